Context: an optimization exercise on an open-source flow, tuned for small area and few clock cycles. The choices shown serve that exercise and are no tape-out recipe. At most, simulation tests tie the RTL to the original design; equivalence was not proved. Order is by start time. A run may have started before the one above it ended, and the first run may already hold edits. Not every run is shown, and edits may drop behaviour that the tests do not exercise. The RTL of runs 1 to 3 and 5 was laid out without a check of its function. Power figures rest on the tool's default switching activity, not on a simulated workload.

`flow/flow/run.sh`:
```
#!/bin/bash
# Layout flow: the standard ORFS flow (standard.sh), with two changes:
# the ports are buffered with buf_2 instead of the slower clkdlybuf4s50_1,
# and clock tree synthesis adds no dummy loads.
set -euo pipefail
export BUFFER_PORTS_ARGS="-buffer_cell sky130_fd_sc_hd__buf_2"
export CTS_ARGS="-sink_clustering_enable -repair_clock_nets -dont_use_dummy_load"
bash standard.sh finish > make_finish.log 2>&1
```
`flow/standard.sh`:
```
#!/bin/bash
# synth_recipe.tcl (not shown) runs the flow's synth.tcl, then flattens the netlist and writes it again
# the make line also repeats each setting of config.mk as NAME=value (left out here)
make -C /OpenROAD-flow-scripts/flow DESIGN_CONFIG=/design/flow/config.mk WORK_HOME=/design/flow/orfs CLKGATE_MAP_FILE= SYNTH_SCRIPT=/design/flow/synth_recipe.tcl "${@:-finish}"
```
`flow/config.mk`:
```
export PLATFORM = sky130hd
export DESIGN_NAME = riscv
export DESIGN_NICKNAME = riscv
export VERILOG_FILES = /design/flow/design.v
export SDC_FILE = /design/flow/constraint.sdc
export NUM_CORES = 4
export LEC_CHECK = 0
export CAP_MARGIN = 20
export CORE_MARGIN = 2
export CORE_UTILIZATION = 40
export SLEW_MARGIN = 20
export SYNTH_HIERARCHICAL = 1
export SYNTH_MINIMUM_KEEP_SIZE = 0
```
`flow/constraint.sdc`:
```
create_clock -name core_clock -period 10.0 [get_ports {clk}]
set_input_delay 2.0000 -clock core_clock [delete_from_list [all_inputs] [get_ports {clk}]]
set_output_delay 2.0000 -clock core_clock [all_outputs]
set_load 0.01 [all_outputs]
```
`flow/design.v`:
```
module alu(input  logic [31:0] a, b,
           input  logic [2:0]  f3,
           input  logic        sub,      
           input  logic        arith,    
           input  logic        addonly,  
           output logic [31:0] sum,      
           output logic        eq, lt, ltu,
           output logic [31:0] y);
    logic [32:0] s33;
    logic [31:0] bx, shin, shr, shl;
    logic        fill;
    assign bx  = b ^ {32{sub}};
    assign s33 = {1'b0, a} + {1'b0, bx} + {32'd0, sub};
    assign sum = s33[31:0];
    assign eq  = (sum == 32'd0);
    assign ltu = ~s33[32];
    assign lt  = (a[31] ^ b[31]) ? a[31] : sum[31];
    always_comb
        for (int i = 0; i < 32; i++) shin[i] = f3[2] ? a[i] : a[31-i];
    assign fill = arith & a[31];
    assign shr  = 32'($signed({fill, shin}) >>> b[4:0]);
    always_comb
        for (int i = 0; i < 32; i++) shl[i] = shr[31-i];
    always_comb
        if (addonly) y = sum;
        else
            case (f3)
                3'b000:  y = sum;
                3'b001:  y = shl;
                3'b010:  y = {31'd0, lt};
                3'b011:  y = {31'd0, ltu};
                3'b100:  y = a ^ b;
                3'b101:  y = shr;
                3'b110:  y = a | b;
                default: y = a & b;
            endcase
endmodule
module rf_read_bit(input  logic [30:0] d,
                   input  logic [30:0] sel,
                   output logic        y);
    assign y = |(d & sel);
endmodule
module register_file(input  logic        clk,
                     input  logic        we,
                     input  logic [4:0]  ra1, ra2, wa,
                     input  logic [31:0] wd,
                     output logic [31:0] rd1, rd2);
    logic [31:0] rf [1:31];
    always_ff @(posedge clk)
        if (we && wa != 5'd0) rf[wa] <= wd;
    logic [30:0] sel1, sel2;
    always_comb
        for (int i = 1; i < 32; i++) begin
            sel1[i-1] = (ra1 == 5'(i));
            sel2[i-1] = (ra2 == 5'(i));
        end
    for (genvar b = 0; b < 32; b++) begin : g_bit
        logic [30:0] col;
        for (genvar i = 1; i < 32; i++) begin : g_col
            assign col[i-1] = rf[i][b];
        end
        rf_read_bit p1 (.d(col), .sel(sel1), .y(rd1[b]));
        rf_read_bit p2 (.d(col), .sel(sel2), .y(rd2[b]));
    end
endmodule
module riscv (  input   logic                       clk, reset,
                input   logic [31:0]          mem_i_rd,
                input   logic [31:0]       mem_d_rd,
                output  logic                       mem_d_we,
                output  logic [3:0]      mem_d_wmask,
                output  logic [31:0]       mem_d_a,
                output  logic [31:0]       mem_d_wd,
                output  logic [31:0]     mem_i_ra);
    logic [31:2] pc;
    logic [31:0] ins;
    assign mem_i_ra = {pc, 2'b00};
    assign ins = mem_i_rd;
    logic [4:0] opc;
    logic [2:0] f3;
    logic is_lui, is_auipc, is_jal, is_jalr, is_br, is_load, is_store, is_opimm, is_op;
    assign opc = ins[6:2];
    assign f3  = ins[14:12];
    assign is_lui   = (opc == 5'b01101);
    assign is_auipc = (opc == 5'b00101);
    assign is_jal   = (opc == 5'b11011);
    assign is_jalr  = (opc == 5'b11001);
    assign is_br    = (opc == 5'b11000);
    assign is_load  = (opc == 5'b00000);
    assign is_store = (opc == 5'b01000);
    assign is_opimm = (opc == 5'b00100);
    assign is_op    = (opc == 5'b01100);
    logic [31:0] imm_i, imm_s, imm_b, imm_u, imm_j;
    assign imm_i = {{20{ins[31]}}, ins[31:20]};
    assign imm_s = {{20{ins[31]}}, ins[31:25], ins[11:7]};
    assign imm_b = {{19{ins[31]}}, ins[31], ins[7], ins[30:25], ins[11:8], 1'b0};
    assign imm_u = {ins[31:12], 12'd0};
    assign imm_j = {{11{ins[31]}}, ins[31], ins[19:12], ins[20], ins[30:21], 1'b0};
    logic        rf_we;
    logic [31:0] rs1v, rs2v, wdata;
    assign rf_we = is_lui | is_auipc | is_jal | is_jalr | is_load | is_opimm | is_op;
    register_file rf (.clk(clk), .we(rf_we),
                      .ra1(ins[19:15]), .ra2(ins[24:20]), .wa(ins[11:7]),
                      .wd(wdata), .rd1(rs1v), .rd2(rs2v));
    logic [31:0] alu_b, sum, alu_y;
    logic        sub, eq, lt, ltu;
    assign alu_b = (is_op | is_br) ? rs2v : (is_store ? imm_s : imm_i);
    assign sub   = is_br | ((is_op | is_opimm) & (f3[2:1] == 2'b01))
                 | (is_op & ins[30] & (f3 == 3'b000));
    alu alu (.a(rs1v), .b(alu_b), .f3(f3), .sub(sub),
             .arith(ins[30]), .addonly(~(is_op | is_opimm)),
             .sum(sum), .eq(eq), .lt(lt), .ltu(ltu), .y(alu_y));
    logic cond, taken;
    always_comb
        case (f3[2:1])
            2'b00:   cond = eq;
            2'b10:   cond = lt;
            default: cond = ltu;
        endcase
    assign taken = is_jal | is_jalr | (is_br & (cond ^ f3[0]));
    logic [31:0] tgt, pc_imm;
    assign pc_imm = is_br ? imm_b : (is_jal ? imm_j : imm_u);
    assign tgt    = (is_lui ? 32'd0 : {pc, 2'b00}) + pc_imm;
    logic [31:2] pc4;
    assign pc4 = pc + 30'd1;
    assign mem_d_a  = sum;
    assign mem_d_we = is_store;
    always_comb begin
        case (f3[1:0])
            2'b00:   mem_d_wmask = 4'b0001 << sum[1:0];
            2'b01:   mem_d_wmask = sum[1] ? 4'b1100 : 4'b0011;
            default: mem_d_wmask = 4'b1111;
        endcase
        case (f3[1:0])
            2'b00:   mem_d_wd = {4{rs2v[7:0]}};
            2'b01:   mem_d_wd = {2{rs2v[15:0]}};
            default: mem_d_wd = rs2v;
        endcase
    end
    logic [15:0] rd16;
    logic [7:0]  rd8;
    logic [31:0] ld;
    assign rd16 = sum[1] ? mem_d_rd[31:16] : mem_d_rd[15:0];
    assign rd8  = sum[0] ? rd16[15:8] : rd16[7:0];
    always_comb
        case (f3[1:0])
            2'b00:   ld = {{24{rd8[7] & ~f3[2]}}, rd8};
            2'b01:   ld = {{16{rd16[15] & ~f3[2]}}, rd16};
            default: ld = mem_d_rd;
        endcase
    always_comb
        if (is_load)                wdata = ld;
        else if (is_jal | is_jalr)  wdata = {pc4, 2'b00};
        else if (is_lui | is_auipc) wdata = tgt;
        else                        wdata = alu_y;
    always_ff @(posedge clk or posedge reset)
        if (reset)
            pc <= 30'h80;    
        else if (taken)
            pc <= is_jalr ? sum[31:2] : tgt[31:2];
        else
            pc <= pc4;
endmodule
```
==> flow_summary.yaml, run 1 <==
status:
  outcome: "finished clean"
worst_setup_path:
  cpMostUsedCell: "buf_4"
  cp-start-kind: "primary input"
  cp_cell_sequence: "buf_2 > buf_4 > nand3b_1 > nor2_4 > buf_4 > a22o_1 > a221oi_2 > nand3_1 > or4_1 > a21o_1 > xor2_1 > ha_1 > a21oi_1 > o21ai_0 > buf_4 > or3_1 > o221a_2 > nor4_1 > nor2_1 > xor2_1 > buf_2"
  slowest_delay_ns: 0.84
  critical-path-slowest-cell: "or4_1"
  required_ns: 8.00
  crit_family: "simple AND/OR/NAND/NOR gates"
  crit_type: "primary input to output port"
  worstPathMaxFanout: 15
  path_buf_inv: 5
  crit_path_end_kind: "output port"
  cp.arrival_ns: 7.91
synth:
  synth_edf_count: 992
  synthesis.area_um2: 53200
  synthTopCellsByArea: "edfxtp_1, a22oi_1, ha_1"
  synth_warnings: 9
  synth_seq_cells: 1022
  netlist-cell-type-count: 89
  yosys.area.top_type: "edfxtp_1"
  ys.flop_type: "edfxtp_1"
  synth_top_area_share: 0.560
  syn_inst: 4301
  postSynthAreaPerCell_um2: 12.4
  async_flop_share: 0.0294
  ys_seq_area_frac: 0.574
routing:
  detail_route.wl_per_cell_um: 34.6
  antenna_left: 0
  vias: 45382
  drc: 0
  drt-pass1-iter-count: 9
  vias_per_cell: 6.84
  drt_iter0_drc: 7085
  wirelength_um: 230000
timing:
  final-hold-violation-count: 0
  relSlewSlack: 0.193
  fin_crit_sh: 0.991
  fin_crit_ns: 9.91
  skew_ns: 0.124
  drv_slew: 0
  whs_ns: 0.618
  rsz0062_at_grt: "false"
  finalSetupTns_ns: 0
  max_freq_ghz: 0.101
  tightest_slew_ns: 1.21
  finalSetupViolations: 0
placed_design:
  routabilityCongestion: 1.06
  placed_area_um2: 60200
  hpwl_um: 165000
  port_buffers: 162
layout:
  multi_input_area_um2: 22600
  area_delta_synth_final_pct: 18.2
  drive_above_1_share: 0.209
  seqCellArea_um2: 30500
  n_fill_cell: 11972
  layout.nets: 5067
  fin_area_um2: 62900
pwr:
  leakage_nw: 22.0
  power_density_nw_per_um2: 207
  total_power_mw: 13.0
  vdd_drop_max_uv: 152
clocking:
  cts.path.max_buffers: 3
  root_buffer: "clkbuf_16"
  cts.reportedPaths.clkPinSlew_ns: 0.06
  cts_inserted_buffers: 106
  cts_tree: "done"
  clock_latency_ns: 0.76
  clock-sinks: 1022
  cts_max_level: 3
  hold_buffers: 0
run:
  max_cap_viol_count: 0
global_routing:
  grt_pass1_vias: 42590
  grt_overflow: 0
  grt_max_degree: 56
  grt_pass1_wl_um: 318000
  grt_usage: 0.327
  antenna_found_initial: 6
hold_path:
  worstHoldPathType: "flip-flop to flip-flop"
floorplan:
  initial_utilization: 0.404
  num_rows: 133
  die_area_um2: 136000
  die_x_um: 369
  num_io_pins: 167
  die_h_um: 369
  core_area_um2: 132000
[synthesized netlist by cell type, drive strengths merged, types with 21 or more instances]
cell type / n
edfxtp: 992
a22oi: 788
nand2: 264
nor2: 239
a21oi: 204
nand3: 172
nand4: 143
o21ai: 138
ha: 125
clkbuf: 120
inv: 116
a221oi: 82
a222oi: 72
a22o: 70
or4: 67
xor2: 67
a21o: 66
xnor2: 51
mux2i: 46
mux4: 41
and2: 38
dfrtp: 29
mux2: 28
a31oi: 26
and3: 26
buf: 23
nor3: 22
a211oi: 21
[cell usage in the layout, fill, tap and decap left out, types with 49 or more instances in the layout]
master       n
buf_2      160
or4_1       66
o21ai_0    134
nand3_1    172
edfxtp_1   992
nor2_4      76
xor2_1      67
a22oi_1    788
a22o_1      70
a21o_1      65
clkbuf_16  106
nand4_1    143
xnor2_1     49
nor2_1     141
nand2_1    264
buf_4      417
inv_1      114
a222oi_1    72
a221oi_2    64
ha_1       125
a21oi_1    184
[kinds of logic (layout without fill, tap and decap cells)]
logic type | count (synthesis) | after routing | share of synthesized area
muxes | 115 | 115 | 0.0322
adders and majority gates | 127 | 127 | 0.0301
xor gates and xnor gates | 118 | 118 | 0.0196
and+or+nand+nor | 1061 | 1062 | 0.100
DFF | 1022 | 1022 | 0.574
AOI/OAI and AO/OA | 1597 | 1597 | 0.225
other | 1 | 9 | 0.0000705
buffers and inverters | 260 | 829 | 0.0188
[Yosys stat by module, one instance, submodules excluded]
module,times used,cells
rf_read_bit,64,20
register_file,1,1130
alu,1,1009
riscv,1,882
[state kept, by name, summed over array words and instances, names as in the netlist]
name,flops
pc,30
rf.rf,992
[final cells by class]
type,instances,area share
flip-flops and latches,1022,0.485
multi-input cells,3021,0.359
repair buffers,606,0.0717
clock buffers,106,0.0422
well taps,1755,0.0349
inverters,117,0.00698
diodes,7,0.000278
[per-stage QoR]
step	std cells	util	setup WS, ns
after floorplan	4302	-	0.315
after global placement	6520	0.457	0.122
after detailed placement	6520	0.457	0.0840
after CTS	6626	0.477	0.0659
after global routing	6627	0.477	0.0101
final	6634	0.477	0.0904
[layer usage]
metal | vias to the layer above | share of wire | global-route usage
met5 | - | 0.00023 | 0
met4 | 8 | 0.078 | 0.214
met3 | 648 | 0.12 | 0.0725
met2 | 3162 | 0.44 | 0.494
met1 | 22610 | 0.37 | 0.424
li1 | 18954 | - | -
[path summary, 6_finish.rpt]
| path | from | endpoint | slack (ns) | cells past startpoint |
|---|---|---|---|---|
| min | pc[2] | pc[2] | 0.62 | 1 |
| max in group asynchronous | reset | pc[6] | 8.21 | 3 |
| min in group asynchronous | reset | pc[7] | 1.44 | 3 |
| max reg2reg | rf.rf[14][2] | pc[30] | 2.71 | 27 |
| max | mem_i_rd[22] | mem_d_a[29] | 0.09 | 21 |
| min reg2reg | pc[2] | pc[2] | 0.62 | 1 |
[report_power, final]
group          total, mW  internal (mW)  switching, mW
sequential          5.51           5.39          0.124
combinational       4.17           1.32           2.85
clock               3.35           1.84           1.51
total               13.0           8.55           4.48
[what timing repair did]
item / in CTS / in global routing
endpoints found under the hold margin: 0 / 0
endpoints found under the setup margin: 0 / 7
buffers inserted: 0 / 0
gates resized for setup: 0 / 4
==> inputs of run 2 (changes only) <==
==> flow/run.sh (new file) <==
#!/bin/bash
# synth_recipe.tcl (not shown) runs the flow's synth.tcl, then flattens the netlist and writes it again
# the make line also repeats each setting of config.mk as NAME=value (left out here)
make -C /OpenROAD-flow-scripts/flow DESIGN_CONFIG=/design/flow/config.mk WORK_HOME=/design/flow/orfs CLKGATE_MAP_FILE= SYNTH_SCRIPT=/design/flow/synth_recipe.tcl finish
--- a/flow/config.mk
+++ b/flow/config.mk
@@ -10,2 +10,5 @@
 export CORE_UTILIZATION = 40
+export CTS_BUF_LIST = sky130_fd_sc_hd__clkbuf_8
+export GPL_TIMING_DRIVEN = 0
+export SETUP_SLACK_MARGIN = 0.2
 export SLEW_MARGIN = 20
removed: flow/flow/run.sh
removed: flow/standard.sh
==> run 2 against run 1 <==
Against the previous run:
- the layout now fails its checks (negative setup slack)
- non-clock buffer count is 44 lower
- first-iteration DRC count is 18% higher
- global-route usage is 2.2 points higher
- critical endpoint is now mem_d_a[19]
- largest cell class unchanged
==> flow_summary.yaml, run 2 <==
status:
  outcome: "failed layout checks"
  violations: "negative setup slack"
worst_setup_path:
  r2r-start: "rf.rf[5][2]"
  required_ns: 8.00
  crit_path_end_kind: "output port"
  cp.arrival_ns: 8.01
  ff2ff_path_depth: 41
  worstPathMaxFanout: 19
  regToRegSetupSlack_ns: 1.92
  cp-start-kind: "primary input"
  crit_end: "mem_d_a[19]"
  cp-startpoint: "mem_i_rd[15]"
  r2r_end: "pc[31]"
  crit_type: "primary input to output port"
timing:
  fin_crit_sh: 1.00
  tightest_slew_ns: 1.23
  relSlewSlack: 0.179
  rsz0062_at_grt: "true"
  drv_slew: 0
  fin_crit_ns: 10.01
  finalSetupViolations: 1
  max_freq_ghz: 0.0999
  final-hold-violation-count: 0
  skew_ns: 0.0681
  finalSetupTns_ns: -0.0125
  timing.final.ws_setup_ns: -0.0125
  whs_ns: 0.604
clocking:
  clock-sinks: 1022
  cts.path.max_buffers: 3
  cts.reportedPaths.clkPinSlew_ns: 0.06
  hold_buffers: 0
  cts_tree: "done"
  root_buffer: "clkbuf_8"
  clock_latency_ns: 0.92
  cts_inserted_buffers: 167
  cts_max_level: 4
global_routing:
  grt_pass1_wl_um: 337000
  grt_overflow: 0
  grt_max_degree: 32
  grt_usage: 0.350
  grt_pass1_vias: 44501
  antenna_found_initial: 11
placed_design:
  port_buffers: 159
  placed_area_um2: 61600
  routabilityCongestion: 1.10
  hpwl_um: 175000
synth:
  postSynthAreaPerCell_um2: 12.4
  ys.flop_type: "edfxtp_1"
  syn_inst: 4301
  netlist-cell-type-count: 89
  synth_seq_cells: 1022
  synthesis.area_um2: 53200
  yosys.area.top_type: "edfxtp_1"
  synth_top_area_share: 0.560
  synth_common_cells: "edfxtp_1, a22oi_1, nand2_1"
  async_flop_share: 0.0294
  yosysMostFrequentCell: "edfxtp_1"
  ys_seq_area_frac: 0.574
  synth_warnings: 9
  synth_edf_count: 992
  synthTopCellsByArea: "edfxtp_1, a22oi_1, ha_1"
layout:
  largest_register_ffs: 992
  multi_input_area_um2: 23300
  area_delta_synth_final_pct: 24.8
  layout.nets: 5083
  fin_area_um2: 66400
  layout_common_cells: "edfxtp_1, a22oi_1, nand2_1, a21oi_1, clkbuf_8"
  largest_registers: "rf.rf: 992 flops, pc: 30 flops"
  layout_commonest_cell: "edfxtp_1"
  seqCellArea_um2: 30500
  drive_above_1_share: 0.177
  n_fill_cell: 11386
  largest_register: "rf.rf"
floorplan:
  die_x_um: 369
  initial_utilization: 0.404
  num_io_pins: 167
  die_h_um: 369
  num_rows: 133
  die_area_um2: 136000
  core_area_um2: 132000
routing:
  vias: 47420
  wirelength_um: 245000
  vias_per_cell: 6.99
  drt-pass1-iter-count: 10
  drc: 0
  antenna_left: 0
  detail_route.wl_per_cell_um: 36.1
  drt_iter0_drc: 8387
pwr:
  leakage_nw: 22.7
  vdd_drop_max_uv: 165
  power_density_nw_per_um2: 207
hold_path:
  worstHoldStart: "pc[2]"
  worstHoldPathType: "flip-flop to flip-flop"
run:
  max_cap_viol_count: 0
==> run 2: final cells by class <==
type,count,share of cell area
Antenna cell,18,0.000678
Buffer,140,0.00983
Clock buffer,170,0.0352
Clock inverter,124,0.0112
Inverter,117,0.00661
Multi-Input combinational cell,3020,0.351
Sequential cell,1022,0.460
Tap cell,1755,0.0331
Timing Repair Buffer,422,0.0927
==> run 2: per-layer routing <==
layer	vias to the layer above	global-route usage	wire length (um)
li1	19133	-	-
met1	23413	0.438	86700
met2	3946	0.508	104000
met3	920	0.109	33000
met4	8	0.257	21300
met5	-	0.00783	183
==> run 2: through the flow <==
step / worst slack [ns] / util / std cells / power, mW
2_1_floorplan: 0.315 / - / 4302 / 7.59
3_3_place_gp: -7.35 / 0.433 / 6216 / 9.46
3_5_place_dp: -3.11 / 0.467 / 6355 / 9.89
4_1_cts: 0.167 / 0.502 / 6759 / 13.5
5_1_grt: -0.00742 / 0.504 / 6771 / 14.1
6_report: -0.0125 / 0.504 / 6788 / 13.7
==> run 2: logic make-up (layout without fill, tap and decap cells) <==
| family | count (synthesis) | after routing | share of synthesized area |
|---|---|---|---|
| DFF | 1022 | 1022 | 0.574 |
| and+or+nand+nor | 1061 | 1061 | 0.100 |
| xor gates and xnor gates | 118 | 118 | 0.0196 |
| AOI/OAI and AO/OA | 1597 | 1597 | 0.225 |
| adders and majority gates | 127 | 127 | 0.0301 |
| muxes | 115 | 115 | 0.0322 |
| buffers and inverters | 260 | 973 | 0.0188 |
| other | 1 | 20 | 0.0000705 |
==> run 2: worst min-delay path by stage <==
stage                     cells past startpoint    end
final                                         1  pc[2]
after global routing                          1  pc[2]
after CTS                                     1  pc[2]
after detailed placement                      1  pc[2]
after global placement                        1  pc[2]
after floorplan                               1  pc[2]
==> run 2: Yosys stat by module (local to each module, per instance) <==
module         times used  cell area, um^2
rf_read_bit            64              154
alu                     1             7010
riscv                   1             5930
register_file           1            30400
==> run 2: timing repair <==
item                                    in CTS  in global routing
setup buffers                              112                 10
gates resized for setup                    158                 49
endpoints found under the setup margin    1057                 57
pin swaps                                   57                 15
==> run 2: worst max-delay path, cell delays in order <==
cell	delay [ns]
clkdlybuf4s50_1	0.84
nand3b_1	0.33
nor2_4	0.20
buf_16	0.23
a222oi_1	0.38
nand3_1	0.26
or4_4	0.75
ha_1	0.51
o21ai_0	0.19
a2111oi_0	0.51
o21ai_1	0.21
a211o_1	0.32
o211ai_1	0.12
a21oi_1	0.14
xnor2_2	0.35
clkdlybuf4s50_1	0.61
==> run 2: power by group <==
group          total (mW)  switching [mW]  internal [mW]
logic                4.70            3.07           1.63
registers            5.52           0.133           5.38
clock network        3.50            1.78           1.73
total                13.7            4.98           8.74
==> inputs of run 3 (changes only) <==
--- a/flow/design.v
+++ b/flow/design.v
@@ -8,10 +8,24 @@
            output logic [31:0] y);
-    logic [32:0] s33;
-    logic [31:0] bx, shin, shr, shl;
-    logic        fill;
-    assign bx  = b ^ {32{sub}};
-    assign s33 = {1'b0, a} + {1'b0, bx} + {32'd0, sub};
-    assign sum = s33[31:0];
+    logic [31:0] bx, p, g, c, shin, shr, shl;
+    logic        cout, fill;
+    assign bx = b ^ {32{sub}};
+    assign p  = a ^ bx;
+    assign g  = a & bx;
+    always_comb begin
+        logic [31:0] gg, pp;
+        gg = g;
+        pp = p;
+        gg[0] = g[0] | (p[0] & sub);
+        for (int l = 0; l < 5; l++)
+            for (int j = 0; j < 32; j++)
+                if (j & (1 << l)) begin
+                    gg[j] = gg[j] | (pp[j] & gg[((j >> l) << l) - 1]);
+                    pp[j] = pp[j] & pp[((j >> l) << l) - 1];
+                end
+        c    = {gg[30:0], sub};
+        cout = gg[31];
+    end
+    assign sum = p ^ c;
     assign eq  = (sum == 32'd0);
-    assign ltu = ~s33[32];
+    assign ltu = ~cout;
     assign lt  = (a[31] ^ b[31]) ? a[31] : sum[31];
@@ -23,15 +37,41 @@
         for (int i = 0; i < 32; i++) shl[i] = shr[31-i];
-    always_comb
-        if (addonly) y = sum;
-        else
-            case (f3)
-                3'b000:  y = sum;
-                3'b001:  y = shl;
-                3'b010:  y = {31'd0, lt};
-                3'b011:  y = {31'd0, ltu};
-                3'b100:  y = a ^ b;
-                3'b101:  y = shr;
-                3'b110:  y = a | b;
-                default: y = a & b;
-            endcase
+    logic s_add, s_sll, s_slt, s_sltu, s_xor, s_srl, s_or, s_and;
+    assign s_add  = addonly | (f3 == 3'b000);
+    assign s_sll  = ~addonly & (f3 == 3'b001);
+    assign s_slt  = ~addonly & (f3 == 3'b010);
+    assign s_sltu = ~addonly & (f3 == 3'b011);
+    assign s_xor  = ~addonly & (f3 == 3'b100);
+    assign s_srl  = ~addonly & (f3 == 3'b101);
+    assign s_or   = ~addonly & (f3 == 3'b110);
+    assign s_and  = ~addonly & (f3 == 3'b111);
+    assign y = ({32{s_add}} & sum) | ({32{s_sll}} & shl) | ({32{s_srl}} & shr)
+             | ({32{s_xor}} & p) | ({32{s_or}} & (p | g)) | ({32{s_and}} & g)
+             | {31'd0, (s_slt & lt) | (s_sltu & ltu)};
+endmodule
+module add32_bk(input  logic [31:0] a, b,
+                output logic [31:0] s);
+    logic [31:0] p, g, c;
+    assign p = a ^ b;
+    assign g = a & b;
+    always_comb begin
+        logic [31:0] gg, pp;
+        gg = g;
+        pp = p;
+        for (int i = 1; i <= 5; i++)
+            for (int j = (1 << i) - 1; j < 32; j += (1 << i)) begin
+                gg[j] = gg[j] | (pp[j] & gg[j - (1 << (i - 1))]);
+                pp[j] = pp[j] & pp[j - (1 << (i - 1))];
+            end
+        for (int i = 5; i > 0; i--)
+            for (int j = (1 << i) + (1 << (i - 1)) - 1; j < 32; j += (1 << i)) begin
+                gg[j] = gg[j] | (pp[j] & gg[j - (1 << (i - 1))]);
+                pp[j] = pp[j] & pp[j - (1 << (i - 1))];
+            end
+        c = {gg[30:0], 1'b0};
+    end
+    assign s = p ^ c;
+endmodule
+module aoi222(input  logic a0, b0, a1, b1, a2, b2,
+              output logic y);
+    assign y = ~((a0 & b0) | (a1 & b1) | (a2 & b2));
 endmodule
@@ -40,3 +80,10 @@
                    output logic        y);
-    assign y = |(d & sel);
+    logic [10:0] n;
+    for (genvar k = 0; k < 10; k++) begin : g_aoi
+        aoi222 u (.a0(d[3*k]),   .b0(sel[3*k]),
+                  .a1(d[3*k+1]), .b1(sel[3*k+1]),
+                  .a2(d[3*k+2]), .b2(sel[3*k+2]), .y(n[k]));
+    end
+    assign n[10] = ~(d[30] & sel[30]);
+    assign y = ~&n;
 endmodule
@@ -73,6 +120,6 @@
                 output  logic [31:0]     mem_i_ra);
-    logic [31:2] pc;
-    logic [31:0] ins;
-    assign mem_i_ra = {pc, 2'b00};
-    assign ins = mem_i_rd;
+    logic [31:2] pc, npc;
+    logic [31:0] ir, ins;
+    assign mem_i_ra = {npc, 2'b00};
+    assign ins = ir;
     logic [4:0] opc;
@@ -121,3 +168,3 @@
     assign pc_imm = is_br ? imm_b : (is_jal ? imm_j : imm_u);
-    assign tgt    = (is_lui ? 32'd0 : {pc, 2'b00}) + pc_imm;
+    add32_bk tgt_add (.a(is_lui ? 32'd0 : {pc, 2'b00}), .b(pc_imm), .s(tgt));
     logic [31:2] pc4;
@@ -154,9 +201,11 @@
         else                        wdata = alu_y;
+    assign npc = taken ? (is_jalr ? sum[31:2] : tgt[31:2]) : pc4;
     always_ff @(posedge clk or posedge reset)
-        if (reset)
-            pc <= 30'h80;    
-        else if (taken)
-            pc <= is_jalr ? sum[31:2] : tgt[31:2];
-        else
-            pc <= pc4;
-endmodule
+        if (reset) begin
+            pc <= 30'h7f;            
+            ir <= 32'h00000013;      
+        end else begin
+            pc <= npc;
+            ir <= mem_i_rd;
+        end
+endmodule
==> flow/flow/run.sh (new file) <==
#!/bin/bash
# Layout flow: the standard ORFS flow (standard.sh), with these changes:
# the ports are buffered with buf_2 instead of the slower clkdlybuf4s50_1,
# and clock tree synthesis uses larger sink clusters and adds no dummy loads.
set -euo pipefail
export BUFFER_PORTS_ARGS="-buffer_cell sky130_fd_sc_hd__buf_2"
export CTS_ARGS="-sink_clustering_enable -repair_clock_nets -dont_use_dummy_load -sink_clustering_size 30 -sink_clustering_max_diameter 100"
bash standard.sh finish > make_finish.log 2>&1
==> flow/standard.sh (new file) <==
#!/bin/bash
# synth_recipe.tcl (not shown) runs the flow's synth.tcl, then flattens the netlist and writes it again
# the make line also repeats each setting of config.mk as NAME=value (left out here)
make -C /OpenROAD-flow-scripts/flow DESIGN_CONFIG=/design/flow/config.mk WORK_HOME=/design/flow/orfs CLKGATE_MAP_FILE= SYNTH_SCRIPT=/design/flow/synth_recipe.tcl "${@:-finish}"
==> flow/config.mk (replaced) <==
export PLATFORM = sky130hd
export DESIGN_NAME = riscv
export DESIGN_NICKNAME = riscv
export VERILOG_FILES = /design/flow/design.v
export SDC_FILE = /design/flow/constraint.sdc
export NUM_CORES = 4
export LEC_CHECK = 0
export CAP_MARGIN = 10
export CORE_MARGIN = 2
export CORE_UTILIZATION = 50
export SLEW_MARGIN = 10
export SYNTH_HIERARCHICAL = 1
export SYNTH_MINIMUM_KEEP_SIZE = 0
removed: flow/run.sh
==> run 3 against run 2 <==
Against the previous run:
- the layout still fails its checks (negative setup slack)
- cell area fell by 5.7%
- fmax fell by 7.8%
- first-iteration DRC count rose by 14%
- critical path depth rose by 20
- die area fell by 22%
- largest power group unchanged
- hold slack improved by 0.20 ns
==> flow_summary.yaml, run 3 <==
layout:
  largest_register_ffs: 992
  layout_common_cells: "edfxtp_1, a222oi_1, buf_4, nand2_1, nand4_1"
  fin_cells: 5824
  largest_register: "rf.rf"
  fin_area_um2: 62700
  drive_above_1_share: 0.291
  largest_registers: "rf.rf: 992 flops, ir: 30 flops, pc: 30 flops"
  layout_commonest_cell: "edfxtp_1"
  layout.nets: 4633
  n_fill_cell: 7851
  postLayoutCoreUtil: 0.615
  area_delta_synth_final_pct: 21.9
synth:
  yosysMostFrequentCell: "edfxtp_1"
  ys_seq_area_frac: 0.609
  synth_edf_count: 992
  synth_common_cells: "edfxtp_1, a222oi_1, nand2_1"
  synth_warnings: 10
  syn_inst: 3628
  synth_seq_cells: 1052
  synthesis.area_um2: 51400
  postSynthAreaPerCell_um2: 14.2
  synthTopCellsByArea: "edfxtp_1, a222oi_1, mux2i_1"
  synth_top_area_share: 0.579
  netlist-cell-type-count: 98
  yosys.area.top_type: "edfxtp_1"
  async_flop_share: 0.0570
  ys.flop_type: "edfxtp_1"
global_routing:
  grt_usage: 0.409
  grt_pass1_vias: 41604
  grt_max_degree: 62
  antenna_found_initial: 9
  grt_overflow: 0
  grt_pass1_wl_um: 309000
routing:
  vias: 43072
  detail_route.wl_per_cell_um: 38.3
  drt-pass1-iter-count: 13
  drc: 0
  wirelength_um: 223000
  drt_iter0_drc: 9555
  vias_per_cell: 7.40
  antenna_left: 0
status:
  outcome: "failed layout checks"
  violations: "negative setup slack"
worst_setup_path:
  critical-path-slowest-cell: "a2111o_2"
  crit_type: "flip-flop to output port"
  crit_path_end_kind: "output port"
  cp.arrival_ns: 8.86
  cp-start-kind: "flip-flop"
  worstPathMaxFanout: 8
  cp-startpoint: "ir[24]"
  slowest_delay_ns: 0.57
  required_ns: 8.00
  r2r-start: "ir[24]"
floorplan:
  num_rows: 117
  num_io_pins: 167
  initial_utilization: 0.505
  die_h_um: 325
  die_area_um2: 105000
  die_x_um: 325
  core_area_um2: 102000
hold_path:
  worstHoldPathType: "flip-flop to flip-flop"
  worstHoldStart: "pc[28]"
pwr:
  intPower_mw: 7.84
  seq_power_share: 0.460
  leakage_nw: 22.7
  power_density_nw_per_um2: 195
  p_switching_mw: 4.40
  switching_share: 0.360
  p_clk_frac: 0.172
  p_comb_frac: 0.367
  vdd_drop_max_uv: 189
run:
  max_cap_viol_count: 0
timing:
  fin_crit_sh: 1.09
  timing.final.ws_setup_ns: -0.860
  relSlewSlack: 0.216
  rsz0062_at_grt: "true"
  fin_crit_ns: 10.86
  final-hold-violation-count: 0
  drv_slew: 0
  skew_ns: 0.154
  tightest_slew_ns: 1.17
  finalSetupViolations: 30
  max_freq_ghz: 0.0921
clocking:
  root_buffer: "clkbuf_16"
  cts_max_level: 2
  clock_latency_ns: 0.73
  cts.path.max_buffers: 3
  cts.reportedPaths.clkPinSlew_ns: 0.12
  clock-sinks: 1052
  cts_tree: "done"
  cts_inserted_buffers: 45
placed_design:
  routabilityCongestion: 1.05
  pre_cts_slack_ns: -0.942
  placed_area_um2: 59900
  hpwl_um: 162000
  dp_cells: 5686
  port_buffers: 162
## run 3: cell count changes after synthesis, sizes merged, moves of 64 or more
cell    before  now
a2111o       0   64
a21oi      204   85
a222oi      72  641
a22o        70    6
a22oi      788   27
mux2i       46  143
nand3      172   22
o21ai      138   74
## run 3: modules after synthesis, one instance, submodules excluded
module / times used / cells
add32_bk: 1 / 149
alu: 1 / 792
aoi222: 640 / 1
register_file: 1 / 1130
rf_read_bit: 64 / 4
riscv: 1 / 661
## run 3: final timing paths
path | cells past startpoint | slack [ns] | endpoint
min | 2 | 0.80 | pc[28]
max | 36 | -0.86 | mem_i_ra[19]
max reg2reg | 36 | 1.64 | pc[29]
min in group asynchronous | 3 | 1.59 | ir[24]
max in group asynchronous | 3 | 7.66 | ir[13]
min reg2reg | 2 | 0.80 | pc[28]
## run 3: logic make-up (layout without fill, tap and decap cells)
family	Yosys count	count (layout)	synth area share
mux	227	227	0.0543
buf+inv	254	1072	0.0198
simple gates	769	769	0.0747
other cells	1	11	0.0000729
flops	1052	1052	0.609
xor+xnor	103	103	0.0175
fa+ha+maj	116	116	0.0312
compound gates	1106	1106	0.194
## run 3: layout make-up
class / instances / area (um^2) / area share
repair buffers: 892 / 7260 / 0.116
inverters: 135 / 507 / 0.00809
diodes: 6 / 15.0 / 0.000240
multi-input cells: 2326 / 20700 / 0.331
well taps: 1368 / 1710 / 0.0273
clock buffers: 45 / 1130 / 0.0180
flip-flops and latches: 1052 / 31300 / 0.500
## run 3: power by group through the flow
stage | logic [mW] | registers [mW] | clock network [mW]
after floorplan | 1.93 | 5.71 | 0
after global placement | 4.05 | 5.72 | 0
after detailed placement | 4.12 | 5.72 | 0
after CTS | 4.32 | 5.63 | 2.12
after global routing | 4.66 | 5.64 | 2.25
final | 4.50 | 5.64 | 2.11
## run 3: stage by stage
stage / total power, mW / setup TNS [ns] / hold WS [ns]
6_report: 12.2 / -24.33 / 0.801
5_1_grt: 12.6 / -28.74 / 0.827
4_1_cts: 12.1 / -27.50 / 0.800
3_5_place_dp: 9.85 / -26.27 / 0.704
3_3_place_gp: 9.78 / -22.81 / 0.690
2_1_floorplan: 7.64 / 0 / 0.673
## run 3: what timing repair did
item / in CTS / in global routing
pin swaps: 69 / 41
cloned: 2 / 0
buffers inserted: 65 / 27
gates resized for setup: 123 / 54
endpoints found under the setup margin: 30 / 30
hold buffers: 0 / 0
## run 3: critical path: cells and delay by family, from the launching register on
| family | cells | cell delay, ns |
|---|---|---|
| simple gates | 13 | 2.85 |
| compound gates | 7 | 1.94 |
| buf+inv | 10 | 1.46 |
| fa+ha+maj | 2 | 0.82 |
| flops | 1 | 0.51 |
| xor+xnor | 2 | 0.29 |
| mux | 2 | 0.28 |
## run 3: layer usage
layer,GRT usage,wire length (um),vias up
li1,-,-,17564
met1,0.495,75700,21366
met2,0.644,100000,3453
met3,0.106,27700,687
met4,0.280,18900,2
met5,0,12,-
==> inputs of run 4 (changes only) <==
--- a/flow/design.v
+++ b/flow/design.v
@@ -120,6 +120,6 @@
                 output  logic [31:0]     mem_i_ra);
-    logic [31:2] pc, npc;
-    logic [31:0] ir, ins;
-    assign mem_i_ra = {npc, 2'b00};
-    assign ins = ir;
+    logic [31:2] pc;
+    logic [31:0] ins;
+    assign mem_i_ra = {pc, 2'b00};
+    assign ins = mem_i_rd;
     logic [4:0] opc;
@@ -201,11 +201,9 @@
         else                        wdata = alu_y;
-    assign npc = taken ? (is_jalr ? sum[31:2] : tgt[31:2]) : pc4;
     always_ff @(posedge clk or posedge reset)
-        if (reset) begin
-            pc <= 30'h7f;            
-            ir <= 32'h00000013;      
-        end else begin
-            pc <= npc;
-            ir <= mem_i_rd;
-        end
-endmodule
+        if (reset)
+            pc <= 30'h80;    
+        else if (taken)
+            pc <= is_jalr ? sum[31:2] : tgt[31:2];
+        else
+            pc <= pc4;
+endmodule
==> flow/flow/run.sh (replaced) <==
#!/bin/bash
# Layout flow: the standard ORFS flow (standard.sh), with two changes:
# the ports are buffered with buf_2 instead of the slower clkdlybuf4s50_1,
# and clock tree synthesis adds no dummy loads.
set -euo pipefail
export BUFFER_PORTS_ARGS="-buffer_cell sky130_fd_sc_hd__buf_2"
export CTS_ARGS="-sink_clustering_enable -repair_clock_nets -dont_use_dummy_load"
bash standard.sh finish > make_finish.log 2>&1
--- a/flow/config.mk
+++ b/flow/config.mk
@@ -7,6 +7,6 @@
 export LEC_CHECK = 0
-export CAP_MARGIN = 10
+export CAP_MARGIN = 20
 export CORE_MARGIN = 2
-export CORE_UTILIZATION = 50
-export SLEW_MARGIN = 10
+export CORE_UTILIZATION = 40
+export SLEW_MARGIN = 20
 export SYNTH_HIERARCHICAL = 1
==> run 4 against run 3 <==
Against the previous run:
- worst setup slack improved by 1.1 ns
- die area rose by 23%
- critical path depth fell by 16
- first-iteration DRC count rose by 1.2%
- critical endpoint is now mem_d_a[31]
- clock skew fell by 0.042 ns
- clock power rose by 55%
- largest cell class unchanged
- now clean on timing, DRC and antenna
==> flow_summary.yaml, run 4 <==
status:
  outcome: "finished clean"
layout:
  fin_area_um2: 60400
  n_fill_cell: 11100
  largest_register: "rf.rf"
  area_delta_synth_final_pct: 19.4
  largest_registers: "rf.rf: 992 flops, pc: 30 flops"
  seqCellArea_um2: 30500
  layout_commonest_cell: "edfxtp_1"
  drive_above_1_share: 0.226
  largest_register_ffs: 992
  layout.nets: 4390
  multi_input_area_um2: 20200
  postLayoutCoreUtil: 0.481
  fin_cells: 5860
  layout_common_cells: "edfxtp_1, a222oi_1, buf_4, nand2_1, buf_2"
synth:
  synth-compound-area-share: 0.200
  yosys.area.top_type: "edfxtp_1"
  synth_edf_count: 992
  synth_warnings: 10
  syn_inst: 3628
  ys_seq_area_frac: 0.603
  synth_seq_cells: 1022
  synth-xor-area-share: 0.0180
  ys.flop_type: "edfxtp_1"
  netlist-cell-type-count: 101
  synthTopCellsByArea: "edfxtp_1, a222oi_1, mux2i_1"
  synth_simple_gate_area_frac: 0.0786
  synthesis.area_um2: 50600
  yosysMostFrequentCell: "edfxtp_1"
  synthAdderAreaFrac: 0.0317
  synth_top_family_by_area: "compound AO/OA/AOI/OAI gates"
  synth_top_area_share: 0.588
  synth_common_cells: "edfxtp_1, a222oi_1, nand2_1"
  postSynthAreaPerCell_um2: 14.0
  async_flop_share: 0.0294
  synth.mux.area_fraction: 0.0486
routing:
  vias: 42004
  drt-pass1-iter-count: 15
  drt_iter0_drc: 9673
  vias_per_cell: 7.17
  antenna_left: 0
  drc: 0
  detail_route.wl_per_cell_um: 36.9
  wirelength_um: 217000
placed_design:
  port_buffers: 162
  pre_cts_slack_ns: -0.00595
  hpwl_um: 153000
  routabilityCongestion: 1.00
  dp_cells: 5744
  placed_area_um2: 57700
global_routing:
  antenna_found_initial: 15
  grt_usage: 0.323
  grt_pass1_vias: 39615
  grt_overflow: 0
  grt_max_degree: 69
  grt_pass1_wl_um: 300000
worst_setup_path:
  regToRegSetupSlack_ns: 2.42
  crit_path_end_kind: "output port"
  cp.arrival_ns: 7.79
  worstPathMaxFanout: 18
  slowest_delay_ns: 0.61
  crit_type: "primary input to output port"
  cp-start-kind: "primary input"
  cp_cell_sequence: "buf_2 > nand2b_1 > buf_4 > nor2_4 > buf_4 > a222oi_1 > nand4_1 > a2111o_1 > nand2_1 > nand2_1 > xor2_1 > inv_1 > ha_1 > a21o_1 > a21oi_1 > o21ai_0 > a21oi_1 > a311oi_4 > xnor2_1 > buf_2"
  path_buf_inv: 5
  crit_family: "compound AO/OA/AOI/OAI gates"
  critical-path-slowest-cell: "a2111o_1"
  required_ns: 8.00
timing:
  tightest_slew_ns: 1.13
  max_freq_ghz: 0.102
  rsz0062_at_grt: "false"
  relSlewSlack: 0.245
  drv_slew: 0
  finalSetupViolations: 0
  finalSetupTns_ns: 0
  fin_crit_ns: 9.79
  final-hold-violation-count: 0
  whs_ns: 0.709
  skew_ns: 0.112
  timing.final.ws_setup_ns: 0.209
  fin_crit_sh: 0.979
pwr:
  vdd_drop_max_uv: 168
  total_power_mw: 12.8
  power_density_nw_per_um2: 213
  leakage_nw: 21.2
floorplan:
  core_area_um2: 126000
  die_area_um2: 129000
  initial_utilization: 0.403
  num_io_pins: 167
  die_h_um: 360
  die_x_um: 360
  num_rows: 130
clocking:
  clock-sinks: 1022
  hold_buffers: 0
  cts_max_level: 3
  cts.reportedPaths.clkPinSlew_ns: 0.06
  clock_latency_ns: 0.73
  cts_resized: 0
  cts_tree: "done"
  root_buffer: "clkbuf_16"
  cts_inserted_buffers: 103
  cts.path.max_buffers: 3
run:
  max_cap_viol_count: 0
hold_path:
  worstHoldPathType: "flip-flop to flip-flop"
## run 4: worst reg2reg max path, delay by kind of cell (launching register included)
kind / cells / cell delay [ns]
flip-flops: 1 / 0.38
XOR/XNOR: 2 / 0.27
buffers and inverters: 4 / 0.67
AO/OA/AOI/OAI: 11 / 3.06
multiplexers: 2 / 0.32
adder cells (fa/ha/maj): 2 / 0.77
AND/OR/NAND/NOR: 8 / 2.06
## run 4: Yosys stat by module, one instance, submodules excluded
module | cell area (um^2) | flip-flops and latches | cells
riscv | 4810 | 30 | 631
alu | 5890 | 0 | 822
add32_bk | 1320 | 0 | 149
rf_read_bit | 27.5 | 0 | 4
register_file | 30400 | 992 | 1130
aoi222 | 10.0 | 0 | 1
## run 4: cell type report
cell class              count  area share
inverters                 126     0.00783
diodes                      3    0.000124
clock buffers             103      0.0427
flip-flops and latches   1022       0.505
well taps                1650      0.0342
multi-input cells        2362       0.334
repair buffers            594      0.0759
## run 4: what timing repair did
| item | 4_1_cts | 5_1_grt |
|---|---|---|
| setup endpoints to repair | 0 | 2 |
| hold endpoints to repair | 0 | 0 |
| buffers inserted | 0 | 7 |
## run 4: worst paths after layout
| check | to | start | cells after the start |
|---|---|---|---|
| worst max-delay path | mem_d_a[31] | mem_i_rd[21] | 20 |
| worst max register to register | pc[6] | rf.rf[28][2] | 29 |
| max in group asynchronous | pc[25] | reset | 3 |
| worst min register to register | pc[2] | pc[2] | 1 |
| min in group asynchronous | pc[24] | reset | 3 |
| worst min-delay path | pc[2] | pc[2] | 1 |
## run 4: report_power, final
group | internal (mW) | switching (mW)
combinational | 1.24 | 2.79
sequential | 5.40 | 0.132
clock | 1.79 | 1.48
total | 8.44 | 4.41
## run 4: logic make-up after synthesis
group | count (synthesis)
XOR/XNOR | 104
multiplexers | 196
other | 1
AO/OA/AOI/OAI | 1128
flip-flops | 1022
buffers and inverters | 248
adder cells (fa/ha/maj) | 116
AND/OR/NAND/NOR | 813
## run 4: metal layers
metal,track usage,vias up,part of all wire
met3,0.0872,532,0.14
met5,0,-,0.00047
met1,0.425,21003,0.36
met2,0.487,3324,0.43
met4,0.171,14,0.065
li1,-,17131,-
Testbench counts for the RTL of run 4, summed over its fixed seeds: cycles 20,768.
==> inputs of run 5 (changes only) <==
--- a/flow/design.v
+++ b/flow/design.v
@@ -4,3 +4,4 @@
            input  logic        arith,    
-           input  logic        addonly,  
+           input  logic        alu_en,   
+           input  logic [31:0] ext,      
            output logic [31:0] sum,      
@@ -28,3 +29,3 @@
     assign sum = p ^ c;
-    assign eq  = (sum == 32'd0);
+    assign eq  = &p;         
     assign ltu = ~cout;
@@ -38,13 +39,13 @@
     logic s_add, s_sll, s_slt, s_sltu, s_xor, s_srl, s_or, s_and;
-    assign s_add  = addonly | (f3 == 3'b000);
-    assign s_sll  = ~addonly & (f3 == 3'b001);
-    assign s_slt  = ~addonly & (f3 == 3'b010);
-    assign s_sltu = ~addonly & (f3 == 3'b011);
-    assign s_xor  = ~addonly & (f3 == 3'b100);
-    assign s_srl  = ~addonly & (f3 == 3'b101);
-    assign s_or   = ~addonly & (f3 == 3'b110);
-    assign s_and  = ~addonly & (f3 == 3'b111);
+    assign s_add  = alu_en & (f3 == 3'b000);
+    assign s_sll  = alu_en & (f3 == 3'b001);
+    assign s_slt  = alu_en & (f3 == 3'b010);
+    assign s_sltu = alu_en & (f3 == 3'b011);
+    assign s_xor  = alu_en & (f3 == 3'b100);
+    assign s_srl  = alu_en & (f3 == 3'b101);
+    assign s_or   = alu_en & (f3 == 3'b110);
+    assign s_and  = alu_en & (f3 == 3'b111);
     assign y = ({32{s_add}} & sum) | ({32{s_sll}} & shl) | ({32{s_srl}} & shr)
              | ({32{s_xor}} & p) | ({32{s_or}} & (p | g)) | ({32{s_and}} & g)
-             | {31'd0, (s_slt & lt) | (s_sltu & ltu)};
+             | {31'd0, (s_slt & lt) | (s_sltu & ltu)} | ext;
 endmodule
@@ -120,6 +121,7 @@
                 output  logic [31:0]     mem_i_ra);
-    logic [31:2] pc;
-    logic [31:0] ins;
-    assign mem_i_ra = {pc, 2'b00};
-    assign ins = mem_i_rd;
+    logic [31:2] pc, npc, pc4;
+    assign pc4 = pc + 30'd1;
+    logic [31:0] ir, ins;
+    assign mem_i_ra = {npc, 2'b00};
+    assign ins = ir;
     logic [4:0] opc;
@@ -150,3 +152,3 @@
                       .wd(wdata), .rd1(rs1v), .rd2(rs2v));
-    logic [31:0] alu_b, sum, alu_y;
+    logic [31:0] alu_b, sum, alu_y, ld, tgt;
     logic        sub, eq, lt, ltu;
@@ -155,4 +157,7 @@
                  | (is_op & ins[30] & (f3 == 3'b000));
+    logic [31:0] ext;
+    assign ext = ({32{is_load}} & ld) | ({32{is_jal | is_jalr}} & {pc4, 2'b00})
+               | ({32{is_lui | is_auipc}} & tgt);
     alu alu (.a(rs1v), .b(alu_b), .f3(f3), .sub(sub),
-             .arith(ins[30]), .addonly(~(is_op | is_opimm)),
+             .arith(ins[30]), .alu_en(is_op | is_opimm), .ext(ext),
              .sum(sum), .eq(eq), .lt(lt), .ltu(ltu), .y(alu_y));
@@ -166,7 +171,5 @@
     assign taken = is_jal | is_jalr | (is_br & (cond ^ f3[0]));
-    logic [31:0] tgt, pc_imm;
+    logic [31:0] pc_imm;
     assign pc_imm = is_br ? imm_b : (is_jal ? imm_j : imm_u);
     add32_bk tgt_add (.a(is_lui ? 32'd0 : {pc, 2'b00}), .b(pc_imm), .s(tgt));
-    logic [31:2] pc4;
-    assign pc4 = pc + 30'd1;
     assign mem_d_a  = sum;
@@ -187,3 +190,2 @@
     logic [7:0]  rd8;
-    logic [31:0] ld;
     assign rd16 = sum[1] ? mem_d_rd[31:16] : mem_d_rd[15:0];
@@ -196,14 +198,12 @@
         endcase
-    always_comb
-        if (is_load)                wdata = ld;
-        else if (is_jal | is_jalr)  wdata = {pc4, 2'b00};
-        else if (is_lui | is_auipc) wdata = tgt;
-        else                        wdata = alu_y;
+    assign wdata = alu_y;
+    assign npc = taken ? (is_jalr ? sum[31:2] : tgt[31:2]) : pc4;
     always_ff @(posedge clk or posedge reset)
-        if (reset)
-            pc <= 30'h80;    
-        else if (taken)
-            pc <= is_jalr ? sum[31:2] : tgt[31:2];
-        else
-            pc <= pc4;
-endmodule
+        if (reset) begin
+            pc <= 30'h7f;            
+            ir <= 32'h00000013;      
+        end else begin
+            pc <= npc;
+            ir <= mem_i_rd;
+        end
+endmodule
==> flow/flow/run.sh (replaced) <==
#!/bin/bash
# Layout flow: the standard ORFS flow (standard.sh), with these changes:
# the ports are buffered with buf_2 instead of the slower clkdlybuf4s50_1,
# and clock tree synthesis uses larger sink clusters and adds no dummy loads.
set -euo pipefail
export BUFFER_PORTS_ARGS="-buffer_cell sky130_fd_sc_hd__buf_2"
export CTS_ARGS="-sink_clustering_enable -repair_clock_nets -dont_use_dummy_load -sink_clustering_size 20 -sink_clustering_max_diameter 80"
bash standard.sh finish > make_finish.log 2>&1
--- a/flow/config.mk
+++ b/flow/config.mk
@@ -9,3 +9,4 @@
 export CORE_MARGIN = 2
-export CORE_UTILIZATION = 40
+export CORE_UTILIZATION = 45
+export GPL_TIMING_DRIVEN = 0
 export SLEW_MARGIN = 20
==> run 5 against run 4 <==
Against the previous run:
- area after synthesis up 0.78%
- largest cell class unchanged
- worst setup slack got worse by 0.29 ns
- now fails the layout checks on negative setup slack
- via count rose by 1.9%
==> flow_summary.yaml, run 5 <==
pwr:
  total_power_mw: 10.9
  power_density_nw_per_um2: 176
  leakage_nw: 21.4
  vdd_drop_max_uv: 119
worst_setup_path:
  crit_path_end_kind: "output port"
  regToRegSetupSlack_ns: 2.14
  r2r_end: "rf.rf[31][0]"
  required_ns: 8.00
  crit_end: "mem_i_ra[3]"
  r2r-start: "ir[20]"
  ff2ff_path_depth: 25
  crit_type: "flip-flop to output port"
  cp-startpoint: "ir[20]"
  cp.arrival_ns: 8.08
  worstPathMaxFanout: 19
  cp-start-kind: "flip-flop"
synth:
  synth_seq_cells: 1052
  netlist-cell-type-count: 89
  ys_seq_area_frac: 0.613
  synth_common_cells: "edfxtp_1, a222oi_1, nor2_1"
  synthesis.area_um2: 51000
  syn_inst: 3528
  synthTopCellsByArea: "edfxtp_1, a222oi_1, dfrtp_1"
  ys.flop_type: "edfxtp_1"
  async_flop_share: 0.0570
  synth_warnings: 10
  yosysMostFrequentCell: "edfxtp_1"
  yosys.area.top_type: "edfxtp_1"
  synth_edf_count: 992
  postSynthAreaPerCell_um2: 14.5
  synth_top_area_share: 0.584
routing:
  wirelength_um: 239000
  drt_iter0_drc: 10776
  vias: 42815
  antenna_left: 0
  detail_route.wl_per_cell_um: 43.3
  vias_per_cell: 7.76
  drc: 0
  drt-pass1-iter-count: 12
layout:
  layout_common_cells: "edfxtp_1, a222oi_1, buf_2, nand2_1, nand4_1"
  layout_commonest_cell: "edfxtp_1"
  layout.nets: 4190
  fin_cells: 5515
  area_delta_synth_final_pct: 20.6
  largest_register: "rf.rf"
  drive_above_1_share: 0.212
  largest_register_ffs: 992
  largest_registers: "rf.rf: 992 flops, ir: 30 flops, pc: 30 flops"
status:
  outcome: "failed layout checks"
  violations: "negative setup slack"
clocking:
  root_buffer: "clkbuf_16"
  cts_tree: "done"
  cts_max_level: 3
  clock_latency_ns: 0.71
  cts.reportedPaths.clkPinSlew_ns: 0.07
  clock-sinks: 1052
  cts.path.max_buffers: 3
  cts_inserted_buffers: 69
  hold_buffers: 0
timing:
  whs_ns: 0.660
  timing.final.ws_setup_ns: -0.0776
  finalSetupViolations: 14
  fin_crit_sh: 1.01
  max_freq_ghz: 0.0992
  final-hold-violation-count: 0
  skew_ns: 0.123
  relSlewSlack: 0.107
  drv_slew: 0
  fin_crit_ns: 10.08
  tightest_slew_ns: 1.33
hold_path:
  worstHoldPathType: "flip-flop to flip-flop"
  worstHoldStart: "pc[2]"
  holdPathStages: 1
global_routing:
  grt_overflow: 0
  grt_max_degree: 38
  grt_usage: 0.399
  antenna_found_initial: 11
  grt_pass1_wl_um: 324000
  grt_pass1_vias: 40610
floorplan:
  num_io_pins: 167
  die_x_um: 341
  core_area_um2: 112000
  num_rows: 123
  die_area_um2: 116000
  die_h_um: 341
  initial_utilization: 0.454
placed_design:
  hpwl_um: 170000
  port_buffers: 162
  dp_cells: 5361
  routabilityCongestion: 1.04
run:
  max_cap_viol_count: 0
run 5: cell types whose count changed after synthesis, sizes merged, moves of 17 or more:
cell | before | now
a211oi | 26 | 6
mux2 | 38 | 55
a21o | 37 | 59
a21oi | 98 | 124
nor2b | 28 | 11
nand2 | 249 | 173
a22oi | 31 | 10
dfrtp | 29 | 52
nor2 | 227 | 177
run 5: cells by family after synthesis:
logic type	share of synthesized area
multiplexers	0.0524
buffers and inverters	0.0201
XOR/XNOR	0.0194
AND/OR/NAND/NOR	0.0647
AO/OA/AOI/OAI	0.198
other	0.0000735
flip-flops	0.613
adder cells (fa/ha/maj)	0.0315
run 5: per-layer routing:
metal  vias to the layer above  GRT usage  routed length, um
met2                      4103      0.597             102000
li1                      16619          -                  -
met3                       926      0.128              35700
met1                     21153      0.489              79200
met4                        14      0.287              21400
met5                         -    0.00531                219
run 5: per-stage QoR:
stage | cell area, um^2 | util | setup TNS [ns] | setup slack, ns
global placement | 53700 | 0.478 | -3745.06 | -5.76
detailed placement | 58500 | 0.520 | -179.77 | -3.11
floorplan | 51000 | - | 0 | 0.550
CTS | 61100 | 0.544 | 0 | 0.0150
finish | 61500 | 0.547 | -0.443 | -0.0776
global route | 61500 | 0.547 | -0.120 | -0.0321
run 5: area by class of cell:
| cell class | instances | area, um^2 |
|---|---|---|
| multi-input cells | 2240 | 20100 |
| plain buffers | 99 | 609 |
| inverters | 129 | 487 |
| fillers | 9079 | 51000 |
| clock buffers | 69 | 1730 |
| flip-flops and latches | 1052 | 31300 |
| diodes | 8 | 20.0 |
| repair buffers | 418 | 5390 |
| well taps | 1500 | 1880 |
run 5: what timing repair did:
action	in CTS	in global routing
pin swaps	44	36
buffers inserted	62	26
setup endpoints to repair	378	30
hold endpoints to repair	0	0
gates resized for setup	108	39
run 5: where the power goes:
part | switching, mW | internal [mW]
sequential | 0.130 | 5.03
combinational | 1.99 | 1.02
clock | 1.46 | 1.23
run 5: worst min-delay path by stage:
stage and to:
2_1_floorplan pc[31], 3_3_place_gp pc[31], 3_5_place_dp pc[31], 4_1_cts pc[31], 5_1_grt pc[2], 6_report pc[2]
run 5: per-module statistics from Yosys, one instance, submodules excluded:
| module | area [um^2] | cells | flip-flops and latches |
|---|---|---|---|
| alu | 5870 | 771 | 0 |
| add32_bk | 1320 | 149 | 0 |
| register_file | 30400 | 1130 | 992 |
| aoi222 | 10.0 | 1 | 0 |
| rf_read_bit | 27.5 | 4 | 0 |
| riscv | 5220 | 582 | 60 |
run 5: critical path: stages, from the launching register on:
cell and delay (ns):
dfrtp_4 0.57, or3b_4 0.31, nor2_4 0.10, buf_4 0.17, buf_16 0.16, a222oi_1 0.44
nand4_1 0.72, a2111o_1 0.70, a21o_1 0.25, xor2_4 0.24, inv_1 0.07, ha_2 0.42
and2_1 0.21, nand4_1 0.22, nor2_1 0.26, a21o_1 0.23, o41ai_4 0.09, buf_4 0.17
xnor2_2 0.21, maj3_1 0.40, mux2i_1 0.15, o21ai_1 0.11, xnor2_1 0.17, a21oi_2 0.14
buf_6 0.15, buf_12 0.16, mux2_2 0.38, buf_2 0.16
==> inputs of run 6 (changes only) <==
--- a/flow/design.v
+++ b/flow/design.v
@@ -9,7 +9,7 @@
            output logic [31:0] y);
-    logic [31:0] bx, p, g, c, shin, shr, shl;
+    logic [31:0] ax, p, g, c, shin, shr, shl;
     logic        cout, fill;
-    assign bx = b ^ {32{sub}};
-    assign p  = a ^ bx;
-    assign g  = a & bx;
+    assign ax = a ^ {32{sub}};
+    assign p  = ax ^ b;
+    assign g  = ax & b;
     always_comb begin
@@ -18,3 +18,2 @@
         pp = p;
-        gg[0] = g[0] | (p[0] & sub);
         for (int l = 0; l < 5; l++)
@@ -25,9 +24,9 @@
                 end
-        c    = {gg[30:0], sub};
+        c    = {gg[30:0], 1'b0};
         cout = gg[31];
     end
-    assign sum = p ^ c;
-    assign eq  = &p;         
-    assign ltu = ~cout;
-    assign lt  = (a[31] ^ b[31]) ? a[31] : sum[31];
+    assign sum = p ^ c;                      
+    assign eq  = &p;                         
+    assign ltu = cout;                       
+    assign lt  = (a[31] ^ b[31]) ? a[31] : ~sum[31];
     always_comb
@@ -47,3 +46,3 @@
     assign s_and  = alu_en & (f3 == 3'b111);
-    assign y = ({32{s_add}} & sum) | ({32{s_sll}} & shl) | ({32{s_srl}} & shr)
+    assign y = ({32{s_add}} & (sum ^ {32{sub}})) | ({32{s_sll}} & shl) | ({32{s_srl}} & shr)
              | ({32{s_xor}} & p) | ({32{s_or}} & (p | g)) | ({32{s_and}} & g)
@@ -121,7 +120,7 @@
                 output  logic [31:0]     mem_i_ra);
-    logic [31:2] pc, npc, pc4;
+    logic [31:2] pc, pc4;
     assign pc4 = pc + 30'd1;
-    logic [31:0] ir, ins;
-    assign mem_i_ra = {npc, 2'b00};
-    assign ins = ir;
+    logic [31:0] ins;
+    assign mem_i_ra = {pc, 2'b00};
+    assign ins = mem_i_rd;
     logic [4:0] opc;
@@ -199,11 +198,9 @@
     assign wdata = alu_y;
-    assign npc = taken ? (is_jalr ? sum[31:2] : tgt[31:2]) : pc4;
     always_ff @(posedge clk or posedge reset)
-        if (reset) begin
-            pc <= 30'h7f;            
-            ir <= 32'h00000013;      
-        end else begin
-            pc <= npc;
-            ir <= mem_i_rd;
-        end
-endmodule
+        if (reset)
+            pc <= 30'h80;    
+        else if (taken)
+            pc <= is_jalr ? sum[31:2] : tgt[31:2];
+        else
+            pc <= pc4;
+endmodule
==> flow/flow/run.sh (replaced) <==
#!/bin/bash
# Layout flow: the standard ORFS flow (standard.sh), with two changes:
# the ports are buffered with buf_2 instead of the slower clkdlybuf4s50_1,
# and clock tree synthesis adds no dummy loads.
set -euo pipefail
export BUFFER_PORTS_ARGS="-buffer_cell sky130_fd_sc_hd__buf_2"
export CTS_ARGS="-sink_clustering_enable -repair_clock_nets -dont_use_dummy_load"
bash standard.sh finish > make_finish.log 2>&1
--- a/flow/config.mk
+++ b/flow/config.mk
@@ -9,4 +9,3 @@
 export CORE_MARGIN = 2
-export CORE_UTILIZATION = 45
-export GPL_TIMING_DRIVEN = 0
+export CORE_UTILIZATION = 40
 export SLEW_MARGIN = 20
==> run 6 against run 5 <==
Against the previous run:
- now clean on timing, DRC and antenna
- sequential share of layout area is 0.64 points higher
- register-to-register slack better by 1.5 ns
- first-iteration DRC count is 4.7% lower
- fmax is 2.5% higher
- core utilization is 7.7 points lower
- power is 5.3% higher
- sequential power is 2% lower
- critical path type is now primary input to output port
- largest cell class unchanged
==> flow_summary.yaml, run 6 <==
layout:
  fin_cells: 5711
  largest_register: "rf.rf"
  fin_area_um2: 59200
  postLayoutCoreUtil: 0.470
  drive_above_1_share: 0.196
  largest_register_ffs: 992
  layout_commonest_cell: "edfxtp_1"
  layout_common_cells: "edfxtp_1, a222oi_1, buf_4, nand2_1, buf_2"
  n_fill_cell: 11085
  area_delta_synth_final_pct: 16.3
  layout.nets: 4241
  largest_registers: "rf.rf: 992 flops, pc: 30 flops"
placed_design:
  routabilityCongestion: 1.02
  pre_cts_slack_ns: 0.489
  placed_area_um2: 56600
  port_buffers: 162
  hpwl_um: 150000
  dp_cells: 5603
clocking:
  root_buffer: "clkbuf_16"
  clock-sinks: 1022
  cts.reportedPaths.clkPinSlew_ns: 0.06
  clock_latency_ns: 0.72
  hold_buffers: 0
  cts.path.max_buffers: 3
  cts_max_level: 3
  cts_setup_buffers: 0
  cts_tree: "done"
  cts_inserted_buffers: 104
  cts_resized: 0
worst_setup_path:
  cp-start-kind: "primary input"
  crit_type: "primary input to output port"
  required_ns: 8.00
  cp-startpoint: "mem_i_rd[18]"
  crit_family: "compound AO/OA/AOI/OAI gates"
  r2r-start: "rf.rf[10][0]"
  critical-path-slowest-cell: "nor2_4"
  slowest_delay_ns: 0.76
  path_buf_inv: 3
  cp_cell_sequence: "buf_2 > or3b_2 > nor2_4 > a222oi_1 > nand4_1 > a2111o_1 > xor2_1 > ha_1 > fa_1 > nand3_1 > a21oi_1 > o21ai_0 > a21oi_1 > o41ai_1 > buf_4 > xnor2_1 > buf_2"
  cp.arrival_ns: 7.83
  worstPathMaxFanout: 22
  crit_path_end_kind: "output port"
timing:
  whs_ns: 0.674
  tightest_slew_ns: 1.01
  timing.final.ws_setup_ns: 0.166
  fin_crit_ns: 9.83
  fin_crit_sh: 0.983
  finalSetupTns_ns: 0
  skew_ns: 0.0895
  rsz0062_at_grt: "false"
  drv_slew: 0
  final-hold-violation-count: 0
  max_freq_ghz: 0.102
  finalSetupViolations: 0
  relSlewSlack: 0.325
run:
  max_cap_viol_count: 0
global_routing:
  grt_overflow: 0
  grt_pass1_wl_um: 300000
  antenna_found_initial: 9
  grt_pass1_vias: 38885
  grt_max_degree: 51
  grt_usage: 0.323
pwr:
  power_density_nw_per_um2: 193
  leakage_nw: 20.8
  total_power_mw: 11.4
  vdd_drop_max_uv: 127
floorplan:
  die_area_um2: 130000
  num_rows: 130
  core_area_um2: 126000
  initial_utilization: 0.404
  num_io_pins: 167
  die_h_um: 361
  die_x_um: 361
synth:
  synthTopCellsByArea: "edfxtp_1, a222oi_1, ha_1"
  synth_common_cells: "edfxtp_1, a222oi_1, nand2_1"
  async_flop_share: 0.0294
  syn_inst: 3616
  synthesis.area_um2: 50900
  ys_seq_area_frac: 0.599
  yosys.area.top_type: "edfxtp_1"
  synth_warnings: 10
  synth_seq_cells: 1022
  yosysMostFrequentCell: "edfxtp_1"
  postSynthAreaPerCell_um2: 14.1
  netlist-cell-type-count: 95
  ys.flop_type: "edfxtp_1"
  synth_edf_count: 992
  synth_top_area_share: 0.585
routing:
  drc: 0
  vias: 42069
  wirelength_um: 219000
  drt-pass1-iter-count: 14
  vias_per_cell: 7.37
  drt_iter0_drc: 10273
  detail_route.wl_per_cell_um: 38.3
  antenna_left: 0
status:
  outcome: "finished clean"
hold_path:
  worstHoldStart: "pc[2]"
  worstHoldPathType: "flip-flop to flip-flop"
-- run 6: layout make-up --
cell class                 instances  area, um^2  share of cell area
sequential                      1022       30500               0.516
multi-input combinational       2356       20200               0.341
timing repair buffer             465        3390              0.0572
clock buffer                     104        2600              0.0439
tap                             1650        2060              0.0348
inverter                         111         417             0.00703
antenna                            3        7.51            0.000127
-- run 6: worst register-to-register path: cells and delay by family, from the launching register on --
kind                       cells  cell delay [ns]
muxes                          1             0.15
xor gates and xnor gates       1             0.31
buffers and inverters          3             0.83
adders and majority gates      2             0.89
AOI/OAI and AO/OA              8             3.34
and+or+nand+nor                1             0.33
DFF                            1             0.38
-- run 6: power by group --
part / internal (mW) / leakage [nW] / total [mW] / switching, mW
clock: 1.81 / 1.28 / 3.30 / 1.49
combinational: 1.05 / 10.1 / 3.05 / 2.00
sequential: 4.91 / 9.49 / 5.07 / 0.163
-- run 6: Yosys stat by module (local to each module, per instance) --
module,area (um^2),cells,flip-flops and latches,copies in the design
riscv,4360,554,30,1
alu,6660,887,0,1
aoi222,10.0,1,0,640
add32_bk,1320,149,0,1
rf_read_bit,27.5,4,0,64
register_file,30400,1130,992,1
-- run 6: worst paths after layout --
| check | end | slack [ns] | cells after the start |
|---|---|---|---|
| max | mem_d_a[22] | 0.17 | 17 |
| min | pc[2] | 0.67 | 1 |
| max reg2reg | rf.rf[19][23] | 3.64 | 16 |
| min reg2reg | pc[2] | 0.67 | 1 |
| max in group asynchronous | pc[9] | 8.20 | 3 |
| min in group asynchronous | pc[24] | 1.42 | 3 |
-- run 6: logic make-up (layout without fill, tap and decap cells) --
group,Yosys count,in the layout,share of synthesized area
compound gates,1170,1170,0.204
xor+xnor,119,119,0.0215
fa+ha+maj,115,115,0.0313
buf+inv,242,680,0.0190
flops,1022,1022,0.599
mux,195,195,0.0501
other cells,1,8,0.0000736
simple gates,752,752,0.0743
-- run 6: layer usage --
layer / routed length [um] / up-vias / global-route usage
met5: 39 / - / 0
met2: 95200 / 3576 / 0.490
li1: - / 16949 / -
met4: 15600 / 6 / 0.196
met3: 30000 / 517 / 0.0731
met1: 78100 / 21021 / 0.424
Testbench counts for the RTL of run 6, summed over its fixed seeds: cycles 20,768.
==> inputs of run 7 (changes only) <==
==> flow/flow/run.sh (replaced) <==
#!/bin/bash
# Layout flow: the standard ORFS flow (standard.sh), with these changes:
# the ports are buffered with buf_2 instead of the slower clkdlybuf4s50_1,
# and clock tree synthesis uses larger sink clusters and adds no dummy loads.
set -euo pipefail
export BUFFER_PORTS_ARGS="-buffer_cell sky130_fd_sc_hd__buf_2"
export CTS_ARGS="-sink_clustering_enable -repair_clock_nets -dont_use_dummy_load -sink_clustering_size 20 -sink_clustering_max_diameter 80"
bash standard.sh finish > make_finish.log 2>&1
==> run 7 against run 6 <==
Against the previous run:
- worst setup slack better by 0.0041 ns
- fmax about the same
- largest cell class unchanged
- combinational power about the same
- critical endpoint unchanged
- power down 8.1%
- sequential cell count stayed put
- first-iteration DRC count fell by 3.2%
- critical path depth is the same
- sequential power hardly changed
- area after synthesis is the same
==> flow_summary.yaml, run 7 <==
status:
  outcome: "finished clean"
layout:
  layout_common_cells: "edfxtp_1, a222oi_1, buf_4, nand2_1, buf_2"
  drive_above_1_share: 0.187
  layout_commonest_cell: "edfxtp_1"
  largest_registers: "rf.rf: 992 flops, pc: 30 flops"
  fin_area_um2: 58100
  area_delta_synth_final_pct: 14.1
  largest_register: "rf.rf"
  layout.nets: 4196
  largest_register_ffs: 992
floorplan:
  initial_utilization: 0.404
  die_h_um: 361
  core_area_um2: 126000
  num_io_pins: 167
  die_area_um2: 130000
  die_x_um: 361
  num_rows: 130
synth:
  syn_inst: 3616
  ys.flop_type: "edfxtp_1"
  synth_warnings: 10
  postSynthAreaPerCell_um2: 14.1
  yosysMostFrequentCell: "edfxtp_1"
  synthesis.area_um2: 50900
  synth_common_cells: "edfxtp_1, a222oi_1, nand2_1"
  synth_top_family_by_area: "compound AO/OA/AOI/OAI gates"
  synth-compound-area-share: 0.204
  synth_edf_count: 992
  ys_seq_area_frac: 0.599
  synthTopCellsByArea: "edfxtp_1, a222oi_1, ha_1"
  synth_seq_cells: 1022
  yosys.area.top_type: "edfxtp_1"
  synth_simple_gate_area_frac: 0.0743
  synth.mux.area_fraction: 0.0501
  synth-xor-area-share: 0.0215
  netlist-cell-type-count: 95
  synth_top_area_share: 0.585
  synthAdderAreaFrac: 0.0313
  async_flop_share: 0.0294
global_routing:
  grt_overflow: 0
  grt_usage: 0.321
  antenna_found_initial: 11
  grt_pass1_wl_um: 298000
  grt_pass1_vias: 38484
  grt_max_degree: 51
timing:
  finalSetupViolations: 0
  tightest_slew_ns: 1.15
  rsz0062_at_grt: "false"
  skew_ns: 0.138
  fin_crit_sh: 0.983
  max_freq_ghz: 0.102
  drv_slew: 0
  relSlewSlack: 0.231
  final-hold-violation-count: 0
  fin_crit_ns: 9.83
  finalSetupTns_ns: 0
worst_setup_path:
  regToRegSetupSlack_ns: 3.56
  r2r_end: "rf.rf[17][8]"
  crit_path_end_kind: "output port"
  r2r-start: "rf.rf[10][0]"
  crit_type: "primary input to output port"
  cp.arrival_ns: 7.83
  ff2ff_path_depth: 14
  worstPathMaxFanout: 22
  required_ns: 8.00
  cp-start-kind: "primary input"
clocking:
  clock_latency_ns: 0.76
  hold_buffers: 0
  cts_max_level: 2
  cts_inserted_buffers: 60
  cts_tree: "done"
  cts.reportedPaths.clkPinSlew_ns: 0.06
  root_buffer: "clkbuf_16"
  cts.path.max_buffers: 3
  clock-sinks: 1022
hold_path:
  worstHoldStart: "pc[2]"
  min_to: "pc[2]"
  worstHoldPathType: "flip-flop to flip-flop"
  holdPathStages: 1
pwr:
  power_density_nw_per_um2: 181
  vdd_drop_max_uv: 127
  leakage_nw: 20.3
placed_design:
  routabilityCongestion: 1.02
  port_buffers: 162
  placed_area_um2: 56600
  hpwl_um: 150000
routing:
  detail_route.wl_per_cell_um: 38.3
  drc: 0
  vias: 41867
  drt_iter0_drc: 9947
  antenna_left: 0
  wirelength_um: 217000
  drt-pass1-iter-count: 12
  vias_per_cell: 7.39
run:
  max_cap_viol_count: 0
## run 7: cell count changes in the layout (fill, tap and decap cells not counted), sizes merged
cell	before	now
buf	465	464
clkbuf	104	60
diode	3	2
## run 7: Yosys stat by module (local to each module, per instance)
module,cells,flops+latches
riscv,554,30
rf_read_bit,4,0
add32_bk,149,0
register_file,1130,992
alu,887,0
aoi222,1,0
## run 7: cells by family (layout without fill, tap and decap cells)
group                      after synthesis  in the layout
xor gates and xnor gates               119            119
adders and majority gates              115            115
muxes                                  195            195
other                                    1              7
AOI/OAI and AO/OA                     1170           1170
and+or+nand+nor                        752            752
buffers and inverters                  242            635
DFF                                   1022           1022
## run 7: worst max-delay path by stage
stage / startpoint / to / depth (start not counted)
after floorplan: mem_i_rd[20] / mem_d_a[22] / 17
after global placement: mem_i_rd[19] / mem_d_a[22] / 18
after detailed placement: mem_i_rd[19] / mem_d_a[22] / 18
after CTS: mem_i_rd[19] / mem_d_a[22] / 18
after global routing: mem_i_rd[18] / mem_d_a[22] / 17
final: mem_i_rd[18] / mem_d_a[22] / 17
## run 7: metal layers
layer / share of wire / vias to the layer above / GRT usage
met5: 0.00031 / - / 0
met4: 0.073 / 10 / 0.195
met3: 0.14 / 504 / 0.0715
met2: 0.43 / 3662 / 0.482
met1: 0.36 / 20838 / 0.424
li1: - / 16853 / -
## run 7: area by class of cell
class,count,area [um^2]
Inverter,111,417
Clock buffer,60,1500
Tap cell,1650,2060
Sequential cell,1022,30500
Antenna cell,2,5.00
Fill cell,11206,67900
Timing Repair Buffer,464,3380
Multi-Input combinational cell,2356,20200
## run 7: worst max-delay path, cell delays in order
cell	delay, ns
buf_2	0.30
or3b_2	0.61
nor2_4	0.76
a222oi_1	0.31
nand4_1	0.31
a2111o_1	0.64
xor2_1	0.19
ha_1	0.26
fa_1	0.41
nand3_1	0.13
a21oi_1	0.10
o21ai_0	0.42
a21oi_1	0.17
o41ai_1	0.43
buf_4	0.20
xnor2_1	0.30
buf_2	0.25
## run 7: repair_timing
| action | in CTS | in global routing |
|---|---|---|
| setup endpoints to repair | 0 | 1 |
| resized for setup | 0 | 1 |
| setup buffers | 0 | 0 |
## run 7: through the flow
stage / setup slack, ns / hold slack (ns) / utilization / std cells / total power [mW]
2_1_floorplan: 0.865 / 0.605 / - / 3620 / 6.72
3_3_place_gp: 0.482 / 0.655 / 0.449 / 5602 / 8.06
3_5_place_dp: 0.489 / 0.658 / 0.449 / 5603 / 8.09
4_1_cts: 0.446 / 0.676 / 0.461 / 5663 / 10.4
5_1_grt: 0.0502 / 0.698 / 0.461 / 5663 / 10.8
6_report: 0.170 / 0.673 / 0.461 / 5665 / 10.5
## run 7: power breakdown
group / switching, mW / total (mW) / internal, mW
sequential: 0.159 / 5.06 / 4.90
clock: 1.33 / 2.39 / 1.06
combinational: 2.00 / 3.05 / 1.05
total: 3.50 / 10.5 / 7.01
==> inputs of run 8 (changes only) <==
--- a/flow/design.v
+++ b/flow/design.v
@@ -1 +1,28 @@
+module mux2i_cell(input  logic a0, a1, s,
+                  output logic y);
+    assign y = ~(s ? a1 : a0);
+endmodule
+module shifter(input  logic [31:0] a,
+               input  logic [4:0]  sh,
+               input  logic        left, arith,
+               output logic [31:0] y);
+    logic [31:0] x [6];
+    logic        f;
+    assign f = arith & a[31];
+    for (genvar i = 0; i < 32; i++) begin : g_rev
+        mux2i_cell m (.a0(a[i]), .a1(a[31-i]), .s(left), .y(x[0][i]));
+    end
+    for (genvar k = 0; k < 5; k++) begin : g_stage
+        logic fk;
+        assign fk = (k % 2 == 0) ? ~f : f;
+        for (genvar i = 0; i < 32; i++) begin : g_bit
+            if (i + (1 << k) < 32) begin : g_in
+                mux2i_cell m (.a0(x[k][i]), .a1(x[k][i + (1 << k)]), .s(sh[k]), .y(x[k+1][i]));
+            end else begin : g_fill
+                mux2i_cell m (.a0(x[k][i]), .a1(fk), .s(sh[k]), .y(x[k+1][i]));
+            end
+        end
+    end
+    assign y = x[5];
+endmodule
 module alu(input  logic [31:0] a, b,
@@ -9,4 +36,4 @@
            output logic [31:0] y);
-    logic [31:0] ax, p, g, c, shin, shr, shl;
-    logic        cout, fill;
+    logic [31:0] ax, p, g, c, shr, shl;
+    logic        cout;
     assign ax = a ^ {32{sub}};
@@ -31,6 +58,3 @@
     assign lt  = (a[31] ^ b[31]) ? a[31] : ~sum[31];
-    always_comb
-        for (int i = 0; i < 32; i++) shin[i] = f3[2] ? a[i] : a[31-i];
-    assign fill = arith & a[31];
-    assign shr  = 32'($signed({fill, shin}) >>> b[4:0]);
+    shifter shift (.a(a), .sh(b[4:0]), .left(~f3[2]), .arith(arith), .y(shr));
     always_comb
==> run 8 against run 7 <==
Against the previous run:
- still clean on timing, DRC and antenna
- global-route usage is essentially flat
- sequential power is essentially flat
- core utilization shrank 0.40 points
==> flow_summary.yaml, run 8 <==
status:
  outcome: "finished clean"
routing:
  dr_wl_met2_um: 95100
  dr_wl_met3_um: 28200
  wl_met1_um: 75600
  drc: 0
  vias: 40390
  detail_route.wl_per_cell_um: 38.8
  drt_iter0_drc: 9212
  drt-pass1-iter-count: 11
  vias_per_cell: 7.31
  antenna_left: 0
  wirelength_um: 215000
  top_layer: "met5"
synth:
  yosys.area.top_type: "edfxtp_1"
  synth_edf_count: 992
  ys_seq_area_frac: 0.604
  netlist-cell-type-count: 92
  postSynthAreaPerCell_um2: 14.4
  ys.flop_type: "edfxtp_1"
  syn_inst: 3500
  synth_top_area_share: 0.589
  synth_warnings: 12
  async_flop_share: 0.0294
  synth_common_cells: "edfxtp_1, a222oi_1, mux2i_1"
  synth_seq_cells: 1022
  synthesis.area_um2: 50500
  synthTopCellsByArea: "edfxtp_1, a222oi_1, mux2i_1"
  yosysMostFrequentCell: "edfxtp_1"
layout:
  seqCellArea_um2: 30500
  drive_above_1_share: 0.167
  largest_register: "rf.rf"
  layout_common_cells: "edfxtp_1, a222oi_1, mux2i_1, buf_4, nand2_1"
  largest_register_ffs: 992
  layout.nets: 4056
  n_fill_cell: 11238
  largest_registers: "rf.rf: 992 flops, pc: 30 flops"
  multi_input_area_um2: 19900
  area_delta_synth_final_pct: 13.6
  fin_area_um2: 57400
  layout_commonest_cell: "edfxtp_1"
  postLayoutCoreUtil: 0.457
pwr:
  seq_power_share: 0.479
  switching_share: 0.330
  power_density_nw_per_um2: 183
  leakage_nw: 20.5
  p_clk_frac: 0.244
  p_switching_mw: 3.47
  p_comb_frac: 0.277
  vdd_drop_max_uv: 121
  intPower_mw: 7.04
placed_design:
  hpwl_um: 148000
  placed_area_um2: 55700
  port_buffers: 162
  routabilityCongestion: 0.972
floorplan:
  die_h_um: 359
  die_x_um: 359
  num_io_pins: 167
  core_area_um2: 126000
  initial_utilization: 0.403
  num_rows: 130
  die_area_um2: 129000
timing:
  tightest_slew_ns: 1.27
  skew_ns: 0.125
  drv_slew: 0
  rsz0062_at_grt: "false"
  finalSetupViolations: 0
  relSlewSlack: 0.153
  final-hold-violation-count: 0
  finalSetupTns_ns: 0
  max_freq_ghz: 0.104
  fin_crit_ns: 9.64
  fin_crit_sh: 0.964
clocking:
  cts_resized: 0
  cts.reportedPaths.clkPinSlew_ns: 0.05
  hold_buffers: 0
  cts_tree: "done"
  clock-sinks: 1022
  root_buffer: "clkbuf_16"
  cts_setup_buffers: 0
  clock_latency_ns: 0.70
  cts.path.max_buffers: 3
  cts_max_level: 3
  cts_inserted_buffers: 66
hold_path:
  worstHoldPathType: "flip-flop to flip-flop"
global_routing:
  grt_overflow: 0
  antenna_found_initial: 11
  grt_pass1_wl_um: 296000
  grt_pass1_vias: 38482
  grt_max_degree: 44
  grt_usage: 0.321
worst_setup_path:
  regToRegSetupSlack_ns: 3.67
  worstPathMaxFanout: 26
  required_ns: 8.00
  cp-start-kind: "primary input"
  crit_path_end_kind: "output port"
  crit_type: "primary input to output port"
  cp.arrival_ns: 7.64
run:
  max_cap_viol_count: 0
## run 8: cell count changes in the layout (fill, tap and decap cells not counted), sizes merged, moves of 21 or more
cell    before  now
mux2i      107  269
a211oi      14   35
nand2      205  174
buf        464  393
o21ai       81   47
mux4        42    1
a21oi       96   54
## run 8: worst paths after layout
kind | endpoint | start | cells past startpoint
min in group asynchronous | pc[10] | reset | 3
worst min-delay path | pc[31] | pc[31] | 2
worst max register to register | pc[5] | rf.rf[28][27] | 18
worst max-delay path | mem_d_a[31] | mem_i_rd[22] | 18
max in group asynchronous | pc[9] | reset | 3
worst min register to register | pc[31] | pc[31] | 2
## run 8: worst max-delay path, stage by stage
cell and delay, ns:
buf_2 0.22, buf_4 0.23, nand3b_1 0.52, nor2_4 0.94, a222oi_1 0.26, nand4_1 0.29
a2111o_1 0.52, a21o_1 0.22, inv_1 0.05, ha_1 0.49, nand2_1 0.10, o21ai_1 0.35
a21o_1 0.20, o21ai_2 0.17, a211oi_4 0.45, xnor2_1 0.24, inv_1 0.16, buf_2 0.17
## run 8: per-layer routing
layer  GRT usage  up-vias
met2       0.492     3191
met1       0.401    20379
met3      0.0865      495
met4       0.205        4
met5           0        -
li1            -    16321
## run 8: power groups by stage
stage                     Combinational (mW)  Clock (mW)  Sequential [mW]
after CTS                               2.83        2.59             5.03
final                                   2.91        2.56             5.04
after global routing                    3.05        2.72             5.05
after detailed placement                2.82           0             5.13
after global placement                  2.79           0             5.12
after floorplan                         1.60           0             5.11
## run 8: cell families (layout without fill, tap and decap cells)
group | after synthesis | in the layout | synth area share
fa+ha+maj | 116 | 116 | 0.0318
simple gates | 674 | 674 | 0.0679
other cells | 1 | 11 | 0.0000742
compound gates | 1052 | 1052 | 0.193
flops | 1022 | 1022 | 0.604
mux | 301 | 301 | 0.0606
xor+xnor | 135 | 135 | 0.0253
buf+inv | 199 | 568 | 0.0166
## run 8: stage by stage
| stage | setup WS (ns) | std cells | power (mW) | hold WS (ns) |
|---|---|---|---|---|
| finish | 0.358 | 5529 | 10.5 | 0.662 |
| global placement | 0.584 | 5457 | 7.92 | 0.640 |
| CTS | 0.520 | 5523 | 10.5 | 0.669 |
| global route | 0.273 | 5523 | 10.8 | 0.712 |
| floorplan | 0.487 | 3504 | 6.71 | 0.604 |
| detailed placement | 0.527 | 5457 | 7.95 | 0.655 |
## run 8: per-module statistics from Yosys (local to each module, per instance)
module,times used,flops+latches,area (um^2),cells
register_file,1,992,30400,1130
add32_bk,1,0,1320,149
riscv,1,30,4400,548
alu,1,0,4290,583
aoi222,640,0,10.0,1
rf_read_bit,64,0,27.5,4
shifter,1,0,10.0,2
mux2i_cell,192,0,10.0,1
## run 8: final cells by class
cell class,count,share of cell area
timing repair buffer,393,0.0485
tap,1650,0.0360
inverter,109,0.00713
antenna,6,0.000262
multi-input combinational,2283,0.347
clock buffer,66,0.0288
sequential,1022,0.532
Testbench counts for the RTL of run 8, summed over its fixed seeds: cycles 20,768.
==> inputs of run 9 (changes only) <==
--- a/flow/design.v
+++ b/flow/design.v
@@ -36,7 +36,7 @@
            output logic [31:0] y);
-    logic [31:0] ax, p, g, c, shr, shl;
+    logic [31:0] bx, p, g, c, shr, shl;
     logic        cout;
-    assign ax = a ^ {32{sub}};
-    assign p  = ax ^ b;
-    assign g  = ax & b;
+    assign bx = b ^ {32{sub}};
+    assign p  = a ^ bx;
+    assign g  = a & bx;
     always_comb begin
@@ -45,2 +45,3 @@
         pp = p;
+        gg[0] = g[0] | (p[0] & sub);
         for (int l = 0; l < 5; l++)
@@ -51,9 +52,9 @@
                 end
-        c    = {gg[30:0], 1'b0};
+        c    = {gg[30:0], sub};
         cout = gg[31];
     end
-    assign sum = p ^ c;                      
+    assign sum = p ^ c;
     assign eq  = &p;                         
-    assign ltu = cout;                       
-    assign lt  = (a[31] ^ b[31]) ? a[31] : ~sum[31];
+    assign ltu = ~cout;                      
+    assign lt  = (a[31] ^ b[31]) ? a[31] : sum[31];
     shifter shift (.a(a), .sh(b[4:0]), .left(~f3[2]), .arith(arith), .y(shr));
@@ -70,3 +71,3 @@
     assign s_and  = alu_en & (f3 == 3'b111);
-    assign y = ({32{s_add}} & (sum ^ {32{sub}})) | ({32{s_sll}} & shl) | ({32{s_srl}} & shr)
+    assign y = ({32{s_add}} & sum) | ({32{s_sll}} & shl) | ({32{s_srl}} & shr)
              | ({32{s_xor}} & p) | ({32{s_or}} & (p | g)) | ({32{s_and}} & g)
==> flow/flow/run.sh (replaced) <==
#!/bin/bash
# Layout flow: the standard ORFS flow (standard.sh), with these changes:
# the ports are buffered with buf_2 instead of the slower clkdlybuf4s50_1,
# and clock tree synthesis uses clkbuf_8 sink buffers with small sink clusters
# and adds no dummy loads.
set -euo pipefail
export BUFFER_PORTS_ARGS="-buffer_cell sky130_fd_sc_hd__buf_2"
export CTS_ARGS="-sink_clustering_enable -repair_clock_nets -dont_use_dummy_load -buf_list sky130_fd_sc_hd__clkbuf_8 -sink_clustering_size 15 -sink_clustering_max_diameter 60"
bash standard.sh finish > make_finish.log 2>&1
==> run 9 against run 8 <==
Against the previous run:
- area after synthesis fell by 0.74%
- hold slack improved by 0.033 ns
- critical path depth rose by 2
==> flow_summary.yaml, run 9 <==
status:
  outcome: "finished clean"
global_routing:
  grt.met3_usage: 0.0753
  antenna_found_initial: 8
  grt_use_met1: 0.419
  use_met2: 0.473
  grt_pass1_wl_um: 286000
  top_usage_layer: "met2"
  grt_usage: 0.315
  grt_overflow: 0
  grt_pass1_vias: 37204
  grt_max_degree: 43
routing:
  drt_iter0_drc: 9365
  wirelength_um: 208000
  detail_route.wl_per_cell_um: 37.8
  vias_per_cell: 7.26
  drc: 0
  drt-pass1-iter-count: 13
  vias: 40046
  antenna_left: 0
synth:
  synth_seq_cells: 1022
  synth_edf_count: 992
  async_flop_share: 0.0294
  synth-xor-area-share: 0.0182
  synth_top_family_by_area: "compound AO/OA/AOI/OAI gates"
  ys.flop_type: "edfxtp_1"
  synth.mux.area_fraction: 0.0587
  ys_seq_area_frac: 0.609
  synth_common_cells: "edfxtp_1, a222oi_1, mux2i_1"
  synth_warnings: 12
  synth-compound-area-share: 0.198
  yosysMostFrequentCell: "edfxtp_1"
  postSynthAreaPerCell_um2: 14.4
  synthAdderAreaFrac: 0.0318
  syn_inst: 3484
  synthTopCellsByArea: "edfxtp_1, a222oi_1, mux2i_1"
  netlist-cell-type-count: 92
  synthesis.area_um2: 50200
  yosys.area.top_type: "edfxtp_1"
  synth_top_area_share: 0.594
  synth_simple_gate_area_frac: 0.0675
layout:
  fin_area_um2: 56600
  seqCellArea_um2: 30500
  layout.nets: 4058
  area_delta_synth_final_pct: 12.9
  postLayoutCoreUtil: 0.456
  layout_common_cells: "edfxtp_1, a222oi_1, mux2i_1, buf_4, nand2_1"
  drive_above_1_share: 0.168
  layout_commonest_cell: "edfxtp_1"
  largest_registers: "rf.rf: 992 flops, pc: 30 flops"
  largest_register: "rf.rf"
  multi_input_area_um2: 19600
  n_fill_cell: 11101
  largest_register_ffs: 992
floorplan:
  initial_utilization: 0.404
  core_area_um2: 124000
  die_area_um2: 128000
  die_x_um: 358
  num_rows: 129
  die_h_um: 358
  num_io_pins: 167
pwr:
  vdd_drop_max_uv: 116
  leakage_nw: 20.1
  p_comb_frac: 0.279
  p_switching_mw: 3.34
  p_clk_frac: 0.217
  power_density_nw_per_um2: 176
  switching_share: 0.334
  intPower_mw: 6.64
  seq_power_share: 0.504
worst_setup_path:
  required_ns: 8.00
  r2r_end: "rf.rf[24][19]"
  cp-start-kind: "primary input"
  r2r-start: "rf.rf[10][0]"
  slowest_delay_ns: 1.00
  critical-path-slowest-cell: "nor2_4"
  crit_family: "simple AND/OR/NAND/NOR gates"
  regToRegSetupSlack_ns: 3.58
  crit_path_end_kind: "output port"
  ff2ff_path_depth: 19
  crit_type: "primary input to output port"
  cpMostUsedCell: "nand2_1"
  cp.depth: 20
  cp.arrival_ns: 7.69
  path_buf_inv: 5
  worstPathMaxFanout: 32
  cp_cell_sequence: "buf_2 > nand3b_1 > nor2_4 > a222oi_1 > nand4_1 > a2111o_1 > nand2_1 > nand2_1 > xor2_1 > inv_1 > ha_1 > nand2_1 > o21ai_0 > o21ai_2 > a21o_1 > a22oi_1 > buf_4 > xnor2_1 > inv_1 > buf_2"
clocking:
  cts_max_level: 3
  clock_latency_ns: 0.87
  hold_buffers: 0
  clock-sinks: 1022
  cts_resized: 0
  root_buffer: "clkbuf_8"
  cts.reportedPaths.clkPinSlew_ns: 0.06
  cts_tree: "done"
  cts_setup_buffers: 0
  cts_inserted_buffers: 92
  cts.path.max_buffers: 3
hold_path:
  worstHoldStart: "pc[2]"
  holdPathStages: 1
  worstHoldPathType: "flip-flop to flip-flop"
  min_to: "pc[2]"
placed_design:
  port_buffers: 162
  placed_area_um2: 55200
  pre_cts_slack_ns: 0.466
  hpwl_um: 142000
  routabilityCongestion: 0.987
timing:
  tightest_slew_ns: 1.20
  drv_slew: 0
  finalSetupViolations: 0
  final-hold-violation-count: 0
  max_freq_ghz: 0.103
  skew_ns: 0.207
  rsz0062_at_grt: "false"
  finalSetupTns_ns: 0
  timing.final.ws_setup_ns: 0.305
  relSlewSlack: 0.199
  fin_crit_ns: 9.69
  fin_crit_sh: 0.969
run:
  max_cap_viol_count: 0
[run 9: changes by cell type in the layout (fill, tap and decap cells not counted), moves of 11 or more]
cell and change:
a221oi_1 +11, a222oi_1 -18, nor2_1 -26, inv_1 +13
clkbuf_16 -66, o21ai_0 +21, buf_4 -11, a22oi_1 +29
mux2_2 -12, a211oi_1 -22, clkbuf_8 +92, xnor2_1 -22
[run 9: area by class of cell]
| class | instances | share of cell area |
|---|---|---|
| well taps | 1637 | 0.0362 |
| clock buffers | 92 | 0.0224 |
| multi-input cells | 2260 | 0.345 |
| inverters | 118 | 0.00782 |
| diodes | 2 | 0.0000884 |
| flip-flops and latches | 1022 | 0.539 |
| repair buffers | 383 | 0.0488 |
[run 9: how the worst max path moves through the flow]
stage / startpoint / endpoint / slack, ns
final: mem_i_rd[23] / mem_d_a[31] / 0.31
after global placement: mem_i_rd[24] / mem_d_a[31] / 0.52
after floorplan: mem_i_rd[20] / mem_d_a[15] / 0.28
after CTS: mem_i_rd[18] / mem_d_a[31] / 0.45
after detailed placement: mem_i_rd[24] / mem_d_a[31] / 0.47
after global routing: mem_i_rd[23] / mem_d_a[31] / 0.25
[run 9: metrics by stage]
step,power [mW],hold slack (ns),std cells
finish,9.98,0.694,5514
global route,10.3,0.723,5514
CTS,9.91,0.700,5508
detailed placement,7.81,0.683,5416
global placement,7.78,0.663,5413
floorplan,6.61,0.580,3488
[run 9: per-layer routing]
| metal | wire length [um] | share of wire | vias up |
|---|---|---|---|
| met1 | 77400 | 0.37 | 20162 |
| li1 | - | - | 16279 |
| met3 | 26600 | 0.13 | 475 |
| met2 | 90200 | 0.43 | 3118 |
| met4 | 13900 | 0.067 | 12 |
| met5 | 80 | 0.00038 | - |
[run 9: per-module statistics from Yosys (local to each module, per instance)]
module / flip-flops and latches / cell area (um^2) / times used / cells
rf_read_bit: 0 / 27.5 / 64 / 4
add32_bk: 0 / 1320 / 1 / 149
shifter: 0 / 10.0 / 1 / 2
alu: 0 / 3920 / 1 / 565
riscv: 30 / 4400 / 1 / 550
aoi222: 0 / 10.0 / 640 / 1
register_file: 992 / 30400 / 1 / 1130
mux2i_cell: 0 / 10.0 / 192 / 1
[run 9: logic make-up (layout without fill, tap and decap cells)]
logic type | after synthesis | count (layout)
xor gates and xnor gates | 104 | 104
and+or+nand+nor | 661 | 661
DFF | 1022 | 1022
other | 1 | 7
buffers and inverters | 206 | 593
adders and majority gates | 115 | 115
AOI/OAI and AO/OA | 1086 | 1086
muxes | 289 | 289
[run 9: power by group through the flow]
stage,clock [mW],combinational (mW),sequential [mW]
global route,2.33,2.93,5.04
floorplan,0,1.51,5.11
CTS,2.18,2.70,5.03
finish,2.16,2.79,5.03
global placement,0,2.66,5.12
detailed placement,0,2.69,5.12
Testbench counts for the RTL of run 9, summed over its fixed seeds: cycles 20,768.
==> inputs of run 10 (changes only) <==
--- a/flow/design.v
+++ b/flow/design.v
@@ -32,3 +32,4 @@
            input  logic        alu_en,   
-           input  logic [31:0] ext,      
+           input  logic [31:0] ld, link, tgt, imm_u,
+           input  logic        s_ld, s_link, s_tgt, s_lui,
            output logic [31:0] sum,      
@@ -71,5 +72,20 @@
     assign s_and  = alu_en & (f3 == 3'b111);
-    assign y = ({32{s_add}} & sum) | ({32{s_sll}} & shl) | ({32{s_srl}} & shr)
-             | ({32{s_xor}} & p) | ({32{s_or}} & (p | g)) | ({32{s_and}} & g)
-             | {31'd0, (s_slt & lt) | (s_sltu & ltu)} | ext;
+    logic s_p, s_g, lt_bit;
+    logic [31:0] n0, n1, n2;
+    assign s_p = s_xor | s_or;
+    assign s_g = s_or | s_and;
+    assign lt_bit = (s_slt & lt) | (s_sltu & ltu);
+    for (genvar i = 0; i < 32; i++) begin : g_y
+        aoi222 u0 (.a0(sum[i]), .b0(s_add), .a1(shl[i]), .b1(s_sll), .a2(shr[i]), .b2(s_srl), .y(n0[i]));
+        aoi222 u1 (.a0(p[i]), .b0(s_p), .a1(g[i]), .b1(s_g), .a2(ld[i]), .b2(s_ld), .y(n1[i]));
+        if (i == 0) begin : g_lt
+            aoi221 u2 (.a0(link[i]), .b0(s_link), .a1(tgt[i]), .b1(s_tgt), .c(lt_bit), .y(n2[i]));
+        end else if (i < 12) begin : g_lo
+            aoi22 u2 (.a0(link[i]), .b0(s_link), .a1(tgt[i]), .b1(s_tgt), .y(n2[i]));
+        end else begin : g_hi
+            aoi222 u2 (.a0(link[i]), .b0(s_link), .a1(tgt[i]), .b1(s_tgt), .a2(imm_u[i]), .b2(s_lui),
+                       .y(n2[i]));
+        end
+    end
+    assign y = ~(n0 & n1 & n2);
 endmodule
@@ -101,2 +117,10 @@
     assign y = ~((a0 & b0) | (a1 & b1) | (a2 & b2));
+endmodule
+module aoi22(input  logic a0, b0, a1, b1,
+             output logic y);
+    assign y = ~((a0 & b0) | (a1 & b1));
+endmodule
+module aoi221(input  logic a0, b0, a1, b1, c,
+              output logic y);
+    assign y = ~((a0 & b0) | (a1 & b1) | c);
 endmodule
@@ -181,7 +205,7 @@
                  | (is_op & ins[30] & (f3 == 3'b000));
-    logic [31:0] ext;
-    assign ext = ({32{is_load}} & ld) | ({32{is_jal | is_jalr}} & {pc4, 2'b00})
-               | ({32{is_lui | is_auipc}} & tgt);
     alu alu (.a(rs1v), .b(alu_b), .f3(f3), .sub(sub),
-             .arith(ins[30]), .alu_en(is_op | is_opimm), .ext(ext),
+             .arith(ins[30]), .alu_en(is_op | is_opimm),
+             .ld(ld), .link({pc4, 2'b00}), .tgt(tgt),
+             .imm_u(imm_u), .s_lui(is_lui),
+             .s_ld(is_load), .s_link(is_jal | is_jalr), .s_tgt(is_auipc),
              .sum(sum), .eq(eq), .lt(lt), .ltu(ltu), .y(alu_y));
@@ -197,3 +221,3 @@
     assign pc_imm = is_br ? imm_b : (is_jal ? imm_j : imm_u);
-    add32_bk tgt_add (.a(is_lui ? 32'd0 : {pc, 2'b00}), .b(pc_imm), .s(tgt));
+    add32_bk tgt_add (.a({pc, 2'b00}), .b(pc_imm), .s(tgt));
     assign mem_d_a  = sum;
@@ -223,2 +247,12 @@
     assign wdata = alu_y;
+    logic [31:2] npc_n, npc;
+    logic        s_jr, s_tg, s_nx;
+    assign s_jr = taken & is_jalr;
+    assign s_tg = taken & ~is_jalr;
+    assign s_nx = ~taken;
+    for (genvar i = 2; i < 32; i++) begin : g_npc
+        aoi222 u (.a0(sum[i]), .b0(s_jr), .a1(tgt[i]), .b1(s_tg), .a2(pc4[i]), .b2(s_nx),
+                  .y(npc_n[i]));
+    end
+    assign npc = ~npc_n;
     always_ff @(posedge clk or posedge reset)
@@ -226,6 +260,4 @@
             pc <= 30'h80;    
-        else if (taken)
-            pc <= is_jalr ? sum[31:2] : tgt[31:2];
         else
-            pc <= pc4;
-endmodule
+            pc <= npc;
+endmodule
==> run 10 against run 9 <==
Against the previous run:
- critical path depth is 1 lower
- die area is 3.5% lower
- area after synthesis is 3.6% lower
- sequential power is 0.8% lower
- worst setup slack worse by 0.047 ns
- sequential share of layout area is 1.9 points higher
- final cell count is 5.6% lower
- register-to-register slack worse by 0.10 ns
- combinational power is 14% lower
- clock power hardly changed
- largest cell class unchanged
- highest routed layer unchanged
==> flow_summary.yaml, run 10 <==
layout:
  largest_register: "rf.rf"
  drive_above_1_share: 0.184
  layout_common_cells: "edfxtp_1, a222oi_1, mux2i_1, buf_4, buf_2"
  postLayoutCoreUtil: 0.456
  layout_commonest_cell: "edfxtp_1"
  n_fill_cell: 10658
  area_delta_synth_final_pct: 13.1
  largest_register_ffs: 992
  multi_input_area_um2: 18000
  layout.nets: 3738
  seqCellArea_um2: 30500
  largest_registers: "rf.rf: 992 flops, pc: 30 flops"
global_routing:
  grt_overflow: 0
  grt_pass1_wl_um: 275000
  grt_pass1_vias: 36394
  antenna_found_initial: 6
  grt_usage: 0.314
  grt_max_degree: 68
worst_setup_path:
  cp_cell_sequence: "buf_2 > nand3b_1 > nor2_4 > buf_4 > a222oi_1 > nand4_1 > a2111o_1 > mux2_4 > xor2_1 > ha_1 > nand4_1 > nor2_1 > o21ai_0 > a21oi_1 > nor3_1 > o21bai_1 > a21oi_1 > xnor2_1 > buf_2"
  cp-start-kind: "primary input"
  critical-path-slowest-cell: "a222oi_1"
  r2r-start: "rf.rf[25][5]"
  crit_type: "primary input to output port"
  worstPathMaxFanout: 22
  cp-startpoint: "mem_i_rd[23]"
  slowest_delay_ns: 0.63
  crit_path_end_kind: "output port"
  required_ns: 8.00
  cp.arrival_ns: 7.74
  path_buf_inv: 3
  crit_family: "compound AO/OA/AOI/OAI gates"
timing:
  drv_slew: 0
  final-hold-violation-count: 0
  skew_ns: 0.111
  relSlewSlack: 0.234
  tightest_slew_ns: 1.15
  max_freq_ghz: 0.103
  rsz0062_at_grt: "false"
  fin_crit_ns: 9.74
  finalSetupTns_ns: 0
  timing.final.ws_setup_ns: 0.258
  fin_crit_sh: 0.974
  finalSetupViolations: 0
synth:
  syn_inst: 3148
  netlist-cell-type-count: 91
  synthTopCellsByArea: "edfxtp_1, a222oi_1, mux2i_1"
  synth_common_cells: "edfxtp_1, a222oi_1, mux2i_1"
  ys_seq_area_frac: 0.631
  synth_seq_cells: 1022
  synth_top_area_share: 0.616
  synthesis.area_um2: 48400
  synth_warnings: 12
  ys.flop_type: "edfxtp_1"
  postSynthAreaPerCell_um2: 15.4
  async_flop_share: 0.0294
  synth_edf_count: 992
  yosys.area.top_type: "edfxtp_1"
  yosysMostFrequentCell: "edfxtp_1"
routing:
  vias: 38511
  drt_iter0_drc: 9944
  detail_route.wl_per_cell_um: 38.6
  antenna_left: 0
  vias_per_cell: 7.40
  drt-pass1-iter-count: 12
  wirelength_um: 201000
  drc: 0
hold_path:
  worstHoldStart: "pc[31]"
  worstHoldPathType: "flip-flop to flip-flop"
clocking:
  root_buffer: "clkbuf_8"
  cts_resized: 0
  hold_buffers: 0
  cts_setup_buffers: 0
  cts.path.max_buffers: 3
  cts_tree: "done"
  cts_max_level: 3
  cts_inserted_buffers: 90
  cts.reportedPaths.clkPinSlew_ns: 0.06
  clock-sinks: 1022
  clock_latency_ns: 0.80
floorplan:
  die_x_um: 352
  num_rows: 127
  core_area_um2: 120000
  initial_utilization: 0.403
  die_area_um2: 124000
  num_io_pins: 167
  die_h_um: 352
pwr:
  leakage_nw: 19.4
  vdd_drop_max_uv: 129
  power_density_nw_per_um2: 174
placed_design:
  routabilityCongestion: 0.952
  hpwl_um: 136000
  pre_cts_slack_ns: 0.610
  port_buffers: 162
run:
  max_cap_viol_count: 0
status:
  outcome: "finished clean"
==> run 10: where the power goes <==
group          total, mW  leakage, nW  internal, mW  switching [mW]
logic               2.41         9.19         0.796            1.61
registers           4.99         9.53          4.85           0.142
clock network       2.14        0.647         0.799            1.34
==> run 10: cell type report <==
class,count,area share
clock buffers,90,0.0226
inverters,88,0.00608
well taps,1612,0.0368
multi-input cells,2005,0.329
diodes,8,0.000366
repair buffers,382,0.0470
flip-flops and latches,1022,0.558
==> run 10: logic make-up after synthesis <==
family | share of synthesized area
other | 0.0000775
AND/OR/NAND/NOR | 0.0590
XOR/XNOR | 0.0185
AO/OA/AOI/OAI | 0.205
buffers and inverters | 0.0115
adder cells (fa/ha/maj) | 0.0250
multiplexers | 0.0501
flip-flops | 0.631
==> run 10: modules after synthesis (local to each module, per instance), a selection <==
module       cells inside  flops+latches  copies in the design  area [um^2]
add32_bk              149              0                     1         1320
alu                   246              0                     1         1880
aoi22                   1              0                    11         12.5
aoi221                  1              0                     1         15.0
mux2i_cell              1              0                   192         10.0
rf_read_bit             4              0                    64         27.5
riscv                 407             30                     1         3350
shifter                 2              0                     1         10.0
==> run 10: stage by stage <==
stage | cell area, um^2 | cells | power, mW | hold slack, ns
global route | 54700 | 5202 | 9.83 | 0.812
detailed placement | 53500 | 5109 | 7.41 | 0.737
CTS | 54700 | 5199 | 9.49 | 0.752
finish | 54700 | 5207 | 9.54 | 0.751
floorplan | 48400 | 3154 | 6.34 | 0.722
global placement | 53400 | 5107 | 7.40 | 0.728
==> run 10: final timing paths <==
kind                          endpoint  slack, ns  cells past startpoint
max in group asynchronous       pc[22]       8.27                      3
setup reg to reg                pc[19]       3.48                     21
setup / recovery           mem_d_a[23]       0.26                     19
min in group asynchronous       pc[21]       1.37                      3
hold / removal                  pc[31]       0.75                      3
hold reg to reg                 pc[31]       0.75                      3
==> run 10: worst register-to-register path, cell delays in order (launching register included) <==
cell and delay, ns:
edfxtp_1 0.40, a222oi_1 0.43, nand4_1 0.45, a2111o_1 0.67, mux2_4 0.33, xor2_1 0.14, ha_1 0.39, a21oi_1 0.17
o21ai_1 0.08, buf_4 0.16, o211ai_2 0.15, nand3_2 0.21, a211o_1 0.34, xor2_1 0.25, buf_4 0.21, maj3_2 0.26
mux2i_1 0.08, o21ai_0 0.22, xor2_1 0.25, a21o_1 0.92, a222oi_1 0.20, inv_1 0.11
==> run 10: routing by layer <==
| metal | global-route usage | wire, um | vias to the layer above |
|---|---|---|---|
| met3 | 0.0707 | 26300 | 465 |
| li1 | - | - | 15492 |
| met5 | 0 | 9 | - |
| met2 | 0.469 | 87100 | 3097 |
| met1 | 0.417 | 73700 | 19455 |
| met4 | 0.191 | 13800 | 2 |
Testbench counts for the RTL of run 10, summed over its fixed seeds: cycles 20,768.
==> inputs of run 11 (changes only) <==
--- a/flow/design.v
+++ b/flow/design.v
@@ -240,8 +240,10 @@
     assign rd8  = sum[0] ? rd16[15:8] : rd16[7:0];
-    always_comb
-        case (f3[1:0])
-            2'b00:   ld = {{24{rd8[7] & ~f3[2]}}, rd8};
-            2'b01:   ld = {{16{rd16[15] & ~f3[2]}}, rd16};
-            default: ld = mem_d_rd;
-        endcase
+    logic ld_b, ld_w, sx8, sx16;
+    assign ld_b = (f3[1:0] == 2'b00);
+    assign ld_w = f3[1];
+    assign sx8  = rd8[7] & ~f3[2];
+    assign sx16 = rd16[15] & ~f3[2];
+    assign ld[7:0]   = ld_b ? rd8 : rd16[7:0];
+    assign ld[15:8]  = ld_b ? {8{sx8}} : rd16[15:8];
+    assign ld[31:16] = ld_w ? mem_d_rd[31:16] : {16{ld_b ? sx8 : sx16}};
     assign wdata = alu_y;
==> run 11 against run 10 <==
Against the previous run:
- final cell count shrank 0.33%
- synthesized cell count shrank 0.29%
- register-to-register slack gained 0.33 ns
- sequential cell count is the same
- non-clock buffer count shrank 2
- cell area shrank 0.36%
- power grew 0.15%
- critical path type unchanged
- critical endpoint is now mem_d_a[17]
- highest routed layer unchanged
==> flow_summary.yaml, run 11 <==
pwr:
  leakage_nw: 19.2
  switching_share: 0.326
  vdd_drop_max_uv: 113
  power_density_nw_per_um2: 175
  p_comb_frac: 0.254
  p_switching_mw: 3.11
  p_clk_frac: 0.225
  intPower_mw: 6.44
  seq_power_share: 0.521
timing:
  timing.final.ws_setup_ns: 0.464
  final-hold-violation-count: 0
  skew_ns: 0.131
  relSlewSlack: 0.371
  drv_slew: 0
  rsz0062_at_grt: "false"
  finalSetupTns_ns: 0
  finalSetupViolations: 0
  fin_crit_sh: 0.954
  fin_crit_ns: 9.54
  max_freq_ghz: 0.105
  whs_ns: 0.767
  tightest_slew_ns: 0.941
routing:
  drt_iter0_drc: 9660
  antenna_left: 0
  detail_route.wl_per_cell_um: 38.9
  wirelength_um: 202000
  drc: 0
  vias: 38338
  drt-pass1-iter-count: 14
  vias_per_cell: 7.39
synth:
  postSynthAreaPerCell_um2: 15.4
  synth_seq_cells: 1022
  yosys.area.top_type: "edfxtp_1"
  synth_warnings: 12
  synth_top_area_share: 0.617
  async_flop_share: 0.0294
  syn_inst: 3139
  synth_edf_count: 992
  netlist-cell-type-count: 87
  ys_seq_area_frac: 0.633
  synthTopCellsByArea: "edfxtp_1, a222oi_1, mux2i_1"
  yosysMostFrequentCell: "edfxtp_1"
  ys.flop_type: "edfxtp_1"
  synth_common_cells: "edfxtp_1, a222oi_1, mux2i_1"
  synthesis.area_um2: 48300
layout:
  layout.nets: 3724
  largest_registers: "rf.rf: 992 flops, pc: 30 flops"
  largest_register_ffs: 992
  drive_above_1_share: 0.188
  layout_common_cells: "edfxtp_1, a222oi_1, buf_4, mux2i_1, buf_2"
  n_fill_cell: 10758
  area_delta_synth_final_pct: 13.0
  seqCellArea_um2: 30500
  multi_input_area_um2: 18000
  fin_cells: 5190
  layout_commonest_cell: "edfxtp_1"
  largest_register: "rf.rf"
global_routing:
  grt_pass1_vias: 36208
  grt_usage: 0.317
  grt_max_degree: 40
  grt_overflow: 0
  grt_pass1_wl_um: 276000
  antenna_found_initial: 11
floorplan:
  core_area_um2: 120000
  num_io_pins: 167
  die_h_um: 351
  num_rows: 127
  initial_utilization: 0.403
  die_x_um: 351
  die_area_um2: 123000
clocking:
  cts.path.max_buffers: 3
  cts.reportedPaths.clkPinSlew_ns: 0.05
  clock_latency_ns: 0.83
  hold_buffers: 0
  cts_tree: "done"
  cts_inserted_buffers: 89
  root_buffer: "clkbuf_8"
  cts_setup_buffers: 0
  clock-sinks: 1022
  cts_resized: 0
  cts_max_level: 3
placed_design:
  port_buffers: 162
  routabilityCongestion: 1.00
  pre_cts_slack_ns: 0.600
  dp_cells: 5096
  hpwl_um: 137000
worst_setup_path:
  worstPathMaxFanout: 18
  cp-start-kind: "primary input"
  crit_path_end_kind: "output port"
  crit_type: "primary input to output port"
  cp.arrival_ns: 7.54
  required_ns: 8.00
  ff2ff_path_depth: 23
run:
  max_cap_viol_count: 0
hold_path:
  holdPathStages: 3
  worstHoldPathType: "flip-flop to flip-flop"
status:
  outcome: "finished clean"
-- run 11: area by class of cell --
type                    instances  share of cell area
diodes                          5            0.000229
repair buffers                380              0.0453
multi-input cells            1998               0.329
well taps                    1612              0.0370
inverters                      84             0.00578
clock buffers                  89              0.0225
flip-flops and latches       1022               0.560
-- run 11: final timing paths --
kind | startpoint | slack, ns | end
max reg2reg | rf.rf[16][1] | 3.81 | pc[3]
min in group asynchronous | reset | 1.36 | pc[28]
min reg2reg | pc[31] | 0.77 | pc[31]
min | pc[31] | 0.77 | pc[31]
max | mem_i_rd[23] | 0.46 | mem_d_a[17]
max in group asynchronous | reset | 8.27 | pc[3]
-- run 11: cell families (layout without fill, tap and decap cells) --
family | Yosys count | in the layout | synth area share
AO/OA/AOI/OAI | 1005 | 1005 | 0.201
XOR/XNOR | 101 | 101 | 0.0185
adder cells (fa/ha/maj) | 84 | 84 | 0.0250
buffers and inverters | 125 | 553 | 0.0114
flip-flops | 1022 | 1022 | 0.633
multiplexers | 240 | 240 | 0.0522
other | 1 | 12 | 0.0000777
AND/OR/NAND/NOR | 561 | 561 | 0.0596
-- run 11: power groups by stage --
stage	registers (mW)	clock network, mW	logic [mW]
global route	5.00	2.31	2.54
finish	4.98	2.15	2.42
global placement	5.07	0	2.33
detailed placement	5.08	0	2.34
CTS	4.98	2.17	2.35
floorplan	5.07	0	1.27
-- run 11: per-module statistics from Yosys, one instance, submodules excluded, a selection --
module	cell area, um^2	cells inside	times used
add32_bk	1320	149	1
aoi221	15.0	1	1
register_file	30400	1130	1
rf_read_bit	27.5	4	64
shifter	10.0	2	1
alu	1960	252	1
-- run 11: per-stage QoR --
| stage | instance area (um^2) | utilization | power [mW] |
|---|---|---|---|
| floorplan | 48300 | - | 6.34 |
| global placement | 53300 | 0.445 | 7.40 |
| detailed placement | 53300 | 0.445 | 7.41 |
| CTS | 54500 | 0.455 | 9.50 |
| global route | 54500 | 0.455 | 9.84 |
| finish | 54500 | 0.455 | 9.56 |
-- run 11: metal layers --
layer  share of wire  wire length, um  vias to the layer above  GRT usage
met1            0.36            72800                    19292      0.420
met2            0.43            87500                     3134      0.475
li1                -                -                    15402          -
met4           0.074            14900                        2      0.198
met3            0.13            26500                      508     0.0690
met5        0.000069               14                        -          0
-- run 11: critical path, stage by stage --
cell	delay, ns
buf_2	0.42
or3b_2	0.39
nor2_4	0.20
buf_4	0.29
a222oi_1	0.39
nand4_1	0.47
a2111o_1	0.58
mux2_2	0.33
xor2_1	0.15
ha_1	0.40
nand4_1	0.18
a21oi_2	0.28
o21ai_0	0.17
nand2_1	0.15
inv_1	0.07
fa_1	0.38
xnor2_1	0.41
buf_2	0.22
Testbench counts for the RTL of run 11, summed over its fixed seeds: cycles 20,768.
==> inputs of run 12 (changes only) <==
--- a/flow/design.v
+++ b/flow/design.v
@@ -91,2 +91,20 @@
 endmodule
+module ha_cell(input  logic a, b,
+               output logic s, co);
+    assign s  = a ^ b;
+    assign co = a & b;
+endmodule
+module inc30(input  logic [29:0] a,
+             output logic [29:0] y);
+    logic [29:0] c;
+    assign y[0] = ~a[0];
+    assign c[1] = a[0];
+    for (genvar i = 1; i < 30; i++) begin : g_ha
+        if (i < 29) begin : g_mid
+            ha_cell u (.a(a[i]), .b(c[i]), .s(y[i]), .co(c[i+1]));
+        end else begin : g_top
+            assign y[i] = a[i] ^ c[i];
+        end
+    end
+endmodule
 module add32_bk(input  logic [31:0] a, b,
@@ -170,3 +188,3 @@
     logic [31:2] pc, pc4;
-    assign pc4 = pc + 30'd1;
+    inc30 pc_inc (.a(pc), .y(pc4));
     logic [31:0] ins;
==> run 12 against run 11 <==
Against the previous run:
- combinational power is 3% lower
- register-to-register slack got worse by 1.2 ns
- die area decreased by 0.23%
- hold slack got worse by 0.042 ns
- critical path type unchanged
==> flow_summary.yaml, run 12 <==
status:
  outcome: "finished clean"
clocking:
  cts.path.max_buffers: 3
  cts_max_level: 3
  hold_buffers: 0
  cts.reportedPaths.clkPinSlew_ns: 0.07
  cts_tree: "done"
  cts_resized: 0
  clock-sinks: 1022
  cts_inserted_buffers: 90
  cts_setup_buffers: 0
  root_buffer: "clkbuf_8"
  clock_latency_ns: 0.82
run:
  max_cap_viol_count: 0
worst_setup_path:
  crit_family: "simple AND/OR/NAND/NOR gates"
  cp-start-kind: "primary input"
  crit_path_end_kind: "output port"
  cp_cell_sequence: "buf_2 > buf_4 > or3b_2 > nor2_4 > a222oi_1 > nand4_1 > a2111o_1 > nand2_1 > o21ai_4 > xor2_1 > inv_1 > fa_1 > nand3b_1 > a21oi_1 > nor2_1 > inv_1 > a211o_1 > inv_1 > fa_1 > xnor2_1 > buf_2"
  required_ns: 8.00
  critical-path-slowest-cell: "nor2_4"
  cpMostUsedCell: "inv_1"
  cp.arrival_ns: 7.84
  crit_type: "primary input to output port"
  path_buf_inv: 6
  regToRegSetupSlack_ns: 2.65
  worstPathMaxFanout: 18
  slowest_delay_ns: 0.68
synth:
  ys.flop_type: "edfxtp_1"
  synth_seq_cells: 1022
  synth_edf_count: 992
  ys_seq_area_frac: 0.634
  syn_inst: 3107
  yosys.area.top_type: "edfxtp_1"
  yosysMostFrequentCell: "edfxtp_1"
  synth_top_area_share: 0.619
  synth_common_cells: "edfxtp_1, a222oi_1, mux2i_1"
  postSynthAreaPerCell_um2: 15.5
  netlist-cell-type-count: 79
  async_flop_share: 0.0294
  synth_warnings: 12
  synthesis.area_um2: 48200
  synthTopCellsByArea: "edfxtp_1, a222oi_1, mux2i_1"
timing:
  max_freq_ghz: 0.102
  final-hold-violation-count: 0
  fin_crit_ns: 9.84
  finalSetupViolations: 0
  drv_slew: 0
  relSlewSlack: 0.252
  fin_crit_sh: 0.984
  rsz0062_at_grt: "false"
  tightest_slew_ns: 1.12
  finalSetupTns_ns: 0
  skew_ns: 0.132
layout:
  largest_registers: "rf.rf: 992 flops, pc: 30 flops"
  drive_above_1_share: 0.189
  n_fill_cell: 10588
  multi_input_area_um2: 17900
  layout_commonest_cell: "edfxtp_1"
  layout_common_cells: "edfxtp_1, a222oi_1, buf_4, mux2i_1, buf_2"
  layout.nets: 3746
  largest_register: "rf.rf"
  fin_cells: 5189
  area_delta_synth_final_pct: 13.7
  seqCellArea_um2: 30500
  largest_register_ffs: 992
routing:
  vias_per_cell: 7.36
  wirelength_um: 198000
  antenna_left: 0
  wl_met1_um: 71400
  dr_wl_met2_um: 86100
  vias: 38196
  top_layer: "met5"
  drt-pass1-iter-count: 15
  drc: 0
  drt_iter0_drc: 9506
  detail_route.wl_per_cell_um: 38.2
  dr_wl_met3_um: 28300
pwr:
  seq_power_share: 0.524
  intPower_mw: 6.43
  p_comb_frac: 0.250
  total_power_mw: 9.42
  p_clk_frac: 0.226
  vdd_drop_max_uv: 116
  power_density_nw_per_um2: 172
  leakage_nw: 19.5
  switching_share: 0.318
  p_switching_mw: 3.00
floorplan:
  num_rows: 127
  die_area_um2: 123000
  num_io_pins: 167
  initial_utilization: 0.402
  die_h_um: 351
  die_x_um: 351
  core_area_um2: 120000
global_routing:
  grt_pass1_wl_um: 271000
  antenna_found_initial: 10
  grt_usage: 0.310
  grt_pass1_vias: 35905
  grt_overflow: 0
  grt_max_degree: 56
placed_design:
  routabilityCongestion: 0.975
  port_buffers: 162
  dp_cells: 5090
  hpwl_um: 134000
hold_path:
  worstHoldPathType: "flip-flop to flip-flop"
-- run 12: cell types whose count changed in the layout (fill, tap and decap cells not counted), sizes merged, moves of 13 or more --
cell	previous run	this run
o21ai	33	47
ha	62	89
nor2	131	110
a21oi	35	48
nand2	151	126
buf	380	407
nand3	54	41
xnor2	47	26
-- run 12: logic make-up (layout without fill, tap and decap cells) --
family / after synthesis / count (layout) / synth area share
AOI/OAI and AO/OA: 1025 / 1025 / 0.202
xor gates and xnor gates: 78 / 78 / 0.0143
adders and majority gates: 111 / 111 / 0.0321
buffers and inverters: 126 / 581 / 0.0106
DFF: 1022 / 1022 / 0.634
muxes: 238 / 238 / 0.0522
other: 1 / 16 / 0.0000779
and+or+nand+nor: 506 / 506 / 0.0545
-- run 12: final timing paths --
path | end | startpoint | depth (start not counted)
max | mem_d_a[17] | mem_i_rd[23] | 21
min | pc[29] | pc[29] | 3
max reg2reg | rf.rf[26][31] | pc[2] | 32
min reg2reg | pc[29] | pc[29] | 3
max in group asynchronous | pc[9] | reset | 3
min in group asynchronous | pc[27] | reset | 3
-- run 12: area by class of cell --
cell class,count,area share
Antenna cell,9,0.000411
Inverter,84,0.00576
Multi-Input combinational cell,1965,0.326
Tap cell,1612,0.0368
Timing Repair Buffer,407,0.0500
Clock buffer,90,0.0226
Sequential cell,1022,0.558
-- run 12: power by group through the flow --
stage | sequential [mW] | combinational [mW] | clock [mW]
floorplan | 5.04 | 1.24 | 0
finish | 4.94 | 2.35 | 2.13
global placement | 5.03 | 2.25 | 0
detailed placement | 5.03 | 2.26 | 0
CTS | 4.94 | 2.28 | 2.14
global route | 4.95 | 2.47 | 2.29
-- run 12: Yosys stat by module (local to each module, per instance) --
module	copies in the design	cells	flops+latches
register_file	1	1130	992
riscv	1	332	30
alu	1	243	0
add32_bk	1	156	0
rf_read_bit	64	4	0
aoi221	1	1	0
aoi22	11	1	0
ha_cell	28	1	0
inc30	1	2	0
aoi222	754	1	0
mux2i_cell	192	1	0
shifter	1	2	0
-- run 12: per-layer routing --
| metal | vias to the layer above | global-route usage |
|---|---|---|
| li1 | 15387 | - |
| met1 | 19258 | 0.405 |
| met2 | 3121 | 0.465 |
| met3 | 424 | 0.0906 |
| met4 | 6 | 0.170 |
| met5 | - | 0 |
-- run 12: tightest hold or removal path, delay by kind of cell (launching register included) --
family	cells	cell delay, ns
AO/OA/AOI/OAI	1	0.08
buffers and inverters	1	0.06
flip-flops	1	0.39
adder cells (fa/ha/maj)	1	0.16
-- run 12: per-stage QoR --
stage | worst slack, ns | hold slack [ns] | instance area, um^2 | util
floorplan | 0.143 | 0.687 | 48200 | -
global placement | 0.418 | 0.692 | 53500 | 0.447
detailed placement | 0.410 | 0.693 | 53500 | 0.447
CTS | 0.401 | 0.712 | 54700 | 0.457
global route | 0.127 | 0.750 | 54700 | 0.457
finish | 0.158 | 0.725 | 54700 | 0.457
Testbench counts for the RTL of run 12, summed over its fixed seeds: cycles 20,768.
==> inputs of run 13 (changes only) <==
--- a/flow/config.mk
+++ b/flow/config.mk
@@ -10,2 +10,3 @@
 export CORE_UTILIZATION = 40
+export PLACE_DENSITY = 0.7
 export SLEW_MARGIN = 20
==> run 13 against run 12 <==
Against the previous run:
- clock power is 2% lower
- still clean
- via count up 0.83%
- critical endpoint unchanged
- first-iteration DRC count up 9.4%
- fmax up 1.4%
- die area did not move
- core utilization is 0.19 points lower
- highest routed layer unchanged
- area after synthesis stayed put
- combinational power about the same
- critical path depth shrank 1
- routed wire length decreased by 2.2%
==> flow_summary.yaml, run 13 <==
status:
  outcome: "finished clean"
clocking:
  cts.path.max_buffers: 3
  cts_resized: 0
  cts_setup_buffers: 0
  cts_max_level: 3
  cts_inserted_buffers: 86
  cts_tree: "done"
  clock-sinks: 1022
  hold_buffers: 0
  root_buffer: "clkbuf_8"
  clock_latency_ns: 0.81
  cts.reportedPaths.clkPinSlew_ns: 0.07
placed_design:
  dp_cells: 5082
  port_buffers: 162
  placed_area_um2: 53300
  hpwl_um: 129000
  routabilityCongestion: 0.975
synth:
  yosysMostFrequentCell: "edfxtp_1"
  ys.flop_type: "edfxtp_1"
  synth_edf_count: 992
  ys_seq_area_frac: 0.634
  synth_common_cells: "edfxtp_1, a222oi_1, mux2i_1"
  netlist-cell-type-count: 79
  postSynthAreaPerCell_um2: 15.5
  async_flop_share: 0.0294
  synth_warnings: 12
  synth_seq_cells: 1022
  syn_inst: 3107
  synth_top_area_share: 0.619
  synthesis.area_um2: 48200
  synthTopCellsByArea: "edfxtp_1, a222oi_1, mux2i_1"
  yosys.area.top_type: "edfxtp_1"
pwr:
  p_switching_mw: 3.00
  switching_share: 0.319
  seq_power_share: 0.525
  intPower_mw: 6.41
  leakage_nw: 19.4
  vdd_drop_max_uv: 105
  power_density_nw_per_um2: 173
  p_clk_frac: 0.222
  p_comb_frac: 0.253
run:
  max_cap_viol_count: 0
routing:
  drc: 0
  vias: 38513
  wirelength_um: 194000
  detail_route.wl_per_cell_um: 37.5
  drt-pass1-iter-count: 17
  drt_iter0_drc: 10399
  vias_per_cell: 7.45
  antenna_left: 0
global_routing:
  top_usage_layer: "met2"
  grt_usage: 0.302
  grt_pass1_vias: 36020
  use_met2: 0.446
  grt_overflow: 0
  grt_max_degree: 57
  grt_use_met1: 0.388
  grt_pass1_wl_um: 266000
  grt.met3_usage: 0.101
  antenna_found_initial: 12
worst_setup_path:
  cpMostUsedCell: "inv_1"
  worstPathMaxFanout: 25
  crit_type: "primary input to output port"
  ff2ff_path_depth: 31
  required_ns: 8.00
  cp.arrival_ns: 7.71
  cp_cell_sequence: "buf_2 > nand3_1 > nor2_4 > a222oi_1 > nand4_1 > a2111o_1 > nand2_1 > o21ai_4 > xor2_1 > inv_1 > fa_1 > nand3b_1 > a21oi_1 > nor2_1 > inv_1 > a211o_1 > inv_1 > fa_1 > xnor2_1 > buf_2"
  regToRegSetupSlack_ns: 2.64
  cp-start-kind: "primary input"
  crit_end: "mem_d_a[17]"
  cp-startpoint: "mem_i_rd[22]"
  r2r-start: "pc[2]"
  slowest_delay_ns: 0.94
  critical-path-slowest-cell: "nor2_4"
  crit_path_end_kind: "output port"
  r2r_end: "rf.rf[21][30]"
layout:
  layout_common_cells: "edfxtp_1, a222oi_1, buf_4, mux2i_1, buf_2"
  fin_cells: 5173
  largest_registers: "rf.rf: 992 flops, pc: 30 flops"
  layout.nets: 3735
  n_fill_cell: 10561
  postLayoutCoreUtil: 0.456
  largest_register_ffs: 992
  drive_above_1_share: 0.186
  area_delta_synth_final_pct: 13.2
  fin_area_um2: 54500
  layout_commonest_cell: "edfxtp_1"
  largest_register: "rf.rf"
timing:
  finalSetupViolations: 0
  skew_ns: 0.130
  final-hold-violation-count: 0
  tightest_slew_ns: 1.22
  relSlewSlack: 0.184
  drv_slew: 0
  rsz0062_at_grt: "false"
  fin_crit_sh: 0.971
  fin_crit_ns: 9.71
  finalSetupTns_ns: 0
  max_freq_ghz: 0.103
floorplan:
  die_x_um: 351
  die_area_um2: 123000
  initial_utilization: 0.402
  die_h_um: 351
  core_area_um2: 120000
  num_io_pins: 167
  num_rows: 127
hold_path:
  worstHoldPathType: "flip-flop to flip-flop"
[run 13: cell counts after synthesis]
Identical to the previous run, type by type.
[run 13: worst max-delay path, delay by kind of cell]
kind / cells / cell delay, ns
adder cells (fa/ha/maj): 2 / 0.84
XOR/XNOR: 2 / 0.66
buffers and inverters: 5 / 0.87
AO/OA/AOI/OAI: 5 / 1.07
AND/OR/NAND/NOR: 6 / 2.22
[run 13: logic make-up after synthesis]
group,synth area share
xor+xnor,0.0143
mux,0.0522
buf+inv,0.0106
simple gates,0.0545
other cells,0.0000779
compound gates,0.202
flops,0.634
fa+ha+maj,0.0321
[run 13: power by group through the flow]
stage | logic [mW] | clock network, mW | registers (mW)
floorplan | 1.24 | 0 | 5.04
global placement | 2.26 | 0 | 5.03
detailed placement | 2.28 | 0 | 5.03
CTS | 2.29 | 2.08 | 4.94
global route | 2.49 | 2.21 | 4.95
finish | 2.38 | 2.09 | 4.94
[run 13: cell type report]
cell class | count | area (um^2) | area share
multi-input combinational | 1965 | 17800 | 0.326
clock buffer | 86 | 1180 | 0.0217
timing repair buffer | 400 | 2670 | 0.0490
antenna | 4 | 10.0 | 0.000184
inverter | 84 | 315 | 0.00578
tap | 1612 | 2020 | 0.0370
sequential | 1022 | 30500 | 0.560
[run 13: Yosys stat by module, one instance, submodules excluded, excerpt]
module,times used,flops+latches,cell area [um^2]
mux2i_cell,192,0,10.0
shifter,1,0,10.0
register_file,1,992,30400
riscv,1,30,2720
alu,1,0,1880
ha_cell,28,0,12.5
aoi221,1,0,15.0
rf_read_bit,64,0,27.5
aoi22,11,0,12.5
add32_bk,1,0,1370
inc30,1,0,12.5
[run 13: how the worst min path moves through the flow]
stage / from / endpoint / slack [ns] / depth (start not counted)
floorplan: pc[2] / pc[2] / 0.69 / 3
global placement: pc[27] / pc[27] / 0.69 / 3
detailed placement: pc[27] / pc[27] / 0.69 / 3
CTS: pc[27] / pc[27] / 0.71 / 3
global route: pc[29] / pc[29] / 0.75 / 3
finish: pc[27] / pc[27] / 0.71 / 3
[run 13: through the flow]
step | power (mW) | hold slack, ns | setup slack (ns)
6_report | 9.41 | 0.714 | 0.292
3_3_place_gp | 7.29 | 0.688 | 0.658
3_5_place_dp | 7.31 | 0.691 | 0.623
5_1_grt | 9.65 | 0.753 | 0.180
2_1_floorplan | 6.28 | 0.687 | 0.143
4_1_cts | 9.31 | 0.709 | 0.602
[run 13: metal layers]
layer / routed length, um / share of wire
met4: 13400 / 0.069
met1: 65800 / 0.34
met3: 31600 / 0.16
met2: 82900 / 0.43
met5: 120 / 0.00062

## what the ideal ports hide
Ports are ideal in the flow. The routed layouts listed here were re-timed in OpenROAD.
Step 1 sets driving cells, clkbuf_16 on the clock port and buf_2 on the other inputs (assumed; they add their load-dependent delay and slew).
Step 2 moves the port delays by t, midway between the first and last clock arrival at a register: inputs arrive t later, outputs are due t later. That takes back most of the time a late clock gives input paths.
Slacks: ideal ports / drivers / drivers and shift; pairs: ideal ports / drivers.
| run | t (ns) | slack for setup (ns) | worst data-port slew with drivers (ns) |
|---|---|---|---|
| run 1 | 0.774 | 0.090 / 0.063 / 0.063 | 0.09 |
| run 2 | 0.954 | -0.013 / -0.046 / -0.628 | 0.08 |
| run 3 | 0.721 | -0.860 / -0.932 / -0.211 | 0.05 |
| run 4 | 0.744 | 0.209 / 0.178 / -0.298 | 0.11 |
| run 5 | 0.723 | -0.078 / -0.154 / 0.568 | 0.08 |
| run 6 | 0.754 | 0.166 / 0.132 / 0.132 | 0.04 |
| run 7 | 0.765 | 0.170 / 0.136 / 0.136 | 0.04 |
| run 8 | 0.715 | 0.358 / 0.331 / 0.331 | 0.09 |
| run 9 | 0.832 | 0.305 / 0.273 / 0.273 | 0.11 |
| run 10 | 0.814 | 0.258 / 0.233 / 0.233 | 0.06 |
| run 11 | 0.833 | 0.464 / 0.435 / 0.435 | 0.07 |
| run 12 | 0.828 | 0.158 / 0.135 / 0.135 | 0.04 |
| run 13 | 0.810 | 0.292 / 0.261 / 0.261 | 0.04 |
With both steps, setup timing fails in run 4, where it was met with ideal ports. The setup slack of run 2, which loses most, moves by -0.033 ns with the drivers and by -0.615 ns with both steps.
